Background: an optimization exercise with open tools, aiming at small area. Do not read the settings as production practice.
Where RTL was checked, it was by simulation tests only, not by an equivalence proof against the original.
Order is by start time. A run may have started before the one above it ended, and the first run may already hold edits.
The series may have gaps, and a smaller design here may also do less where the tests do not look.
No functional check of the RTL was part of runs 2 and 3.
The clock cells of runs 6 to 15 come from the design's own scripts or RTL, not from TritonCTS.
The clock input has no modelled driver; a real chip could not lean on it and would need a root buffer or a full tree.
Power is estimated from default activity; no workload was simulated.

## design/flow/run.sh

```bash
#!/bin/bash
# synth_recipe.tcl (not shown) runs the flow's synth.tcl, then flattens the netlist and writes it again
# the make line also repeats each setting of config.mk as NAME=value (left out here)
make -C /OpenROAD-flow-scripts/flow DESIGN_CONFIG=/design/flow/config.mk WORK_HOME=/design/flow/orfs CLKGATE_MAP_FILE= SYNTH_SCRIPT=/design/flow/synth_recipe.tcl finish
```

## design/flow/config.mk

```make
export PLATFORM = sky130hd
export DESIGN_NAME = sync_fifo_sp
export DESIGN_NICKNAME = sync_fifo_sp
export VERILOG_FILES = /design/flow/design.v
export SDC_FILE = /design/flow/constraint.sdc
export NUM_CORES = 4
export LEC_CHECK = 0
export CAP_MARGIN = 20
export CORE_MARGIN = 2
export CORE_UTILIZATION = 40
export PLACE_DENSITY = 0.6
export SLEW_MARGIN = 20
```

## design/flow/constraint.sdc

```tcl
create_clock -name core_clock -period 5.0 [get_ports {clk}]
set_input_delay 1.0000 -clock core_clock [delete_from_list [all_inputs] [get_ports {clk}]]
set_output_delay 1.0000 -clock core_clock [all_outputs]
set_load 0.01 [all_outputs]
```

## design/flow/design.v

```verilog
module sync_fifo_sp#( 
	parameter W_WIDTH = 32,
	parameter R_WIDTH = 8 ,
	parameter DEPTH = 24
)(
	input						clk		,
	input						rst_n	,
	input						wr_en	,
	input		[W_WIDTH -1:0] 	din		,
	input						rd_en	,
	output  reg	[R_WIDTH -1:0]	dout	,
	output						wfull	,
	output						rempty	,
	output	reg [$clog2(DEPTH) :0]	fifo_cnt
);
localparam AW = $clog2(DEPTH);
reg [AW -1:0] w_ptr;
reg [AW -1:0] r_ptr;
generate 
if(W_WIDTH > R_WIDTH) begin  
	localparam SP_CNT = W_WIDTH/R_WIDTH ;
	reg [W_WIDTH -1:0] mem[0: DEPTH];
	reg  rd_flag;
	reg [$clog2(SP_CNT) -1:0] r_cnt;
	wire [W_WIDTH -1:0] mem_out;
	reg [W_WIDTH -1:0] shift_reg;
	reg [W_WIDTH -1:0] shift_q;
	always@(posedge clk or negedge rst_n) begin
		if(~rst_n)
			w_ptr <= 'd0;
		else if(wr_en && !wfull && w_ptr == DEPTH -1)
			w_ptr <= 'd0;
		else if(wr_en && !wfull)
			w_ptr <= w_ptr +1;
	end
	always@(posedge clk) begin
		if(wr_en && !wfull)
			mem[w_ptr] <= din;
	end
	always@(posedge clk or negedge rst_n) begin
		if(~rst_n)
			rd_flag <= 1'b0;
		else if(rd_en && !rempty && !(rd_flag && r_cnt == SP_CNT -1 && fifo_cnt == 1))
			rd_flag <= 1'b1;
		else if(rd_flag && r_cnt == SP_CNT -1)
			rd_flag <= 1'b0;	
	end
	always@(posedge clk or negedge rst_n) begin
		if(~rst_n)
			r_cnt <= 'd0;
		else if(rd_flag && r_cnt == SP_CNT -1)
			r_cnt <= 'd0;
		else if(rd_flag)
			r_cnt <= r_cnt +1;
	end
	always@(posedge clk or negedge rst_n) begin
		if(~rst_n)
			r_ptr <= 'd0;
		else if(rd_flag && r_cnt == SP_CNT -1 && r_ptr == DEPTH -1)
			r_ptr <= 'd0;
		else if(rd_flag && r_cnt == SP_CNT -1)
			r_ptr <= r_ptr +1;
	end
	assign mem_out = mem[r_ptr];
	always@(*) begin
		if(rd_flag && r_cnt==0) 
			shift_reg = mem_out;
		else
			shift_reg = shift_q;
	end
	always@(posedge clk or negedge rst_n) begin
		if(~rst_n)
			shift_q <= 'd0;
		else if(rd_flag)
			shift_q <= {{R_WIDTH{1'b0}}, shift_reg[W_WIDTH-1: R_WIDTH]};
	end
	always@(*) begin
		dout = shift_reg[R_WIDTH -1:0];
	end 
	always@(posedge clk or negedge rst_n) begin
		if(~rst_n)
			fifo_cnt <= 'd0;
		else if(wr_en && !wfull && rd_flag && r_cnt == SP_CNT -1 && !rempty)
			fifo_cnt <= fifo_cnt;
		else if(wr_en && !wfull)
			fifo_cnt <= fifo_cnt +1;
		else if(rd_flag && r_cnt == SP_CNT -1 && !rempty)
			fifo_cnt <= fifo_cnt -1;
	end
end
else if(W_WIDTH > R_WIDTH) begin  
	localparam SP_CNT = R_WIDTH/W_WIDTH ;
	reg [R_WIDTH -1:0] mem[0: DEPTH];
	reg wr_flag;
	reg [R_WIDTH -1:0] shift_reg;
	reg [$clog2(SP_CNT) -1:0] w_cnt;
	always@(posedge clk or negedge rst_n) begin
		if(~rst_n)
			w_cnt <= 'd0;
		else if(wr_en && w_cnt == SP_CNT -1 && !wfull)
			w_cnt <= 'd0;
		else if(wr_en && !wfull)
			w_cnt <= w_cnt +1;
	end
	always@(posedge clk or negedge rst_n) begin
		if(~rst_n)
			shift_reg <= 'd0;
		else if(wr_en && !wfull)
			shift_reg <= {shift_reg[R_WIDTH-W_WIDTH-1: 0] , din};
	end
	always@(posedge clk or negedge rst_n) begin
		if(~rst_n)
			wr_flag <= 1'b0;
		else if(wr_en && w_cnt == SP_CNT -1 && !wfull)
			wr_flag <= 1'b1;
		else
			wr_flag <= 1'b0;
	end
	always@(posedge clk or negedge rst_n) begin
		if(~rst_n)
			w_ptr <= 'd0;
		else if(wr_flag && !wfull && w_ptr == DEPTH -1)
			w_ptr <= 'd0;
		else if(wr_flag && !wfull)
			w_ptr <= w_ptr +1;
	end
	always@(posedge clk or negedge rst_n) begin
		if(~rst_n)
			r_ptr <= 'd0;
		else if(rd_en && !rempty && r_ptr == DEPTH -1)
			r_ptr <= 'd0;
		else if(rd_en && !rempty)
			r_ptr <= r_ptr +1;
	end
	always@(posedge clk) begin
		if(wr_flag && !wfull)
			mem[w_ptr] <= shift_reg;
	end
	always@(posedge clk) begin
		if(rd_en && !rempty)
			dout <= mem[r_ptr];
	end
	always@(posedge clk or negedge rst_n) begin
		if(~rst_n)
			fifo_cnt <= 'd0;
		else if(wr_flag && !wfull && rd_en && !rempty)
			fifo_cnt <= fifo_cnt;
		else if(wr_flag && !wfull)
			fifo_cnt <= fifo_cnt + 1;
		else if(rd_en && !rempty)
			fifo_cnt <= fifo_cnt -1;
	end
end
else begin
reg [W_WIDTH -1:0] mem[0: DEPTH];
always@(posedge clk or negedge rst_n) begin
	if(~rst_n) begin
		w_ptr <= 'd0;
		r_ptr <= 'd0;
	end
	else begin
		if(wr_en && !wfull && w_ptr == DEPTH -1)
			w_ptr <= 'd0;
		else if(wr_en && !wfull)
			w_ptr <= w_ptr + 1;
		if(rd_en && !rempty && r_ptr == DEPTH -1)	
			r_ptr <= 'd0;
		else if(rd_en && !rempty)
			r_ptr <= r_ptr + 1;
	end
end
always@(posedge clk or negedge rst_n) begin
	if(rst_n && wr_en && !wfull)
		mem[w_ptr] <= din;
end
always@(posedge clk or negedge rst_n) begin
	if(~rst_n)
		dout <= 'd0;
	if(rd_en && !rempty)
		dout <= mem[r_ptr];
end
always @(posedge clk or negedge rst_n) begin
	if(~rst_n)
		fifo_cnt <= 'd0;
	else if(wr_en && !wfull && rd_en && !rempty)
		fifo_cnt <= fifo_cnt;
	else if(wr_en && !wfull)
		fifo_cnt <= fifo_cnt+1;
	else if(rd_en && !rempty)
		fifo_cnt <= fifo_cnt -1;
end
end
endgenerate
assign wfull = fifo_cnt == DEPTH;
assign rempty = fifo_cnt == 0;
endmodule
```

==> results of run 1 <==
-- cells in the mapped netlist, types with 8 or more instances --
cell       number
and2_1          9
o21ai_0        18
mux4_2        103
a221oi_2       12
dfrtp_1        43
a211oi_1       18
o22ai_1        32
nand2_1       100
mux2i_1       157
o221ai_1       17
nor4_1         10
a22oi_1        17
o2bb2ai_1       8
buf_4          16
edfxtp_1      800
mux2_2         30
buf_2          27
a21o_1          9
clkbuf_1       36
a21oi_1        24
nor2_1         52
a22o_1         33
buf_6          15
ha_1           10
a31oi_1        15
-- power groups by stage --
stage	logic [mW]	registers [mW]	clock network, mW
after floorplan	4.31	8.58	0
after global placement	5.84	8.90	0
after detailed placement	5.89	8.93	0
after CTS	5.91	8.78	6.44
after global routing	6.27	8.83	6.73
final	5.86	8.78	6.33
-- area by class of cell --
type,instances,area (um^2)
Sequential cell,843,25100
Inverter,8,30.0
Clock inverter,47,469
Tap cell,1070,1340
Clock buffer,114,2350
Fill cell,6786,44000
Timing Repair Buffer,109,1110
Multi-Input combinational cell,748,7410
-- worst max-delay path by stage --
stage,from,end
final,r_ptr[1],dout[7]
after global routing,r_ptr[1],dout[7]
after CTS,r_ptr[1],dout[7]
after detailed placement,r_ptr[1],dout[7]
after global placement,r_ptr[1],dout[7]
after floorplan,fifo_cnt[0],genblk1.mem[16][0]
-- metrics by stage --
step | cells | util [%] | setup slack (ns)
final | 2939 | 46.2 | 0.371
after global routing | 2939 | 46.2 | 0.255
after CTS | 2938 | 46.2 | 0.307
after detailed placement | 2777 | 42.8 | 1.01
after global placement | 2777 | 42.8 | 0.989
after floorplan | 1704 | - | 0.626
-- metal layers --
layer	GRT usage, %	vias up	routed length [um]
met5	0	-	21
met4	6.00	4	2070
met2	30.0	530	37900
met3	2.70	112	4700
met1	26.0	8706	34000
li1	-	7134	-
-- flip-flops by register name (all words and copies together), names as in the netlist --
signal,count
genblk1.mem,800
genblk1.shift_q,24
fifo_cnt,6
r_ptr,5
w_ptr,5
genblk1.r_cnt,2
genblk1.rd_flag,1
-- worst register-to-register path, stage by stage, from the launching register on --
cell     delay (ns)
dfrtp_4        0.80
buf_4          0.42
buf_12         0.58
mux4_2         0.73
a22o_1         0.25
nor4b_1        0.62
o31ai_1        0.15
-- cells by family (layout without fill, tap and decap cells) --
logic type | Yosys count | in the layout | synth area share [%]
adders and majority gates | 10 | 10 | 0.379
muxes | 290 | 290 | 12.8
buffers and inverters | 113 | 278 | 2.18
and+or+nand+nor | 207 | 207 | 2.81
AOI/OAI and AO/OA | 232 | 232 | 5.51
DFF | 843 | 843 | 76.0
xor gates and xnor gates | 9 | 9 | 0.262
==> results.txt, run 1 <==
DRC Markers=0; fraction of layout cells with a size suffix above 1=20.3%; Post-synth EDFFs=800; Max-Cap Viols=0; Starting Density=40.3%; first-pass GRT wire length=115000 um; Synth Area per Inst=19.4 um^2; Die X-Extent=291 um; fin crit period=4.63 ns; Power, Total=21.0 mW; Comb power frac=28.0%; ANT cells=0; sequential area share after synthesis=76.0%; CP top delay family=simple AND/OR/NAND/NOR gates; Syn Nets=1750; IO Pins=52; Max Slew Vio Count=0; Critical Path RT=4.00 ns; Synth area leader=edfxtp_1; dominant synthesized flop cell=edfxtp_1; Switching Fraction=31.4%; Mapped Area=0.0330 mm^2; Internal=14.4 mW; worst slew pin tran=1.10 ns; cells along the critical path=nor2b_2 -> nand2b_1 -> o221ai_1 -> a211oi_1 -> a21oi_1 -> clkdlybuf4s50_1; switching pwr=6.58 mW; Leak=12.2 nW; post-DR wirelength/cell=26.8 um; TritonCTS clock tree=built; Layout Nets=1842; Netlist cell types=56; Warnings, synthesis=1; crit end category=output port; Final Hold Fails=0; clock group share of total power=30.2%; vias in the first global route=16998; most frequent cells in the layout=edfxtp_1 (800), mux2i_1 (157), mux4_2 (103); vias per std cell=5.61; Max IR drop VDD=0.418 mV; initial antenna violation count=2; CP Buf/Inv Count=1; critical path depth=6; CTS resizes=0; R2R Setup Slk=1.32 ns; Setup TNS=0 ns; H-tree depth=3; gpl congestion=0.802; async set or reset register ratio after synthesis=5.10%; Hold Worst Slack=0.237 ns; RSZ-0062 raised after global routing=false; commonest non-fill, non-tap cell in the layout=edfxtp_1; CTS Hold Buffers Added=0; flops & latches, synth=843; R2R depth=6; Setup Buffers After CTS=0; CTS root buf=clkbuf_16; Core Rows=105; drt pass-1 iters=5; clock-pin transition on the worst setup and hold timing paths=0.06 ns; reg2reg start=r_ptr[0]; Die Area=0.0848 mm^2; First DRT Iteration DRCs=1498; DR vias=16486; residual overflow from global routing=0; fin area=0.0378 mm^2; Hold/Removal Path Class=in -> async; Synth Instances=1704; largest net degree at the start of global routing=100; CTS sink count=843; startpoint types=flop; Crit Path Class=reg -> out; synth top area cells=edfxtp_1 (73%), mux4_2 (7.0%), mux2i_1 (4.8%); Num CTS Buffers=86; I/O Buffers=51; Core Box Area=0.0818 mm^2; worst clock skew=0.0390 ns; die height=291 um; Total GRT Usage=18.6%; Area Growth Syn to Fin=14.6%; sequential share of power=41.9%; top cell type's share of synthesized area=72.8%; post-DP HPWL=46100 um; Achievable Freq=0.216 GHz; CP Max Fanout=33; post-route ant nets=0; Worst Path Arrival=3.63 ns; final worst-path cycle share=92.6%; slowest stage delay, CP=0.70 ns; Routed WL=78700 um; max_slew headroom=26.6%; final setup violating endpoints=0; status=complete, no violations; Worst R2R End=genblk1.shift_q[2]; Power per Cell Area=555 mW/mm^2; Skew-Pair Late Insertion Delay=0.64 ns; slowest CP cell=dfrtp_4; clock buffer depth=3; placed inst area=0.0350 mm^2
==> run 2, diff against run 1 <==
==> design/flow/design.v (replaced) <==
module sync_fifo_sp #(
	parameter W_WIDTH = 32,
	parameter R_WIDTH = 8,
	parameter DEPTH   = 24
)(
	input                          clk,
	input                          rst_n,
	input                          wr_en,
	input      [W_WIDTH-1:0]       din,
	input                          rd_en,
	output     [R_WIDTH-1:0]       dout,
	output                         wfull,
	output                         rempty,
	output reg [$clog2(DEPTH):0]   fifo_cnt
);
localparam AW = $clog2(DEPTH);
localparam SP = W_WIDTH / R_WIDTH;
localparam KW = $clog2(SP);
localparam NB = DEPTH * SP;           
localparam NG = NB / 3;               
localparam N4 = NG / 4;               
reg [AW-1:0] w_ptr;
reg [AW-1:0] r_ptr;
reg          busy;
reg [KW-1:0] k;
assign wfull  = fifo_cnt == DEPTH;
assign rempty = fifo_cnt == 0;
wire wacc = wr_en & ~wfull;
wire fin  = busy & (k == SP - 1);
wire racc = rd_en & ~rempty & ~(fin & (fifo_cnt == 1));
always @(posedge clk or negedge rst_n) begin
	if (~rst_n) begin
		w_ptr    <= 0;
		r_ptr    <= 0;
		busy     <= 1'b0;
		k        <= 0;
		fifo_cnt <= 0;
	end else begin
		if (wacc)
			w_ptr <= (w_ptr == DEPTH - 1) ? 0 : w_ptr + 1'b1;
		if (fin)
			r_ptr <= (r_ptr == DEPTH - 1) ? 0 : r_ptr + 1'b1;
		busy <= (busy & ~fin) | racc;
		if (busy)
			k <= k + 1'b1;
		if (wacc & ~fin)
			fifo_cnt <= fifo_cnt + 1'b1;
		else if (~wacc & fin)
			fifo_cnt <= fifo_cnt - 1'b1;
	end
end
reg  [W_WIDTH-1:0] mem   [0:DEPTH-1];
wire [W_WIDTH-1:0] mem_d [0:DEPTH-1];
wire [DEPTH-1:0]   rsel_n;
wire [SP-1:0]      ksel_n;
wire [NB-1:0]      bsel;               
genvar i, b, g;
generate
for (b = 0; b < SP; b = b + 1) begin : g_k
	assign ksel_n[b] = k != b;
end
for (i = 0; i < DEPTH; i = i + 1) begin : g_word
	wire we = wacc & (w_ptr == i);
	for (b = 0; b < W_WIDTH; b = b + 1) begin : g_bit
		fifo_ao22 u_hold (.a1(we), .a2(din[b]), .b1(~we), .b2(mem[i][b]), .y(mem_d[i][b]));
	end
	always @(posedge clk)
		mem[i] <= mem_d[i];
	assign rsel_n[i] = r_ptr != i;
	for (b = 0; b < SP; b = b + 1) begin : g_byte
		fifo_nor2 u_sel (.a(rsel_n[i]), .b(ksel_n[b]), .y(bsel[i*SP + b]));
	end
end
for (b = 0; b < R_WIDTH; b = b + 1) begin : g_out
	wire [NG-1:0] t1;
	wire [N4-1:0] t2;
	wire [1:0]    t3;
	for (g = 0; g < NG; g = g + 1) begin : g_aoi
		fifo_aoi222 u_aoi (
			.a1(bsel[3*g]),     .a2(mem[(3*g)   / SP][((3*g)   % SP)*R_WIDTH + b]),
			.b1(bsel[3*g + 1]), .b2(mem[(3*g+1) / SP][((3*g+1) % SP)*R_WIDTH + b]),
			.c1(bsel[3*g + 2]), .c2(mem[(3*g+2) / SP][((3*g+2) % SP)*R_WIDTH + b]),
			.y(t1[g]));
	end
	for (g = 0; g < N4; g = g + 1) begin : g_nand
		fifo_nand4 u_nand (.a(t1[4*g]), .b(t1[4*g+1]), .c(t1[4*g+2]), .d(t1[4*g+3]), .y(t2[g]));
	end
	fifo_nor4 u_nor0 (.a(t2[0]), .b(t2[1]), .c(t2[2]), .d(t2[3]), .y(t3[0]));
	fifo_nor4 u_nor1 (.a(t2[4]), .b(t2[5]), .c(t2[6]), .d(t2[7]), .y(t3[1]));
	fifo_nand2 u_out (.a(t3[0]), .b(t3[1]), .y(dout[b]));
end
endgenerate
endmodule
module fifo_ao22 (input a1, input a2, input b1, input b2, output y);
assign y = (a1 & a2) | (b1 & b2);
endmodule
module fifo_aoi222 (input a1, input a2, input b1, input b2, input c1, input c2, output y);
assign y = ~((a1 & a2) | (b1 & b2) | (c1 & c2));
endmodule
module fifo_nand4 (input a, input b, input c, input d, output y);
assign y = ~(a & b & c & d);
endmodule
module fifo_nor4 (input a, input b, input c, input d, output y);
assign y = ~(a | b | c | d);
endmodule
module fifo_nand2 (input a, input b, output y);
assign y = ~(a & b);
endmodule
module fifo_nor2 (input a, input b, output y);
assign y = ~(a | b);
endmodule
--- a/design/flow/config.mk
+++ b/design/flow/config.mk
@@ -8,5 +8,9 @@
 export CAP_MARGIN = 20
 export CORE_MARGIN = 2
-export CORE_UTILIZATION = 40
-export PLACE_DENSITY = 0.6
+export CORE_UTILIZATION = 60
+export CTS_BUF_LIST = sky130_fd_sc_hd__clkbuf_2 sky130_fd_sc_hd__clkbuf_4
+export CTS_CLUSTER_SIZE = 20
+export PLACE_DENSITY = 0.7
 export SLEW_MARGIN = 20
+export SYNTH_HIERARCHICAL = 1
+export SYNTH_MINIMUM_KEEP_SIZE = 0
==> run 2 against run 1 <==
The layout now fails its checks (setup timing). Clock skew rose by 0.026 ns. Clock power fell by 13%. Critical path depth rose by 4. Non-clock buffer count rose by 65. Sequential share of layout area fell by 18 points. Worst setup slack got worse by 0.46 ns. Wire length rose by 30%. Cell count rose by 12%. Utilization rose by 26 points. Flip-flop and latch count fell by 56. Maximum frequency fell by 9.0%. Critical path type unchanged.
==> results.txt, run 2 <==
Power per Cell Area=706 mW/mm^2; Layout Nets=2597; Internal=15.4 mW; Starting Density=60.6%; Core Rows=78; I/O Buffers=51; Final Util=71.8%; R2R depth=6; Core Box Area=0.0453 mm^2; Crit. Startpoint=k[0]; Final Hold Fails=0; drt pass-1 iters=11; H-tree depth=4; initial antenna violation count=2; RSZ-0062 raised after global routing=true; crit end category=output port; SO Viols=setup timing; vias in the first global route=23564; Worst R2R End=mem[18][25]; Synth Instances=2192; Setup TNS=-0.121 ns; Achievable Freq=0.197 GHz; Leak=13.7 nW; Final Non-Filler Cells=3300; Max-Cap Viols=0; fin crit period=5.09 ns; CP top delay family=simple AND/OR/NAND/NOR gates; flops & latches, synth=787; commonest non-fill, non-tap cell in the layout=a22o_1; final setup violating endpoints=2; Warnings, synthesis=9; Total GRT Usage=42.0%; # placed instances=2909; gpl congestion=0.923; CTS root buf=clkbuf_4; fin worst setup slack=-0.0884 ns; First DRT Iteration DRCs=4938; slowest CP cell=a222oi_1; Mapped Area=0.0275 mm^2; filler cell count=3273; Critical Path RT=4.00 ns; CTS sink count=787; worst clock skew=0.0654 ns; Max Slew Vio Count=0; worst slew pin tran=1.29 ns; post-route ant nets=0; startpoint types=flop; Biggest register=mem; Synth area leader=dfxtp_1; synth top area cells=dfxtp_1 (56%), a22o_1 (25%), a222oi_1 (9.3%); Routed WL=102000 um; first-pass GRT wire length=150000 um; Switching Fraction=33.1%; status=finished with violations; Comb power frac=26.7%; residual overflow from global routing=0; Synth Area per Inst=12.5 um^2; max_slew headroom=14.0%; clock buffer depth=3; post-DP HPWL=57200 um; async set or reset register ratio after synthesis=2.41%; Syn Nets=2247; DR vias=25037; Area Growth Syn to Fin=18.4%; Regs by FF count=mem x768, fifo_cnt x6; Power, Total=23.0 mW; max FFs per register=768; Worst Path Arrival=4.09 ns; Die X-Extent=218 um; clock group share of total power=24.1%; Post-synth EDFFs=0; fraction of layout cells with a size suffix above 1=20.6%; DRC Markers=0; slowest stage delay, CP=0.61 ns; die height=218 um; Skew-Pair Late Insertion Delay=1.10 ns; Hold/Removal Path Class=in -> async; Max IR drop VDD=0.414 mV; most frequent cells in the layout=a22o_1 (769), dfxtp_1 (768), clkbuf_4 (277); sequential area share after synthesis=57.7%; CP Max Fanout=8; switching pwr=7.59 mW; top post-synthesis cells by count=a22o_1 (769), dfxtp_1 (768), a222oi_1 (256), nor2_1 (104), nand4_1 (79); post-DR wirelength/cell=31.0 um; CP Buf/Inv Count=4; fin area=0.0325 mm^2; final worst-path cycle share=102%; Hold Worst Slack=0.466 ns; cells along the critical path=buf_6 -> ha_2 -> clkinvlp_4 -> buf_4 -> nor2_4 -> a222oi_1 -> nand4_1 -> nor4_2 -> nand2_1 -> dlygate4sd2_1; dominant synthesized flop cell=dfxtp_1; top cell type's share of synthesized area=56.0%; reg2reg start=w_ptr[0]; Crit Path Class=reg -> out; TritonCTS clock tree=built; sequential share of power=49.2%; pre-CTS setup slack=0.375 ns; IO Pins=52; clock-pin transition on the worst setup and hold timing paths=0.07 ns; Num CTS Buffers=191; placed inst area=0.0292 mm^2; most frequent cell after synthesis=a22o_1; critical path depth=10; Netlist cell types=38; largest net degree at the start of global routing=33; vias per std cell=7.59; Die Area=0.0475 mm^2; R2R Setup Slk=2.10 ns; Worst Setup EP=dout[3]
[run 2: power groups by stage]
stage / Combinational [mW] / Sequential, mW / Clock, mW
2_1_floorplan: 3.74 / 10.6 / 0
3_3_place_gp: 5.21 / 11.2 / 0
3_5_place_dp: 5.43 / 11.2 / 0
4_1_cts: 5.72 / 11.2 / 5.57
5_1_grt: 6.48 / 11.5 / 5.90
6_report: 6.14 / 11.3 / 5.53
[run 2: kinds of logic after synthesis]
family | synth area share (%)
flip-flops | 57.7
adder cells (fa/ha/maj) | 0.866
AO/OA/AOI/OAI | 34.2
XOR/XNOR | 0.287
buffers and inverters | 0.488
AND/OR/NAND/NOR | 6.17
multiplexers | 0.242
[run 2: area by class of cell]
| type | count | area, um^2 | area share, % |
|---|---|---|---|
| inverters | 16 | 68.8 | 0.212 |
| flip-flops and latches | 787 | 15900 | 48.8 |
| repair buffers | 174 | 1440 | 4.43 |
| multi-input cells | 1372 | 11800 | 36.4 |
| diodes | 6 | 15.0 | 0.0462 |
| clock inverters | 68 | 468 | 1.44 |
| well taps | 600 | 751 | 2.31 |
| clock buffers | 277 | 2080 | 6.40 |
[run 2: per-layer routing]
layer / part of all wire (%) / vias up / track usage, %
met5: 0 / - / 0
met4: 5.0 / 0 / 22.3
met3: 14 / 346 / 11.6
met2: 41 / 2024 / 57.5
met1: 40 / 12273 / 60.0
li1: - / 10394 / -
[run 2: how the worst min path moves through the flow]
| stage | startpoint | end | slack (ns) | cells after the start |
|---|---|---|---|---|
| floorplan | mem[0][0] | mem[0][0] | 0.44 | 1 |
| global placement | mem[10][16] | mem[10][16] | 0.45 | 1 |
| detailed placement | mem[2][0] | mem[2][0] | 0.45 | 1 |
| CTS | rst_n | fifo_cnt[0] | 0.46 | 1 |
| global route | rst_n | fifo_cnt[0] | 0.47 | 2 |
| finish | rst_n | w_ptr[0] | 0.47 | 2 |
[run 2: modules after synthesis, one instance, submodules excluded]
| module | copies in the design | flip-flops and latches | area (um^2) |
|---|---|---|---|
| fifo_nand4 | 64 | 0 | 6.26 |
| fifo_nor2 | 96 | 0 | 3.75 |
| fifo_aoi222 | 256 | 0 | 10.0 |
| sync_fifo_sp | 1 | 787 | 17200 |
| fifo_nand2 | 8 | 0 | 3.75 |
| fifo_ao22 | 768 | 0 | 8.76 |
| fifo_nor4 | 16 | 0 | 12.5 |
[run 2: repair_timing]
action / CTS / global route
cloned: 0 / 1
endpoints found under the setup margin: 8 / 8
hold endpoints to repair: 0 / 19
setup buffers: 16 / 22
gates resized for setup: 126 / 30
pin swaps: 77 / 35
hold buffers: 0 / 1
[run 2: worst reg2reg max path: stages, from the launching register on]
cell     delay (ns)
dfrtp_1        0.44
inv_1          0.10
ha_1           0.30
nor2b_1        1.04
and4b_1        0.37
buf_4          0.35
a22o_1         0.21
==> run 3, diff against run 2 <==
--- a/design/flow/config.mk
+++ b/design/flow/config.mk
@@ -8,8 +8,7 @@
 export CAP_MARGIN = 20
 export CORE_MARGIN = 2
-export CORE_UTILIZATION = 60
-export CTS_BUF_LIST = sky130_fd_sc_hd__clkbuf_2 sky130_fd_sc_hd__clkbuf_4
-export CTS_CLUSTER_SIZE = 20
-export PLACE_DENSITY = 0.7
+export CORE_UTILIZATION = 50
+export CTS_BUF_LIST = sky130_fd_sc_hd__clkbuf_4 sky130_fd_sc_hd__clkbuf_8
+export PLACE_DENSITY = 0.6
 export SLEW_MARGIN = 20
 export SYNTH_HIERARCHICAL = 1
==> run 3 against run 2 <==
The layout still fails its checks (setup timing). Final area rose by 0.15%. Sequential share of layout area fell by 0.079 points. Critical path depth fell by 1. Largest power group unchanged. Highest routed layer unchanged.
==> results.txt, run 3 <==
I/O Buffers=51; Layout Nets=2514; Synth area leader=dfxtp_1; Worst R2R End=mem[8][23]; Achievable Freq=0.199 GHz; largest net degree at the start of global routing=33; initial antenna violation count=0; sequential area share after synthesis=57.7%; post-DP HPWL=60000 um; Hold/Removal Path Class=in -> async; Syn Nets=2247; R2R depth=7; Power per Cell Area=716 mW/mm^2; worst slew pin tran=1.26 ns; fin area=0.0326 mm^2; Core Box Area=0.0540 mm^2; async set or reset register ratio after synthesis=2.41%; DRC Markers=0; gpl congestion=0.942; dominant synthesized flop cell=dfxtp_1; clock-pin transition on the worst setup and hold timing paths=0.07 ns; Total GRT Usage=37.5%; First DRT Iteration DRCs=4091; fin crit period=5.03 ns; SO Viols=setup timing; top cell type's share of synthesized area=56.0%; placed inst area=0.0293 mm^2; startpoint types=flop; most frequent cells in the layout=a22o_1 (769), dfxtp_1 (768), a222oi_1 (256); Final Hold Fails=0; worst clock skew=0.0373 ns; Leak=13.7 nW; Worst Path Arrival=4.03 ns; reg2reg start=fifo_cnt[0]; Power, Total=23.3 mW; flops & latches, synth=787; max_slew headroom=16.3%; most frequent cell after synthesis=a22o_1; status=finished with violations; Num CTS Buffers=131; Core Rows=85; Routed WL=109000 um; synth top area cells=dfxtp_1 (56%), a22o_1 (25%), a222oi_1 (9.3%); CTS sink count=787; Warnings, synthesis=9; Synth Instances=2192; Regs by FF count=mem x768, fifo_cnt x6; CTS root buf=clkbuf_8; CTS Hold Buffers Added=0; Post-synth EDFFs=0; R2R Setup Slk=2.00 ns; die height=238 um; crit end category=output port; TritonCTS clock tree=built; Skew-Pair Late Insertion Delay=0.82 ns; first-pass GRT wire length=156000 um; DR vias=24154; post-DR wirelength/cell=33.6 um; Critical Path RT=4.00 ns; Die Area=0.0568 mm^2; H-tree depth=4; Starting Density=50.8%; Max-Cap Viols=0; fraction of layout cells with a size suffix above 1=17.2%; IO Pins=52; top post-synthesis cells by count=a22o_1 (769), dfxtp_1 (768), a222oi_1 (256), nor2_1 (104), nand4_1 (79); Synth Area per Inst=12.5 um^2; drt pass-1 iters=8; commonest non-fill, non-tap cell in the layout=a22o_1; CP Max Fanout=8; vias per std cell=7.42; max FFs per register=768; Die X-Extent=238 um; Biggest register=mem; Mapped Area=0.0275 mm^2; Max IR drop VDD=0.348 mV; final setup violating endpoints=1; final worst-path cycle share=101%; Area Growth Syn to Fin=18.6%; clock buffer depth=3; residual overflow from global routing=0; Crit. Startpoint=r_ptr[1]; fin worst setup slack=-0.0252 ns; post-route ant nets=0; Max Slew Vio Count=0; Setup TNS=-0.0252 ns; Crit Path Class=reg -> out; Netlist cell types=38; vias in the first global route=22776
run 3: changes by cell type in the layout (fill, tap and decap cells not counted), moves of 16 or more:
| cell | previous run | this run |
|---|---|---|
| nor2_2 | 47 | 27 |
| nor2_1 | 50 | 76 |
| buf_4 | 110 | 89 |
| clkbuf_4 | 277 | 33 |
| clkdlybuf4s50_1 | 27 | 11 |
| clkinv_1 | 51 | 0 |
| clkbuf_8 | 0 | 174 |
run 3: per-layer routing:
layer  track usage [%]  part of all wire [%]  up-vias
met2              52.9                    42     1629
met3              11.0                    12      283
met4              18.1                   4.5        0
met5                 0                     0        -
li1                  -                     -    10120
met1              52.5                    41    12122
run 3: logic make-up after synthesis:
family | after synthesis | share of synthesized area, %
adders and majority gates | 19 | 0.866
AOI/OAI and AO/OA | 1038 | 34.2
muxes | 6 | 0.242
xor gates and xnor gates | 9 | 0.287
buffers and inverters | 33 | 0.488
DFF | 787 | 57.7
and+or+nand+nor | 300 | 6.17
run 3: timing repair:
item | CTS | global route
setup endpoints to repair | 8 | 8
cloned | 1 | 2
pin swaps | 66 | 39
gates resized for setup | 52 | 29
setup buffers | 3 | 6
run 3: report_power, final:
| group | internal, mW | switching, mW |
|---|---|---|
| logic | 3.01 | 3.03 |
| registers | 9.34 | 1.87 |
| clock network | 3.41 | 2.67 |
| total | 15.8 | 7.57 |
run 3: cell type report:
type / count / area [um^2]
fillers: 4480 / 21500
repair buffers: 151 / 1240
well taps: 696 / 871
inverters: 16 / 68.8
clock inverters: 25 / 183
flip-flops and latches: 787 / 15900
clock buffers: 207 / 2640
diodes: 1 / 2.50
multi-input cells: 1372 / 11700
run 3: per-stage QoR:
stage	hold slack [ns]	util, %	setup WS (ns)	cells
after floorplan	0.438	-	1.89	2192
after global placement	0.450	54.3	0.418	3010
after detailed placement	0.451	54.3	0.394	3010
after CTS	0.154	59.9	-0.0959	3246
after global routing	0.198	60.3	-0.00570	3254
final	0.195	60.3	-0.0252	3255
run 3: worst max-delay path, cell delays in order, from the launching register on:
cell and delay, ns:
dfrtp_2 0.45, ha_4 0.19, and4b_2 0.27, inv_4 0.13
nor2_2 0.10, a222oi_1 0.66, nand4_1 0.51, nor4_2 0.40
nand2_1 0.17, dlygate4sd2_1 0.32
run 3: worst max-delay path by stage:
stage	endpoint	slack [ns]	cells past startpoint
finish	dout[2]	-0.03	9
global route	dout[6]	-0.006	9
CTS	dout[0]	-0.1	11
detailed placement	dout[3]	0.39	9
global placement	dout[3]	0.42	9
floorplan	dout[0]	1.89	7
run 3: per-module statistics from Yosys, one instance, submodules excluded, a selection:
module / flip-flops and latches / copies in the design / cells / cell area (um^2)
fifo_nor2: 0 / 96 / 1 / 3.75
fifo_aoi222: 0 / 256 / 1 / 10.0
fifo_nor4: 0 / 16 / 1 / 12.5
fifo_ao22: 0 / 768 / 1 / 8.76
sync_fifo_sp: 787 / 1 / 984 / 17200
fifo_nand2: 0 / 8 / 1 / 3.75
==> run 4, diff against run 3 <==
--- a/design/flow/design.v
+++ b/design/flow/design.v
@@ -21,12 +21,15 @@
 localparam N4 = NG / 4;               
 reg [AW-1:0] w_ptr;
-reg [AW-1:0] r_ptr;
+reg [AW-1:0] r_ptr;       
+reg [KW-1:0] k;           
 reg          busy;
-reg [KW-1:0] k;
+reg [R_WIDTH-1:0] dout_q;
 assign wfull  = fifo_cnt == DEPTH;
 assign rempty = fifo_cnt == 0;
+assign dout   = dout_q;
 wire wacc = wr_en & ~wfull;
-wire fin  = busy & (k == SP - 1);
+wire fin  = busy & (k == 0);
 wire racc = rd_en & ~rempty & ~(fin & (fifo_cnt == 1));
+wire busy_d = (busy & ~fin) | racc;
 always @(posedge clk or negedge rst_n) begin
 	if (~rst_n) begin
@@ -39,9 +42,10 @@
 		if (wacc)
 			w_ptr <= (w_ptr == DEPTH - 1) ? 0 : w_ptr + 1'b1;
-		if (fin)
-			r_ptr <= (r_ptr == DEPTH - 1) ? 0 : r_ptr + 1'b1;
-		busy <= (busy & ~fin) | racc;
-		if (busy)
+		busy <= busy_d;
+		if (busy_d) begin
 			k <= k + 1'b1;
+			if (k == SP - 1)
+				r_ptr <= (r_ptr == DEPTH - 1) ? 0 : r_ptr + 1'b1;
+		end
 		if (wacc & ~fin)
 			fifo_cnt <= fifo_cnt + 1'b1;
@@ -55,4 +59,5 @@
 wire [SP-1:0]      ksel_n;
 wire [NB-1:0]      bsel;               
+wire [R_WIDTH-1:0] rd_byte;
 genvar i, b, g;
 generate
@@ -88,7 +93,9 @@
 	fifo_nor4 u_nor0 (.a(t2[0]), .b(t2[1]), .c(t2[2]), .d(t2[3]), .y(t3[0]));
 	fifo_nor4 u_nor1 (.a(t2[4]), .b(t2[5]), .c(t2[6]), .d(t2[7]), .y(t3[1]));
-	fifo_nand2 u_out (.a(t3[0]), .b(t3[1]), .y(dout[b]));
+	fifo_nand2 u_out (.a(t3[0]), .b(t3[1]), .y(rd_byte[b]));
 end
 endgenerate
+always @(posedge clk)
+	dout_q <= rd_byte;
 endmodule
 module fifo_ao22 (input a1, input a2, input b1, input b2, output y);
--- a/design/flow/config.mk
+++ b/design/flow/config.mk
@@ -8,7 +8,9 @@
 export CAP_MARGIN = 20
 export CORE_MARGIN = 2
-export CORE_UTILIZATION = 50
-export CTS_BUF_LIST = sky130_fd_sc_hd__clkbuf_4 sky130_fd_sc_hd__clkbuf_8
-export PLACE_DENSITY = 0.6
+export CORE_UTILIZATION = 55
+export CTS_BUF_LIST = sky130_fd_sc_hd__clkbuf_8
+export CTS_CLUSTER_DIAMETER = 50
+export CTS_CLUSTER_SIZE = 16
+export PLACE_DENSITY = 0.65
 export SLEW_MARGIN = 20
 export SYNTH_HIERARCHICAL = 1
==> run 4 against run 3 <==
The run now finishes clean. Global-route usage fell by 2.5 points. Clock skew fell by 0.0084 ns. Critical path depth fell by 1. Sequential power barely moved. Clock power fell by 37%. Worst setup slack improved by 1.4 ns. Die area fell by 8.7%. Total power fell by 15%. Largest cell class unchanged. Largest power group unchanged.
==> results.txt, run 4 <==
status=complete, no violations; worst clock skew=0.0289 ns; Hold/Removal Path Class=reg -> reg; Warnings, synthesis=9; DRC Markers=0; top post-synthesis cells by count=dfxtp_1 (776), a22o_1 (768), a222oi_1 (256), nor2_1 (114), nand4_1 (65); Die Area=0.0519 mm^2; drt pass-1 iters=8; CP Max Fanout=14; post-route ant nets=0; startpoint types=flop; vias per std cell=7.46; CTS resizes=0; CTS root buf=clkbuf_8; CTS Hold Buffers Added=0; Hold Path Sink=mem[12][10]; met2 global-route usage=51.0%; Setup Buffers After CTS=0; Max Slew Vio Count=0; Core Box Area=0.0498 mm^2; Skew-Pair Late Insertion Delay=0.68 ns; Netlist cell types=43; max_slew headroom=26.0%; Synth area leader=dfxtp_1; vias in the first global route=21305; crit end category=flop; H-tree depth=3; Max-Cap Viols=0; clock-pin transition on the worst setup and hold timing paths=0.10 ns; top cell type's share of synthesized area=56.4%; Num CTS Buffers=68; flops & latches, synth=795; Area Growth Syn to Fin=10.1%; Synth Instances=2208; fraction of layout cells with a size suffix above 1=8.86%; worst slew pin tran=1.11 ns; Starting Density=55.4%; Total GRT Usage=35.0%; final worst-path cycle share=71.5%; final setup violating endpoints=0; reg2reg start=k[0]; max FFs per register=768; slowest CP cell=nor4_2; First DRT Iteration DRCs=4127; Achievable Freq=0.280 GHz; Biggest register=mem; Power per Cell Area=657 mW/mm^2; synth top area cells=dfxtp_1 (56%), a22o_1 (24%), a222oi_1 (9.3%); Die X-Extent=228 um; Syn Nets=2263; Most common cell on crit path=inv_1; R2R depth=8; commonest non-fill, non-tap cell in the layout=dfxtp_1; slowest stage delay, CP=0.74 ns; R2R Setup Slk=1.42 ns; largest net degree at the start of global routing=34; CTS sink count=795; Crit Path Class=reg -> reg; initial antenna violation count=0; Worst R2R End=dout_q[6]; fin crit period=3.58 ns; Post-synth EDFFs=0; DR vias=22858; dominant synthesized flop cell=dfxtp_1; most frequent cell after synthesis=dfxtp_1; Final Non-Filler Cells=3066; Max IR drop VDD=0.405 mV; IO Pins=52; TritonCTS clock tree=built; Routed WL=94700 um; Worst Path Arrival=4.09 ns; Final Hold Fails=0; Synth Area per Inst=12.5 um^2; first-pass GRT wire length=139000 um; Setup TNS=0 ns; met1 usage=51.6%; I/O Buffers=51; Layout Nets=2407; RSZ-0062 raised after global routing=false; sequential area share after synthesis=58.1%; post-DP HPWL=54200 um; clock buffer depth=3; Regs by FF count=mem x768, dout_q x8, fifo_cnt x6; Most Crowded Layer GR=met1; Leak=12.6 nW; hold depth=1; GRT met3 Usage=6.30%; Critical Path RT=5.51 ns; post-DR wirelength/cell=30.9 um; residual overflow from global routing=0; die height=228 um; hold_sp=mem[12][10]; gpl congestion=0.831; Core Rows=82; cells along the critical path=inv_1 -> ha_1 -> inv_1 -> nor2_1 -> a222oi_1 -> nand4_1 -> nor4_2 -> nand2_1; Mapped Area=0.0275 mm^2; # placed instances=2954; most frequent cells in the layout=dfxtp_1 (776), a22o_1 (768), a222oi_1 (256); async set or reset register ratio after synthesis=2.39%
[run 4: where the power goes]
group	switching (mW)	internal [mW]
clock	2.22	1.63
sequential	1.74	9.37
combinational	2.40	2.57
total	6.35	13.6
[run 4: logic make-up (layout without fill, tap and decap cells)]
family | count (synthesis) | after routing | share of synthesized area [%]
muxes | 5 | 5 | 0.241
AOI/OAI and AO/OA | 1035 | 1035 | 34.0
adders and majority gates | 19 | 19 | 0.863
and+or+nand+nor | 307 | 307 | 5.89
xor gates and xnor gates | 9 | 9 | 0.286
DFF | 795 | 795 | 58.1
other | 0 | 1 | 0
buffers and inverters | 38 | 223 | 0.613
[run 4: stage by stage]
| stage | power (mW) | instance area, um^2 | setup slack [ns] | utilization, % | hold slack [ns] |
|---|---|---|---|---|---|
| 3_3_place_gp | 15.7 | 29000 | 1.22 | 58.2 | 0.451 |
| 5_1_grt | 20.9 | 30300 | 1.27 | 61.0 | 0.485 |
| 6_report | 19.9 | 30300 | 1.42 | 61.0 | 0.478 |
| 4_1_cts | 19.8 | 30300 | 1.08 | 60.9 | 0.478 |
| 3_5_place_dp | 16.0 | 29000 | 1.08 | 58.2 | 0.451 |
| 2_1_floorplan | 14.2 | 27500 | 1.90 | - | 0.438 |
[run 4: worst max-delay path: cells and delay by family, from the launching register on]
kind            cells  cell delay [ns]
buf+inv             2             0.64
flops               1             0.38
fa+ha+maj           1             0.22
compound gates      1             0.48
simple gates        4             1.68
[run 4: worst max-delay path by stage]
stage / slack, ns / end / start / cells after the start
after detailed placement: 1.08 / mem[14][20] / wr_en / 5
final: 1.42 / dout_q[6] / k[0] / 8
after floorplan: 1.90 / mem[12][0] / fifo_cnt[0] / 8
after global routing: 1.27 / mem[23][1] / fifo_cnt[0] / 9
after CTS: 1.08 / mem[14][20] / fifo_cnt[0] / 7
after global placement: 1.22 / mem[14][7] / wr_en / 5
[run 4: layout make-up]
cell class	count	area [um^2]
antenna	1	2.50
clock buffer	78	1070
clock inverter	33	287
fill	4033	19400
inverter	26	97.6
multi-input combinational	1375	11400
sequential	795	16000
tap	672	841
timing repair buffer	86	618
[run 4: per-module statistics from Yosys, one instance, submodules excluded]
module        cell area (um^2)  cells inside  copies in the design  flip-flops and latches
fifo_ao22                 8.76             1                   768                       0
fifo_nand2                3.75             1                     8                       0
fifo_nor4                 12.5             1                    16                       0
fifo_nand4                6.26             1                    64                       0
fifo_nor2                 3.75             1                    96                       0
sync_fifo_sp             17300          1000                     1                     795
fifo_aoi222               10.0             1                   256                       0
[run 4: layer usage]
layer | part of all wire (%) | vias to the layer above
met1 | 43 | 11417
met4 | 3.7 | 0
li1 | - | 9775
met2 | 43 | 1451
met5 | 0 | -
met3 | 11 | 215
==> run 5, diff against run 4 <==
==> design/flow/flow/run.sh (new file) <==
#!/bin/bash
# The standard layout (bash standard.sh), with two changes:
#  - clock tree synthesis without dummy loads on the clock tree;
#  - port buffers of the smallest buffer cell (repair may still resize them).
set -euo pipefail
cd "$(dirname "$0")/.."
export CTS_ARGS="-sink_clustering_enable -repair_clock_nets -buf_list sky130_fd_sc_hd__clkbuf_8 -sink_clustering_size 16 -sink_clustering_max_diameter 50 -dont_use_dummy_load"
export BUFFER_PORTS_ARGS="-buffer_cell sky130_fd_sc_hd__buf_1"
bash standard.sh > standard.log 2>&1
==> design/flow/standard.sh (new file) <==
#!/bin/bash
# synth_recipe.tcl (not shown) runs the flow's synth.tcl, then flattens the netlist and writes it again
# the make line also repeats each setting of config.mk as NAME=value (left out here)
make -C /OpenROAD-flow-scripts/flow DESIGN_CONFIG=/design/flow/config.mk WORK_HOME=/design/flow/orfs CLKGATE_MAP_FILE= SYNTH_SCRIPT=/design/flow/synth_recipe.tcl "${@:-finish}"
removed: design/flow/run.sh
==> run 5 against run 4 <==
Clock skew grew 0.049 ns. Largest cell class unchanged. Still clean. Register-to-register slack worse by 0.20 ns. Worst setup slack worse by 0.20 ns. Critical path type unchanged.
==> results.txt, run 5 <==
Max Slew Vio Count=0; Netlist cell types=43; Setup TNS=0 ns; DR vias=22788; CTS sink count=795; CP top delay family=simple AND/OR/NAND/NOR gates; Die Area=0.0519 mm^2; clock group share of total power=16.8%; Max-Cap Viols=0; residual overflow from global routing=0; Die X-Extent=228 um; Crit. Startpoint=k[0]; critical path depth=8; R2R depth=8; top post-synthesis cells by count=dfxtp_1 (776), a22o_1 (768), a222oi_1 (256), nor2_1 (114), nand4_1 (65); Leak=12.3 nW; Internal=13.1 mW; Final Hold Fails=0; Core Rows=82; worst slew pin tran=1.23 ns; RSZ-0062 raised after global routing=false; clock buffer depth=3; flops & latches, synth=795; max FFs per register=768; final setup violating endpoints=0; Skew-Pair Late Insertion Delay=0.69 ns; vias per std cell=7.56; Worst Path Arrival=4.31 ns; Critical Path RT=5.53 ns; Synth Instances=2208; sequential area share after synthesis=58.1%; reg2reg start=k[0]; area of the multi-input gates=0.0114 mm^2; Worst R2R End=dout_q[0]; Achievable Freq=0.265 GHz; Core Box Area=0.0498 mm^2; die height=228 um; Max IR drop VDD=0.348 mV; Num CTS Buffers=68; Worst Setup EP=dout_q[0]; Starting Density=55.4%; Regs by FF count=mem x768, dout_q x8, fifo_cnt x6; most frequent cell after synthesis=dfxtp_1; First DRT Iteration DRCs=4208; Power, Total=19.3 mW; vias in the first global route=21269; clock-pin transition on the worst setup and hold timing paths=0.09 ns; worst clock skew=0.0774 ns; Biggest register=mem; Layout Nets=2400; Total GRT Usage=35.8%; Mapped Area=0.0275 mm^2; top cell type's share of synthesized area=56.4%; slowest CP cell=a222oi_1; Synth Area per Inst=12.5 um^2; first-pass GRT wire length=141000 um; drt pass-1 iters=9; Comb power frac=25.6%; I/O Buffers=51; TritonCTS clock tree=built; async set or reset register ratio after synthesis=2.39%; fraction of layout cells with a size suffix above 1=7.51%; Syn Nets=2263; R2R Setup Slk=1.22 ns; initial antenna violation count=1; final worst-path cycle share=75.6%; Area Growth Syn to Fin=8.03%; filler cell count=4053; Crit Path Class=reg -> reg; startpoint types=flop; dominant synthesized flop cell=dfxtp_1; fin crit period=3.78 ns; cells along the critical path=ha_1 -> inv_1 -> buf_4 -> nor2_1 -> a222oi_1 -> nand4_1 -> nor4_2 -> nand2_1; DRC Markers=0; CTS Hold Buffers Added=0; H-tree depth=3; sequential share of power=57.6%; CP Max Fanout=13; post-DR wirelength/cell=31.8 um; CP Buf/Inv Count=2; Warnings, synthesis=9; Post-synth EDFFs=0; Hold/Removal Path Class=in -> async; largest net degree at the start of global routing=34; IO Pins=52; CTS root buf=clkbuf_8; post-route ant nets=0; crit end category=flop; post-DP HPWL=54800 um; Switching Fraction=32.1%; most frequent cells in the layout=dfxtp_1 (776), a22o_1 (768), a222oi_1 (256); Routed WL=95900 um; Setup Buffers After CTS=0; CTS resizes=0; synth top area cells=dfxtp_1 (56%), a22o_1 (24%), a222oi_1 (9.3%); Power per Cell Area=648 mW/mm^2; Synth area leader=dfxtp_1; max_slew headroom=18.0%; slowest stage delay, CP=0.65 ns; switching pwr=6.19 mW; status=complete, no violations; gpl congestion=0.886; commonest non-fill, non-tap cell in the layout=dfxtp_1; register cell area after layout=0.0160 mm^2; Hold Worst Slack=0.284 ns
## run 5: cell counts after synthesis
No cell type changed its count.
## run 5: how the worst min path moves through the flow
stage,start,endpoint,slack (ns),depth (start not counted)
6_report,rst_n,fifo_cnt[3],0.28,2
5_1_grt,rst_n,fifo_cnt[3],0.27,2
4_1_cts,rst_n,fifo_cnt[3],0.25,2
3_5_place_dp,mem[13][16],mem[13][16],0.45,1
3_3_place_gp,mem[9][0],mem[9][0],0.45,1
2_1_floorplan,mem[0][0],mem[0][0],0.44,1
## run 5: worst reg2reg max path: cells and delay by family (launching register included)
family | cells | cell delay, ns
DFF | 1 | 0.41
buffers and inverters | 2 | 1.01
adders and majority gates | 1 | 0.28
and+or+nand+nor | 4 | 1.32
AOI/OAI and AO/OA | 1 | 0.66
## run 5: layer usage
layer,wire length [um],track usage [%],vias to the layer above
li1,-,-,9727
met4,3190,12.2,0
met5,0,0,-
met2,41000,52.3,1434
met1,40800,52.9,11432
met3,10900,6.91,195
## run 5: per-module statistics from Yosys, one instance, submodules excluded
module / cells inside / cell area, um^2
sync_fifo_sp: 1000 / 17300
fifo_nor4: 1 / 12.5
fifo_aoi222: 1 / 10.0
fifo_ao22: 1 / 8.76
fifo_nand4: 1 / 6.26
fifo_nand2: 1 / 3.75
fifo_nor2: 1 / 3.75
## run 5: through the flow
step / utilization, % / cell area, um^2 / std cells / worst slack (ns)
detailed placement: 57.8 / 28800 / 2946 / 1.41
global placement: 57.8 / 28800 / 2946 / 1.45
floorplan: - / 27500 / 2208 / 1.90
CTS: 59.7 / 29700 / 3014 / 1.42
global route: 59.8 / 29800 / 3016 / 1.15
finish: 59.8 / 29800 / 3016 / 1.22
## run 5: power groups by stage
stage                     logic [mW]  clock network, mW  registers, mW
final                           4.94               3.24           11.1
after global routing            5.29               3.50           11.4
after CTS                       4.83               3.27           11.0
after detailed placement        4.81                  0           11.1
after global placement          4.63                  0           11.0
after floorplan                 3.55                  0           10.6
## run 5: layout make-up
cell class                 instances  share of cell area [%]
antenna                            1                 0.00841
clock buffer                      68                    3.15
inverter                          26                   0.328
multi-input combinational       1375                    38.4
sequential                       795                    53.8
tap                              672                    2.83
timing repair buffer              79                    1.51
## run 5: cell families (layout without fill, tap and decap cells)
kind of cell / after synthesis / count (layout) / synth area share (%)
AO/OA/AOI/OAI: 1035 / 1035 / 34.0
flip-flops: 795 / 795 / 58.1
AND/OR/NAND/NOR: 307 / 307 / 5.89
buffers and inverters: 38 / 173 / 0.613
adder cells (fa/ha/maj): 19 / 19 / 0.863
XOR/XNOR: 9 / 9 / 0.286
multiplexers: 5 / 5 / 0.241
other: 0 / 1 / 0
==> run 6, diff against run 5 <==
==> design/flow/flow/run.sh (replaced) <==
#!/bin/bash
# The standard layout (bash standard.sh), with two changes:
#  - the clock tree is built by cts_tree.tcl (sourced as the PRE_CTS hook, it
#    replaces clock_tree_synthesis): flip-flops split by recursive bisection
#    into groups of CTREE_LEAF_SIZE, each driven by one inverter, the leaf
#    inverters grouped under mid-level inverters, all under one root buffer;
#  - port buffers of the smallest buffer cell (repair may still resize them).
set -euo pipefail
cd "$(dirname "$0")/.."
export PRE_CTS_TCL="$PWD/flow/cts_tree.tcl"
export CTREE_LEAF_CELL=sky130_fd_sc_hd__inv_8
export CTREE_LEAF_SIZE=20
export CTREE_MID_CELL=sky130_fd_sc_hd__inv_12
export CTREE_MID_SIZE=5
export CTREE_ROOT_CELL=sky130_fd_sc_hd__clkbuf_16
export BUFFER_PORTS_ARGS="-buffer_cell sky130_fd_sc_hd__buf_1"
bash standard.sh > standard.log 2>&1
==> design/flow/flow/cts_tree.tcl (new file) <==
# Clock tree built in place of clock_tree_synthesis (sourced as the PRE_CTS hook).
# The flip-flops are split by recursive bisection of their placement into compact
# groups of at most CTS_LEAF_SIZE; each group gets one leaf buffer at its centre.
# The leaf buffers are grouped the same way under mid-level buffers, which a
# single root buffer next to the clock port's load centre drives. Every register
# sees the same number of buffer levels.

proc ctree_env {name default} {
  if {[info exists ::env($name)] && $::env($name) ne ""} { return $::env($name) }
  return $default
}

proc ctree_bisect {items maxn} {
  set n [llength $items]
  if {$n <= $maxn} { return [list $items] }
  set g [expr {($n + $maxn - 1) / $maxn}]
  set g1 [expr {$g / 2}]
  set k [expr {int(round(double($n) * $g1 / $g))}]
  set xs [lmap it $items {lindex $it 0}]
  set ys [lmap it $items {lindex $it 1}]
  set dx [expr {[tcl::mathfunc::max {*}$xs] - [tcl::mathfunc::min {*}$xs]}]
  set dy [expr {[tcl::mathfunc::max {*}$ys] - [tcl::mathfunc::min {*}$ys]}]
  set axis [expr {$dx >= $dy ? 0 : 1}]
  set sorted [lsort -integer -index $axis $items]
  return [concat [ctree_bisect [lrange $sorted 0 [expr {$k - 1}]] $maxn] \
                 [ctree_bisect [lrange $sorted $k end] $maxn]]
}

proc ctree_centre {items} {
  set sx 0; set sy 0
  foreach it $items { set sx [expr {$sx + [lindex $it 0]}]; set sy [expr {$sy + [lindex $it 1]}] }
  set n [llength $items]
  return [list [expr {$sx / $n}] [expr {$sy / $n}]]
}

proc ctree_buffer {block master name x y innet outnet} {
  set inst [odb::dbInst_create $block $master $name]
  set w [$master getWidth]; set h [$master getHeight]
  $inst setLocation [expr {int($x - $w / 2)}] [expr {int($y - $h / 2)}]
  $inst setPlacementStatus PLACED
  [$inst findITerm A] connect $innet
  set out [$inst findITerm X]
  if {$out eq "NULL" || $out eq ""} { set out [$inst findITerm Y] }
  $out connect $outnet
  return $inst
}

proc clock_tree_synthesis {args} {
  set db [ord::get_db]
  set block [ord::get_db_block]
  set leaf_master [$db findMaster [ctree_env CTREE_LEAF_CELL sky130_fd_sc_hd__clkbuf_4]]
  set mid_master  [$db findMaster [ctree_env CTREE_MID_CELL sky130_fd_sc_hd__clkbuf_8]]
  set root_master [$db findMaster [ctree_env CTREE_ROOT_CELL sky130_fd_sc_hd__clkbuf_16]]
  set leaf_size [ctree_env CTREE_LEAF_SIZE 16]
  set mid_size  [ctree_env CTREE_MID_SIZE 8]

  set clknet [$block findNet clk]
  set sinks {}
  foreach it [$clknet getITerms] {
    set inst [$it getInst]
    set box [$inst getBBox]
    lappend sinks [list [expr {([$box xMin] + [$box xMax]) / 2}] \
                        [expr {([$box yMin] + [$box yMax]) / 2}] $it]
  }
  puts "ctree: [llength $sinks] clock sinks"

  # leaves
  set leaves {}
  set i 0
  foreach grp [ctree_bisect $sinks $leaf_size] {
    lassign [ctree_centre $grp] cx cy
    set net [odb::dbNet_create $block "clknet_leaf_$i"]
    $net setSigType CLOCK
    foreach s $grp { set it [lindex $s 2]; $it disconnect; $it connect $net }
    lappend leaves [list $cx $cy $i]
    incr i
  }
  # mid level (none when CTREE_MID_SIZE is 0: the root drives the leaves)
  set rootnet [odb::dbNet_create $block "clknet_root"]
  $rootnet setSigType CLOCK
  if {$mid_size == 0} {
    foreach l $leaves {
      lassign $l lx ly li
      ctree_buffer $block $leaf_master "clkbuf_leaf_$li" $lx $ly $rootnet [$block findNet "clknet_leaf_$li"]
    }
    lassign [ctree_centre $leaves] cx cy
    ctree_buffer $block $root_master "clkbuf_root" $cx $cy $clknet $rootnet
    puts "ctree: [llength $leaves] leaf buffers, 1 root buffer"
    global_connect
    set_propagated_clock [all_clocks]
    return
  }
  set mids {}
  set j 0
  foreach grp [ctree_bisect $leaves $mid_size] {
    lassign [ctree_centre $grp] cx cy
    set net [odb::dbNet_create $block "clknet_mid_$j"]
    $net setSigType CLOCK
    foreach l $grp {
      lassign $l lx ly li
      ctree_buffer $block $leaf_master "clkbuf_leaf_$li" $lx $ly $net [$block findNet "clknet_leaf_$li"]
    }
    ctree_buffer $block $mid_master "clkbuf_mid_$j" $cx $cy $rootnet $net
    lappend mids [list $cx $cy $j]
    incr j
  }
  lassign [ctree_centre $mids] cx cy
  ctree_buffer $block $root_master "clkbuf_root" $cx $cy $clknet $rootnet
  puts "ctree: [llength $leaves] leaf buffers, [llength $mids] mid buffers, 1 root buffer"
  global_connect
  set_propagated_clock [all_clocks]
}
==> run 6 against run 5 <==
Still clean on timing, DRC and antenna. Global-route usage fell by 0.71 points. Via count fell by 0.15%. First-iteration DRC count up 7.1%. Worst setup slack got worse by 0.0013 ns. Wire length is 0.59% lower. Flip-flop and latch count unchanged. Combinational power is essentially flat. Utilization fell by 0.67 points. Register-to-register slack is essentially flat. Clock skew is 0.062 ns lower. Critical path type unchanged. Largest cell class unchanged.
==> results.txt, run 6 <==
fraction of layout cells with a size suffix above 1=6.76%; switching pwr=6.56 mW; Layout Nets=2381; final worst-path cycle share=75.6%; post-DR wirelength/cell=31.8 um; post-DP HPWL=54800 um; Power, Total=18.8 mW; async set or reset register ratio after synthesis=2.39%; Crit Path Class=reg -> reg; Internal=12.3 mW; vias per std cell=7.59; Max-Cap Viols=0; final setup violating endpoints=0; top cell type's share of synthesized area=56.4%; Warnings, synthesis=9; Synth area leader=dfxtp_1; main combinational cell family by area after synthesis=compound AO/OA/AOI/OAI gates; flops & latches, synth=795; area share of and/or/nand/nor cells after synthesis=5.89%; Final Hold Fails=0; Switching Fraction=34.8%; Core Box Area=0.0498 mm^2; Critical Path RT=5.44 ns; dominant synthesized flop cell=dfxtp_1; synth top area cells=dfxtp_1 (56%), a22o_1 (24%), a222oi_1 (9.3%); Core Rows=82; DRC Markers=0; crit end category=flop; pre-CTS setup slack=1.41 ns; CP Max Fanout=14; Netlist cell types=43; share of synthesized area spent on multiplexers=0.241%; Comb power frac=26.2%; status=complete, no violations; max FFs per register=768; cells along the critical path=inv_1 -> ha_1 -> inv_1 -> buf_4 -> nor2_1 -> a222oi_1 -> nand4_1 -> nor4_2 -> nand2_1; startpoint types=flop; most frequent cells in the layout=dfxtp_1 (776), a22o_1 (768), a222oi_1 (256); initial antenna violation count=0; largest net degree at the start of global routing=34; slowest stage delay, CP=0.69 ns; IO Pins=52; commonest non-fill, non-tap cell in the layout=dfxtp_1; Die X-Extent=228 um; Mapped Area=0.0275 mm^2; fin worst setup slack=1.22 ns; filler cell count=4085; first-pass GRT wire length=140000 um; Die Area=0.0519 mm^2; Adder-Cell Fraction of Synth Area=0.863%; Routed WL=95300 um; Syn Nets=2263; drt pass-1 iters=8; CTS resizes=0; Power per Cell Area=640 mW/mm^2; Final Util=59.1%; Skew-Pair Late Insertion Delay=0.58 ns; die height=228 um; sequential area share after synthesis=58.1%; sequential share of power=59.0%; ANT cells=0; worst clock skew=0.0156 ns; Post-synth EDFFs=0; DR vias=22754; post-synthesis compound-gate area fraction=34.0%; post-route ant nets=0; gpl congestion=0.886; clock-pin transition on the worst setup and hold timing paths=0.10 ns; residual overflow from global routing=0; max_slew headroom=17.0%; Total GRT Usage=35.1%; Synth Instances=2208; CTS Hold Buffers Added=0; clock group share of total power=14.8%; Synth Area per Inst=12.5 um^2; Area Growth Syn to Fin=6.82%; Achievable Freq=0.265 GHz; Most common cell on crit path=inv_1; slowest CP cell=nor4_2; Setup Buffers After CTS=0; Hold/Removal Path Class=in -> async; Biggest register=mem; Regs by FF count=mem x768, dout_q x8, fifo_cnt x6; Max IR drop VDD=0.394 mV; First DRT Iteration DRCs=4505; top post-synthesis cells by count=dfxtp_1 (776), a22o_1 (768), a222oi_1 (256), nor2_1 (114), nand4_1 (65); R2R Setup Slk=1.22 ns; Setup TNS=0 ns; vias in the first global route=21096; I/O Buffers=51; XOR/XNOR share of the synthesized area=0.286%; Leak=12.1 nW; RSZ-0062 raised after global routing=false; most frequent cell after synthesis=dfxtp_1; Starting Density=55.4%; worst slew pin tran=1.25 ns; Max Slew Vio Count=0; fin crit period=3.78 ns; Worst Path Arrival=4.22 ns
==> run 6: modules after synthesis, one instance, submodules excluded <==
| module | flip-flops and latches | cells inside | area [um^2] | copies in the design |
|---|---|---|---|---|
| fifo_ao22 | 0 | 1 | 8.76 | 768 |
| fifo_aoi222 | 0 | 1 | 10.0 | 256 |
| fifo_nand2 | 0 | 1 | 3.75 | 8 |
| fifo_nand4 | 0 | 1 | 6.26 | 64 |
| fifo_nor2 | 0 | 1 | 3.75 | 96 |
| fifo_nor4 | 0 | 1 | 12.5 | 16 |
| sync_fifo_sp | 795 | 1000 | 17300 | 1 |
==> run 6: power groups by stage <==
stage / clock network, mW / logic, mW / registers (mW)
detailed placement: 0 / 4.81 / 11.1
CTS: 2.83 / 4.83 / 11.0
finish: 2.79 / 4.93 / 11.1
floorplan: 0 / 3.55 / 10.6
global placement: 0 / 4.63 / 11.0
global route: 3.06 / 5.29 / 11.4
==> run 6: per-stage QoR <==
stage	hold slack [ns]	cell area, um^2	std cells
floorplan	0.438	27500	2208
global placement	0.450	28800	2946
detailed placement	0.451	28800	2946
global route	0.387	29400	2996
finish	0.367	29400	2996
CTS	0.353	29400	2995
==> run 6: worst paths after layout <==
kind,from,to,cells after the start
worst max-delay path,k[0],dout_q[3],9
max in group asynchronous,rst_n,w_ptr[4],2
worst min-delay path,rst_n,fifo_cnt[4],2
worst max register to register,k[0],dout_q[3],9
worst min register to register,mem[1][19],mem[1][19],1
min in group core_clock,mem[1][19],mem[1][19],1
==> run 6: cell type report <==
cell class | instances | area, um^2 | area share, %
tap | 672 | 841 | 2.86
sequential | 795 | 16000 | 54.4
multi-input combinational | 1375 | 11400 | 38.8
timing repair buffer | 79 | 449 | 1.53
buffer | 1 | 25.0 | 0.0850
inverter | 74 | 678 | 2.30
==> run 6: logic make-up (layout without fill, tap and decap cells) <==
kind of cell	count (synthesis)	in the layout
compound gates	1035	1035
flops	795	795
simple gates	307	307
xor+xnor	9	9
mux	5	5
buf+inv	38	154
fa+ha+maj	19	19
==> run 6: worst max-delay path: cells and delay by family, from the launching register on <==
kind	cells	cell delay, ns
flip-flops	1	0.39
adder cells (fa/ha/maj)	1	0.22
AO/OA/AOI/OAI	1	0.55
buffers and inverters	3	1.14
AND/OR/NAND/NOR	4	1.34
==> run 6: routing by layer <==
| metal | global-route usage [%] | vias to the layer above | routed length, um |
|---|---|---|---|
| li1 | - | 9721 | - |
| met1 | 51.6 | 11352 | 40000 |
| met2 | 51.1 | 1473 | 40300 |
| met3 | 7.46 | 208 | 11400 |
| met4 | 11.8 | 0 | 3650 |
| met5 | 0 | - | 0 |
==> run 7, diff against run 6 <==
--- a/design/flow/design.v
+++ b/design/flow/design.v
@@ -12,5 +12,5 @@
 	output                         wfull,
 	output                         rempty,
-	output reg [$clog2(DEPTH):0]   fifo_cnt
+	output     [$clog2(DEPTH):0]   fifo_cnt
 );
 localparam AW = $clog2(DEPTH);
@@ -25,10 +25,12 @@
 reg          busy;
 reg [R_WIDTH-1:0] dout_q;
-assign wfull  = fifo_cnt == DEPTH;
-assign rempty = fifo_cnt == 0;
+reg [AW-1:0] cnt;         
+assign fifo_cnt = {1'b0, cnt};
+assign wfull  = cnt[AW-1] & cnt[AW-2];
+assign rempty = cnt == 0;
 assign dout   = dout_q;
 wire wacc = wr_en & ~wfull;
 wire fin  = busy & (k == 0);
-wire racc = rd_en & ~rempty & ~(fin & (fifo_cnt == 1));
+wire racc = rd_en & ~rempty & ~(fin & (cnt == 1));
 wire busy_d = (busy & ~fin) | racc;
 always @(posedge clk or negedge rst_n) begin
@@ -38,5 +40,5 @@
 		busy     <= 1'b0;
 		k        <= 0;
-		fifo_cnt <= 0;
+		cnt      <= 0;
 	end else begin
 		if (wacc)
@@ -49,7 +51,7 @@
 		end
 		if (wacc & ~fin)
-			fifo_cnt <= fifo_cnt + 1'b1;
+			cnt <= cnt + 1'b1;
 		else if (~wacc & fin)
-			fifo_cnt <= fifo_cnt - 1'b1;
+			cnt <= cnt - 1'b1;
 	end
 end
@@ -61,16 +63,28 @@
 wire [R_WIDTH-1:0] rd_byte;
 genvar i, b, g;
+wire [7:0] wlo, rlo;
+wire [2:0] whi, rhi;
 generate
+for (i = 0; i < 8; i = i + 1) begin : g_lo
+	assign wlo[i] = w_ptr[2:0] == i;
+	assign rlo[i] = r_ptr[2:0] == i;
+end
+for (i = 0; i < 3; i = i + 1) begin : g_hi
+	assign whi[i] = wacc & (w_ptr[AW-1:3] == i);
+	assign rhi[i] = r_ptr[AW-1:3] == i;
+end
 for (b = 0; b < SP; b = b + 1) begin : g_k
 	assign ksel_n[b] = k != b;
 end
 for (i = 0; i < DEPTH; i = i + 1) begin : g_word
-	wire we = wacc & (w_ptr == i);
+	wire we, wen;
+	fifo_nand2 u_wdec (.a(whi[i / 8]), .b(wlo[i % 8]), .y(wen));
+	fifo_inv   u_winv (.a(wen), .y(we));
 	for (b = 0; b < W_WIDTH; b = b + 1) begin : g_bit
-		fifo_ao22 u_hold (.a1(we), .a2(din[b]), .b1(~we), .b2(mem[i][b]), .y(mem_d[i][b]));
+		fifo_ao22 u_hold (.a1(we), .a2(din[b]), .b1(wen), .b2(mem[i][b]), .y(mem_d[i][b]));
 	end
 	always @(posedge clk)
 		mem[i] <= mem_d[i];
-	assign rsel_n[i] = r_ptr != i;
+	fifo_nand2 u_rdec (.a(rhi[i / 8]), .b(rlo[i % 8]), .y(rsel_n[i]));
 	for (b = 0; b < SP; b = b + 1) begin : g_byte
 		fifo_nor2 u_sel (.a(rsel_n[i]), .b(ksel_n[b]), .y(bsel[i*SP + b]));
@@ -80,5 +94,5 @@
 	wire [NG-1:0] t1;
 	wire [N4-1:0] t2;
-	wire [1:0]    t3;
+	wire [3:0]    t3;
 	for (g = 0; g < NG; g = g + 1) begin : g_aoi
 		fifo_aoi222 u_aoi (
@@ -91,7 +105,8 @@
 		fifo_nand4 u_nand (.a(t1[4*g]), .b(t1[4*g+1]), .c(t1[4*g+2]), .d(t1[4*g+3]), .y(t2[g]));
 	end
-	fifo_nor4 u_nor0 (.a(t2[0]), .b(t2[1]), .c(t2[2]), .d(t2[3]), .y(t3[0]));
-	fifo_nor4 u_nor1 (.a(t2[4]), .b(t2[5]), .c(t2[6]), .d(t2[7]), .y(t3[1]));
-	fifo_nand2 u_out (.a(t3[0]), .b(t3[1]), .y(rd_byte[b]));
+	for (g = 0; g < 4; g = g + 1) begin : g_nor
+		fifo_nor2 u_nor (.a(t2[2*g]), .b(t2[2*g+1]), .y(t3[g]));
+	end
+	fifo_nand4 u_out (.a(t3[0]), .b(t3[1]), .c(t3[2]), .d(t3[3]), .y(rd_byte[b]));
 end
 endgenerate
@@ -108,6 +123,6 @@
 assign y = ~(a & b & c & d);
 endmodule
-module fifo_nor4 (input a, input b, input c, input d, output y);
-assign y = ~(a | b | c | d);
+module fifo_inv (input a, output y);
+assign y = ~a;
 endmodule
 module fifo_nand2 (input a, input b, output y);
==> run 7 against run 6 <==
Worst setup slack gained 0.45 ns. Global-route usage decreased by 0.27 points. Cell count barely moved. Synthesized cell count down 0.27%. Combinational power is 11% lower. Critical endpoint is now dout_q[1]. Largest cell class unchanged.
==> results.txt, run 7 <==
Core Rows=81; Worst Path Arrival=3.70 ns; CTS resizes=0; Hold/Removal Path Class=in -> async; most frequent cells in the layout=dfxtp_1 (776), a22o_1 (768), a222oi_1 (256); Critical Path RT=5.37 ns; largest net degree at the start of global routing=34; RSZ-0062 raised after global routing=false; Max-Cap Viols=0; max_slew headroom=17.9%; dominant synthesized flop cell=dfxtp_1; Regs by FF count=mem x768, dout_q x8; DRC Markers=0; Hold Worst Slack=0.390 ns; max FFs per register=768; Setup Buffers After CTS=0; sequential area share after synthesis=58.5%; post-DR wirelength/cell=30.9 um; Layout Nets=2389; fin crit period=3.33 ns; vias in the first global route=20831; die height=227 um; Max Slew Vio Count=0; filler cell count=4021; Leak=12.0 nW; Achievable Freq=0.301 GHz; Power per Cell Area=608 mW/mm^2; R2R Setup Slk=1.67 ns; gpl congestion=0.897; Synth Area per Inst=12.4 um^2; Synth Instances=2202; Final Util=59.7%; Skew-Pair Late Insertion Delay=0.57 ns; Mapped Area=0.0273 mm^2; crit end category=flop; ANT cells=0; async set or reset register ratio after synthesis=2.27%; Starting Density=55.8%; Total GRT Usage=34.8%; Die X-Extent=227 um; fraction of layout cells with a size suffix above 1=5.23%; Synth area leader=dfxtp_1; synth top area cells=dfxtp_1 (57%), a22o_1 (25%), a222oi_1 (9.4%); clock-pin transition on the worst setup and hold timing paths=0.11 ns; top post-synthesis cells by count=dfxtp_1 (776), a22o_1 (768), a222oi_1 (256), nor2_1 (130), nand4_1 (76); flops & latches, synth=794; Warnings, synthesis=9; Area Growth Syn to Fin=7.01%; Syn Nets=2258; Biggest register=mem; CTS Hold Buffers Added=0; IO Pins=52; Routed WL=92700 um; Setup TNS=0 ns; Final Hold Fails=0; final setup violating endpoints=0; DR vias=22620; residual overflow from global routing=0; status=complete, no violations; commonest non-fill, non-tap cell in the layout=dfxtp_1; First DRT Iteration DRCs=3675; I/O Buffers=50; CP Max Fanout=10; Crit Path Class=reg -> reg; final worst-path cycle share=66.5%; worst clock skew=0.0174 ns; first-pass GRT wire length=136000 um; Core Box Area=0.0490 mm^2; vias per std cell=7.55; initial antenna violation count=2; Die Area=0.0514 mm^2; Netlist cell types=41; Post-synth EDFFs=0; Max IR drop VDD=0.314 mV; startpoint types=flop; drt pass-1 iters=9; post-DP HPWL=53500 um; worst slew pin tran=1.23 ns; most frequent cell after synthesis=dfxtp_1; top cell type's share of synthesized area=56.9%; post-route ant nets=0
## run 7: final cells by class
class | count | area, um^2 | area share [%]
plain buffers | 1 | 25.0 | 0.0856
multi-input cells | 1364 | 11200 | 38.2
inverters | 89 | 739 | 2.53
flip-flops and latches | 794 | 16000 | 54.7
repair buffers | 83 | 488 | 1.67
well taps | 664 | 831 | 2.84
## run 7: modules after synthesis (local to each module, per instance)
module	cells inside	times used
sync_fifo_sp	906	1
fifo_aoi222	1	256
fifo_ao22	1	768
fifo_nand4	1	72
fifo_inv	1	24
fifo_nand2	1	48
fifo_nor2	1	128
## run 7: where the power goes
group | switching, mW | internal, mW
logic | 2.19 | 2.23
clock network | 2.37 | 0.401
registers | 1.54 | 9.05
## run 7: worst max-delay path, cell delays in order (launching register included)
cell	delay (ns)
dfrtp_1	0.44
inv_1	0.08
ha_1	0.26
inv_1	0.38
buf_4	0.31
nor2_1	0.20
a222oi_1	0.50
nand4_1	0.37
nor2_1	0.31
nand4_1	0.26
## run 7: stage by stage
stage          area, um^2  std cells  setup WS [ns]  power, mW
2_1_floorplan       27300       2202           1.78       13.3
3_3_place_gp        28600       2946           1.48       14.7
3_5_place_dp        28600       2946           1.45       14.9
4_1_cts             29200       2995           1.76       17.7
5_1_grt             29200       2995           1.63       18.6
6_report            29200       2995           1.67       17.8
## run 7: path summary, 6_finish.rpt
check	from	to	cells after the start
min	rst_n	r_ptr[2]	2
min in group core_clock	mem[4][15]	mem[4][15]	1
max	k[0]	dout_q[1]	9
min reg2reg	mem[4][15]	mem[4][15]	1
max in group asynchronous	rst_n	cnt[1]	2
max reg2reg	k[0]	dout_q[1]	9
## run 7: logic make-up after synthesis
logic type	Yosys count	synth area share [%]
fa+ha+maj	20	0.916
flops	794	58.5
other cells	1	0.0137
simple gates	291	5.06
compound gates	1041	34.4
buf+inv	44	0.637
xor+xnor	6	0.192
mux	5	0.215
## run 7: routing by layer
| layer | wire, um | GRT usage (%) | up-vias |
|---|---|---|---|
| met5 | 26 | 0 | - |
| met3 | 10500 | 5.09 | 192 |
| met1 | 39000 | 52.1 | 11332 |
| li1 | - | - | 9673 |
| met2 | 40100 | 52.0 | 1419 |
| met4 | 3070 | 9.89 | 4 |
==> run 8, diff against run 7 <==
--- a/design/flow/design.v
+++ b/design/flow/design.v
@@ -24,30 +24,26 @@
 reg [KW-1:0] k;           
 reg          busy;
-reg [R_WIDTH-1:0] dout_q;
 reg [AW-1:0] cnt;         
 assign fifo_cnt = {1'b0, cnt};
 assign wfull  = cnt[AW-1] & cnt[AW-2];
 assign rempty = cnt == 0;
-assign dout   = dout_q;
 wire wacc = wr_en & ~wfull;
-wire fin  = busy & (k == 0);
+wire fin  = busy & (k == SP - 1);
 wire racc = rd_en & ~rempty & ~(fin & (cnt == 1));
-wire busy_d = (busy & ~fin) | racc;
 always @(posedge clk or negedge rst_n) begin
 	if (~rst_n) begin
-		w_ptr    <= 0;
-		r_ptr    <= 0;
-		busy     <= 1'b0;
-		k        <= 0;
-		cnt      <= 0;
+		w_ptr <= 0;
+		r_ptr <= 0;
+		busy  <= 1'b0;
+		k     <= 0;
+		cnt   <= 0;
 	end else begin
 		if (wacc)
 			w_ptr <= (w_ptr == DEPTH - 1) ? 0 : w_ptr + 1'b1;
-		busy <= busy_d;
-		if (busy_d) begin
+		if (fin)
+			r_ptr <= (r_ptr == DEPTH - 1) ? 0 : r_ptr + 1'b1;
+		busy <= (busy & ~fin) | racc;
+		if (busy)
 			k <= k + 1'b1;
-			if (k == SP - 1)
-				r_ptr <= (r_ptr == DEPTH - 1) ? 0 : r_ptr + 1'b1;
-		end
 		if (wacc & ~fin)
 			cnt <= cnt + 1'b1;
@@ -111,6 +107,5 @@
 end
 endgenerate
-always @(posedge clk)
-	dout_q <= rd_byte;
+assign dout = rd_byte;
 endmodule
 module fifo_ao22 (input a1, input a2, input b1, input b2, output y);
--- a/design/flow/config.mk
+++ b/design/flow/config.mk
@@ -8,9 +8,6 @@
 export CAP_MARGIN = 20
 export CORE_MARGIN = 2
-export CORE_UTILIZATION = 55
-export CTS_BUF_LIST = sky130_fd_sc_hd__clkbuf_8
-export CTS_CLUSTER_DIAMETER = 50
-export CTS_CLUSTER_SIZE = 16
-export PLACE_DENSITY = 0.65
+export CORE_UTILIZATION = 75
+export PLACE_DENSITY = 0.85
 export SLEW_MARGIN = 20
 export SYNTH_HIERARCHICAL = 1
==> run 8 against run 7 <==
Clock power is 3% lower. Sequential share of layout area grew 0.25 points. Maximum frequency down 32%. First-iteration DRC count up 19%. Largest cell class unchanged. Utilization is 21 points higher. Area after synthesis fell by 0.74%.
==> results.txt, run 8 <==
Post-synth EDFFs=0; Hold/Removal Path Class=in -> async; First DRT Iteration DRCs=4374; most frequent cell after synthesis=a22o_1; Final Hold Fails=0; top post-synthesis cells by count=a22o_1 (770), dfxtp_1 (768), a222oi_1 (256), nor2_1 (131), nand4_1 (76); largest net degree at the start of global routing=34; switching pwr=6.29 mW; fin area=0.0288 mm^2; Crit Path Class=reg -> out; Max Slew Vio Count=0; Die X-Extent=194 um; Starting Density=76.2%; Leak=11.9 nW; first-pass GRT wire length=132000 um; final worst-path cycle share=97.9%; drt pass-1 iters=9; Biggest register=mem; most frequent cells in the layout=a22o_1 (770), dfxtp_1 (768), a222oi_1 (256); Final Util=81.0%; post-DR wirelength/cell=31.5 um; Core Rows=69; async set or reset register ratio after synthesis=2.29%; ANT cells=0; fin crit period=4.90 ns; Switching Fraction=34.8%; Final Non-Filler Cells=2786; commonest non-fill, non-tap cell in the layout=a22o_1; placed inst area=0.0282 mm^2; clock-pin transition on the worst setup and hold timing paths=0.10 ns; Total GRT Usage=44.4%; Warnings, synthesis=9; WL met2=37200 um; worst clock skew=0.0109 ns; Routed WL=87900 um; max FFs per register=768; Synth area leader=dfxtp_1; gpl congestion=0.951; post-DP HPWL=52600 um; I/O Buffers=50; Worst Path Arrival=3.90 ns; Skew-Pair Late Insertion Delay=0.56 ns; crit end category=output port; Comb power frac=25.3%; Internal=11.8 mW; pre-CTS setup slack=0.942 ns; Power, Total=18.0 mW; fin worst setup slack=0.103 ns; Setup Buffers After CTS=0; sequential share of power=59.7%; IO Pins=52; CTS resizes=0; initial antenna violation count=0; die height=194 um; met3 routed WL=12700 um; Netlist cell types=33; flops & latches, synth=786; CTS Hold Buffers Added=0; Core Box Area=0.0356 mm^2; max_slew headroom=24.1%; Synth Instances=2192; DRC Markers=0; synth top area cells=dfxtp_1 (57%), a22o_1 (25%), a222oi_1 (9.5%); startpoint types=flop; Achievable Freq=0.204 GHz; DR vias=22986; Area Growth Syn to Fin=6.23%; Power per Cell Area=627 mW/mm^2; top cell type's share of synthesized area=56.7%; Mapped Area=0.0271 mm^2; Layout Nets=2383; sequential area share after synthesis=58.4%; worst slew pin tran=1.14 ns; post-route ant nets=0; fraction of layout cells with a size suffix above 1=5.42%; wl on met1=32700 um; Max IR drop VDD=0.505 mV; clock group share of total power=15.0%; Die Area=0.0377 mm^2; Hold Worst Slack=0.400 ns; vias per std cell=8.25; Setup TNS=0 ns; Syn Nets=2248; Max-Cap Viols=0; CP Max Fanout=11; R2R depth=6; vias in the first global route=21816; Max Used Layer=met4; residual overflow from global routing=0; RSZ-0062 raised after global routing=false; Synth Area per Inst=12.4 um^2; final setup violating endpoints=0; Critical Path RT=4.00 ns; dominant synthesized flop cell=dfxtp_1; # placed instances=2737; status=complete, no violations
==> run 8: changes by cell type after synthesis, sizes merged, moves of 2 or more <==
cell	delta
inv	-2
a31oi	+2
o21ai	-2
o31ai	-2
dfxtp	-8
nand2b	-2
a22o	+2
==> run 8: power groups by stage <==
| stage | logic [mW] | registers [mW] | clock network [mW] |
|---|---|---|---|
| after CTS | 4.43 | 10.7 | 2.69 |
| after floorplan | 3.19 | 10.2 | 0 |
| after global routing | 4.84 | 11.0 | 2.90 |
| after detailed placement | 4.41 | 10.7 | 0 |
| after global placement | 4.16 | 10.6 | 0 |
| final | 4.56 | 10.8 | 2.70 |
==> run 8: cells by family after synthesis <==
logic type	after synthesis	share of synthesized area, %
AOI/OAI and AO/OA	1039	34.6
xor gates and xnor gates	6	0.194
adders and majority gates	20	0.923
buffers and inverters	43	0.614
DFF	786	58.4
muxes	5	0.203
other	1	0.0138
and+or+nand+nor	292	5.05
==> run 8: final timing paths <==
path	start	end	slack (ns)
worst max-delay path	k[0]	dout[6]	0.10
worst min register to register	mem[12][13]	mem[12][13]	0.48
worst max register to register	cnt[3]	mem[12][17]	1.70
min in group core_clock	mem[12][13]	mem[12][13]	0.48
max in group asynchronous	rst_n	busy	4.26
worst min-delay path	rst_n	cnt[3]	0.40
==> run 8: final cells by class <==
cell class	instances	area, um^2
inverters	87	727
flip-flops and latches	786	15800
fillers	2223	6770
multi-input cells	1363	11100
plain buffers	1	25.0
repair buffers	88	527
well taps	461	577
==> run 8: worst max-delay path, stage by stage (launching register included) <==
cell and delay, ns:
dfrtp_1 0.44, ha_1 0.26, inv_1 0.42, buf_4 0.31
nor2_1 0.22, a222oi_1 0.47, nand4_1 0.26, nor2_1 0.52
nand4_1 0.24, buf_1 0.18
==> run 8: modules after synthesis, one instance, submodules excluded <==
module,flip-flops and latches,times used,cell area (um^2),cells inside
fifo_nor2,0,128,3.75,1
sync_fifo_sp,786,1,16600,896
fifo_nand4,0,72,6.26,1
fifo_inv,0,24,3.75,1
fifo_aoi222,0,256,10.0,1
fifo_nand2,0,48,3.75,1
fifo_ao22,0,768,8.76,1
==> run 8: routing by layer <==
layer	vias up	global-route usage (%)
met3	348	9.05
met4	0	20.6
li1	9666	-
met5	-	0
met1	11158	62.5
met2	1814	66.1
==> run 9, diff against run 8 <==
--- a/design/flow/design.v
+++ b/design/flow/design.v
@@ -31,4 +31,8 @@
 wire fin  = busy & (k == SP - 1);
 wire racc = rd_en & ~rempty & ~(fin & (cnt == 1));
+wire w_lo7 = &w_ptr[2:0];
+wire r_lo7 = &r_ptr[2:0];
+wire [1:0] w_hi_n = (w_ptr[4:3] == 2'd2) ? 2'd0 : w_ptr[4:3] + 1'b1;
+wire [1:0] r_hi_n = (r_ptr[4:3] == 2'd2) ? 2'd0 : r_ptr[4:3] + 1'b1;
 always @(posedge clk or negedge rst_n) begin
 	if (~rst_n) begin
@@ -39,8 +43,14 @@
 		cnt   <= 0;
 	end else begin
-		if (wacc)
-			w_ptr <= (w_ptr == DEPTH - 1) ? 0 : w_ptr + 1'b1;
-		if (fin)
-			r_ptr <= (r_ptr == DEPTH - 1) ? 0 : r_ptr + 1'b1;
+		if (wacc) begin
+			w_ptr[2:0] <= w_ptr[2:0] + 1'b1;
+			if (w_lo7)
+				w_ptr[4:3] <= w_hi_n;
+		end
+		if (fin) begin
+			r_ptr[2:0] <= r_ptr[2:0] + 1'b1;
+			if (r_lo7)
+				r_ptr[4:3] <= r_hi_n;
+		end
 		busy <= (busy & ~fin) | racc;
 		if (busy)
==> run 9 against run 8 <==
Sequential share of layout area is 0.10 points higher. Die area is 0.19% lower. Synthesized cell count is 0.55% lower. Maximum frequency is 0.79% higher. Largest cell class unchanged. Critical path type unchanged. Register-to-register slack better by 0.09 ns. Worst hold slack hardly changed. Clock skew is 0.0062 ns higher. Final area is 0.19% lower. Via count is 0.48% higher. Clock power hardly changed.
==> results.txt, run 9 <==
Syn Nets=2236; Power, Total=17.4 mW; startpoint types=flop; fraction of layout cells with a size suffix above 1=5.62%; Starting Density=76.1%; pre-CTS setup slack=1.04 ns; Mapped Area=0.0271 mm^2; fin crit period=4.86 ns; CP top delay family=simple AND/OR/NAND/NOR gates; CP Max Fanout=12; Final Hold Fails=0; top cell type's share of synthesized area=56.8%; commonest non-fill, non-tap cell in the layout=a22o_1; Synth Area per Inst=12.4 um^2; Layout Nets=2373; post-DP HPWL=52200 um; slowest CP cell=a222oi_1; CTS resizes=0; Synth area leader=dfxtp_1; die height=194 um; filler cell count=2266; gpl congestion=0.933; RSZ-0062 raised after global routing=false; vias in the first global route=21455; fin area=0.0287 mm^2; largest net degree at the start of global routing=34; top post-synthesis cells by count=a22o_1 (769), dfxtp_1 (768), a222oi_1 (256), nor2_1 (131), nand4_1 (75); Skew-Pair Late Insertion Delay=0.57 ns; Crit. Startpoint=k[0]; Max IR drop VDD=0.474 mV; max FFs per register=768; Max-Cap Viols=0; placed inst area=0.0281 mm^2; CTS Hold Buffers Added=0; most frequent cell after synthesis=a22o_1; crit end category=output port; status=complete, no violations; Biggest register=mem; drt pass-1 iters=9; worst clock skew=0.0171 ns; final setup violating endpoints=0; Leak=11.9 nW; First DRT Iteration DRCs=4783; DRC Markers=0; Power per Cell Area=607 mW/mm^2; Die Area=0.0376 mm^2; DR vias=23096; Synth Instances=2180; async set or reset register ratio after synthesis=2.29%; Warnings, synthesis=9; initial antenna violation count=2; Max Slew Vio Count=0; clock-pin transition on the worst setup and hold timing paths=0.10 ns; Crit Path Class=reg -> out; flops & latches, synth=786; Total GRT Usage=44.8%; R2R Setup Slk=1.79 ns; Final Util=80.8%; max_slew headroom=13.9%; Setup TNS=0 ns; Post-synth EDFFs=0; worst slew pin tran=1.29 ns; cells along the critical path=ha_1 -> inv_1 -> buf_4 -> nor2_1 -> a222oi_1 -> nand4_1 -> nor2_1 -> nand4_1 -> buf_1; Core Rows=69; sequential area share after synthesis=58.5%; Critical Path RT=4.00 ns; residual overflow from global routing=0; Routed WL=89000 um; final worst-path cycle share=97.2%; IO Pins=52; Core Box Area=0.0356 mm^2; Die X-Extent=194 um; register cell area after layout=0.0158 mm^2; Netlist cell types=30; reg2reg start=cnt[3]; Achievable Freq=0.206 GHz; Worst Path Arrival=3.86 ns; vias per std cell=8.32; dominant synthesized flop cell=dfxtp_1; post-route ant nets=0; Setup Buffers After CTS=0; fin worst setup slack=0.142 ns; area of the multi-input gates=0.0111 mm^2; slowest stage delay, CP=0.53 ns; I/O Buffers=50; Hold/Removal Path Class=in -> async; synth top area cells=dfxtp_1 (57%), a22o_1 (25%), a222oi_1 (9.5%); CP Buf/Inv Count=3; Area Growth Syn to Fin=6.23%; post-DR wirelength/cell=32.0 um; most frequent cells in the layout=a22o_1 (769), dfxtp_1 (768), a222oi_1 (256); first-pass GRT wire length=132000 um
[run 9: through the flow]
| stage | hold slack [ns] | instances |
|---|---|---|
| floorplan | 0.438 | 2180 |
| global placement | 0.451 | 2727 |
| detailed placement | 0.451 | 2727 |
| CTS | 0.480 | 2776 |
| global route | 0.430 | 2777 |
| finish | 0.399 | 2777 |
[run 9: worst paths after layout]
kind	endpoint	depth (start not counted)
worst max-delay path	dout[5]	9
worst min-delay path	w_ptr[0]	1
worst max register to register	mem[7][17]	6
worst min register to register	mem[16][25]	1
max in group asynchronous	cnt[0]	1
min in group core_clock	mem[16][25]	1
[run 9: kinds of logic after synthesis]
family / after synthesis / synth area share [%]
mux: 6 / 0.245
flops: 786 / 58.5
simple gates: 284 / 4.91
other cells: 1 / 0.0139
xor+xnor: 8 / 0.259
fa+ha+maj: 20 / 0.925
buf+inv: 41 / 0.587
compound gates: 1034 / 34.6
[run 9: Yosys stat by module (local to each module, per instance)]
module | area (um^2) | flip-flops and latches | cells | times used
fifo_nor2 | 3.75 | 0 | 1 | 128
fifo_nand2 | 3.75 | 0 | 1 | 48
fifo_nand4 | 6.26 | 0 | 1 | 72
fifo_inv | 3.75 | 0 | 1 | 24
sync_fifo_sp | 16600 | 786 | 884 | 1
fifo_ao22 | 8.76 | 0 | 1 | 768
fifo_aoi222 | 10.0 | 0 | 1 | 256
[run 9: where the power goes]
group	switching [mW]	internal (mW)	leakage, nW	total [mW]
registers	1.52	8.74	6.57	10.3
logic	2.33	2.15	5.02	4.49
clock network	2.31	0.400	0.313	2.71
[run 9: layout make-up]
class                      instances  area share [%]
inverter                          87            2.53
tap                              461            2.01
antenna                            1         0.00871
timing repair buffer              88            1.79
multi-input combinational       1353            38.5
buffer                             1          0.0871
sequential                       786            55.1
[run 9: layer usage]
layer | track usage [%] | part of all wire, %
met1 | 63.4 | 36
met2 | 63.8 | 41
met3 | 11.6 | 16
met4 | 23.0 | 6.4
met5 | 0 | 0.015
==> run 10, diff against run 9 <==
--- a/design/flow/design.v
+++ b/design/flow/design.v
@@ -64,22 +64,20 @@
 reg  [W_WIDTH-1:0] mem   [0:DEPTH-1];
 wire [W_WIDTH-1:0] mem_d [0:DEPTH-1];
-wire [DEPTH-1:0]   rsel_n;
-wire [SP-1:0]      ksel_n;
 wire [NB-1:0]      bsel;               
 wire [R_WIDTH-1:0] rd_byte;
 genvar i, b, g;
-wire [7:0] wlo, rlo;
-wire [2:0] whi, rhi;
+wire [7:0]    wlo, rlo_n;
+wire [2:0]    whi;
+wire [3*SP-1:0] rhk_n;
 generate
 for (i = 0; i < 8; i = i + 1) begin : g_lo
 	assign wlo[i] = w_ptr[2:0] == i;
-	assign rlo[i] = r_ptr[2:0] == i;
+	assign rlo_n[i] = r_ptr[2:0] != i;
 end
 for (i = 0; i < 3; i = i + 1) begin : g_hi
 	assign whi[i] = wacc & (w_ptr[AW-1:3] == i);
-	assign rhi[i] = r_ptr[AW-1:3] == i;
-end
-for (b = 0; b < SP; b = b + 1) begin : g_k
-	assign ksel_n[b] = k != b;
+	for (b = 0; b < SP; b = b + 1) begin : g_k
+		assign rhk_n[i*SP + b] = ~((r_ptr[AW-1:3] == i) & (k == b));
+	end
 end
 for (i = 0; i < DEPTH; i = i + 1) begin : g_word
@@ -92,7 +90,6 @@
 	always @(posedge clk)
 		mem[i] <= mem_d[i];
-	fifo_nand2 u_rdec (.a(rhi[i / 8]), .b(rlo[i % 8]), .y(rsel_n[i]));
 	for (b = 0; b < SP; b = b + 1) begin : g_byte
-		fifo_nor2 u_sel (.a(rsel_n[i]), .b(ksel_n[b]), .y(bsel[i*SP + b]));
+		fifo_nor2 u_sel (.a(rlo_n[i % 8]), .b(rhk_n[(i / 8)*SP + b]), .y(bsel[i*SP + b]));
 	end
 end
==> run 10 against run 9 <==
Utilization shrank 0.25 points. Final area shrank 0.56%. Worst hold slack gained 0.017 ns. Critical path type unchanged. Critical endpoint is now dout[3]. Sequential power is essentially flat. Synthesized cell count shrank 0.60%. Cell count shrank 0.94%.
==> results.txt, run 10 <==
status=complete, no violations; Max Slew Vio Count=0; final setup violating endpoints=0; fin worst setup slack=0.0303 ns; Biggest register=mem; Internal=11.2 mW; Area Growth Syn to Fin=5.91%; switching pwr=6.00 mW; max_slew headroom=24.1%; DRC Markers=0; initial antenna violation count=1; Max IR drop VDD=0.490 mV; Netlist cell types=30; die height=194 um; Setup Buffers After CTS=0; CP Max Fanout=12; largest net degree at the start of global routing=34; Die X-Extent=194 um; first-pass GRT wire length=130000 um; Final Util=80.5%; Warnings, synthesis=9; Leak=11.8 nW; Mapped Area=0.0270 mm^2; post-DP HPWL=51800 um; top cell type's share of synthesized area=57.0%; area of the multi-input gates=0.0110 mm^2; fraction of layout cells with a size suffix above 1=5.11%; Synth Instances=2167; GRT met3 Usage=8.87%; filler cell count=2169; drt pass-1 iters=11; Synth area leader=dfxtp_1; Setup TNS=0 ns; Die Area=0.0375 mm^2; Power, Total=17.2 mW; Starting Density=76.1%; max FFs per register=768; IO Pins=52; residual overflow from global routing=0; met1 usage=64.9%; Core Rows=69; startpoint types=flop; I/O Buffers=50; pre-CTS setup slack=0.826 ns; sequential area share after synthesis=58.6%; RSZ-0062 raised after global routing=false; First DRT Iteration DRCs=5233; R2R depth=6; Worst R2R End=mem[3][8]; Final Hold Fails=0; crit end category=output port; gpl congestion=0.942; Synth Area per Inst=12.5 um^2; vias per std cell=8.25; ANT cells=0; dominant synthesized flop cell=dfxtp_1; clock group share of total power=15.7%; Crit Path Class=reg -> out; Comb power frac=24.8%; Worst Path Arrival=3.97 ns; reg2reg start=cnt[3]; Core Box Area=0.0355 mm^2; top post-synthesis cells by count=a22o_1 (768), dfxtp_1 (768), a222oi_1 (256), nor2_1 (131), nand4_1 (75); Most Crowded Layer GR=met1; synth top area cells=dfxtp_1 (57%), a22o_1 (25%), a222oi_1 (9.5%); post-DR wirelength/cell=31.7 um; Routed WL=87100 um; most frequent cells in the layout=a22o_1 (768), dfxtp_1 (768), a222oi_1 (256); Post-synth EDFFs=0; worst clock skew=0.0146 ns; Critical Path RT=4.00 ns; Max-Cap Viols=0; worst slew pin tran=1.14 ns; register cell area after layout=0.0158 mm^2; flops & latches, synth=786; Power per Cell Area=601 mW/mm^2; CTS Hold Buffers Added=0; Switching Fraction=34.9%; Total GRT Usage=44.1%; Achievable Freq=0.201 GHz; Hold/Removal Path Class=in -> async; async set or reset register ratio after synthesis=2.29%; met2 global-route usage=62.3%; clock-pin transition on the worst setup and hold timing paths=0.09 ns; CTS resizes=0; Syn Nets=2223; Layout Nets=2348; DR vias=22688; vias in the first global route=20905; sequential share of power=59.6%; post-route ant nets=0; fin crit period=4.97 ns; final worst-path cycle share=99.4%; Skew-Pair Late Insertion Delay=0.56 ns; R2R Setup Slk=1.90 ns
## run 10: critical path, cell delays in order, from the launching register on
cell and delay (ns):
dfrtp_1 0.43, ha_1 0.26, ha_1 0.19, inv_1 0.44
nor2_1 0.30, a222oi_1 0.62, nand4_1 0.29, nor2_1 0.44
nand4_1 0.25, buf_1 0.19
## run 10: final cells by class
cell class / instances / share of cell area (%)
inverter: 86 / 2.53
buffer: 1 / 0.0876
timing repair buffer: 76 / 1.48
tap: 461 / 2.02
multi-input combinational: 1341 / 38.5
sequential: 786 / 55.4
## run 10: logic make-up after synthesis
family / after synthesis / synth area share [%]
xor+xnor: 8 / 0.260
fa+ha+maj: 20 / 0.927
other cells: 1 / 0.0139
flops: 786 / 58.6
mux: 6 / 0.246
compound gates: 1035 / 34.7
buf+inv: 40 / 0.570
simple gates: 271 / 4.67
## run 10: per-layer routing
layer	wire length, um	vias up
met5	8	-
met4	5370	2
met3	13900	382
met2	35500	1954
met1	32400	10801
li1	-	9549
## run 10: how the worst max path moves through the flow
stage          cells after the start  slack [ns]          to     start
2_1_floorplan                      5        1.67  mem[16][0]     wr_en
3_3_place_gp                       9        0.90     dout[3]  r_ptr[0]
3_5_place_dp                       9        0.83     dout[3]  r_ptr[0]
4_1_cts                            9        0.21     dout[3]  r_ptr[0]
5_1_grt                            9        0.09     dout[3]  r_ptr[0]
6_report                           9        0.03     dout[3]  r_ptr[0]
## run 10: through the flow
step / cells / hold slack [ns] / instance area (um^2)
2_1_floorplan: 2167 / 0.438 / 27000
3_3_place_gp: 2702 / 0.451 / 28000
3_5_place_dp: 2702 / 0.452 / 28000
4_1_cts: 2751 / 0.480 / 28600
5_1_grt: 2751 / 0.440 / 28600
6_report: 2751 / 0.416 / 28600
## run 10: per-module statistics from Yosys, one instance, submodules excluded
module,area (um^2),copies in the design,cells
fifo_nand4,6.26,72,1
fifo_aoi222,10.0,256,1
sync_fifo_sp,16600,1,895
fifo_ao22,8.76,768,1
fifo_inv,3.75,24,1
fifo_nand2,3.75,24,1
fifo_nor2,3.75,128,1
## run 10: power by group through the flow
stage / registers [mW] / logic, mW / clock network (mW)
after global placement: 10.2 / 3.89 / 0
after detailed placement: 10.2 / 4.11 / 0
after CTS: 10.1 / 4.13 / 2.69
after floorplan: 9.76 / 2.94 / 0
final: 10.2 / 4.25 / 2.69
after global routing: 10.4 / 4.52 / 2.90
==> run 11, diff against run 10 <==
--- a/design/flow/design.v
+++ b/design/flow/design.v
@@ -73,12 +73,10 @@
 for (i = 0; i < 8; i = i + 1) begin : g_lo
 	assign wlo[i] = w_ptr[2:0] == i;
-	assign rlo_n[i] = r_ptr[2:0] != i;
 end
 for (i = 0; i < 3; i = i + 1) begin : g_hi
 	assign whi[i] = wacc & (w_ptr[AW-1:3] == i);
-	for (b = 0; b < SP; b = b + 1) begin : g_k
-		assign rhk_n[i*SP + b] = ~((r_ptr[AW-1:3] == i) & (k == b));
-	end
 end
+fifo_dec_lo u_rlo (.a(r_ptr[2:0]), .yn(rlo_n));
+fifo_dec_hk u_rhk (.h(r_ptr[AW-1:3]), .k(k), .yn(rhk_n));
 for (i = 0; i < DEPTH; i = i + 1) begin : g_word
 	wire we, wen;
@@ -116,4 +114,22 @@
 assign dout = rd_byte;
 endmodule
+module fifo_dec_lo (input [2:0] a, output [7:0] yn);
+genvar i;
+generate
+for (i = 0; i < 8; i = i + 1) begin : g
+	assign yn[i] = a != i;
+end
+endgenerate
+endmodule
+module fifo_dec_hk (input [1:0] h, input [1:0] k, output [11:0] yn);
+genvar i, j;
+generate
+for (i = 0; i < 3; i = i + 1) begin : g_h
+	for (j = 0; j < 4; j = j + 1) begin : g_k
+		assign yn[4*i + j] = ~((h == i) & (k == j));
+	end
+end
+endgenerate
+endmodule
 module fifo_ao22 (input a1, input a2, input b1, input b2, output y);
 assign y = (a1 & a2) | (b1 & b2);
--- a/design/flow/config.mk
+++ b/design/flow/config.mk
@@ -10,4 +10,5 @@
 export CORE_UTILIZATION = 75
 export PLACE_DENSITY = 0.85
+export SETUP_SLACK_MARGIN = 0.2
 export SLEW_MARGIN = 20
 export SYNTH_HIERARCHICAL = 1
==> run 11 against run 10 <==
Worst hold slack lost 0.019 ns. Die area is essentially flat. Clock skew grew 0.0028 ns. Critical path depth shrank 2. Flip-flop and latch count is the same. Maximum frequency grew 3.9%. Critical endpoint is now dout[6]. Largest power group unchanged.
==> results.txt, run 11 <==
Leak=11.8 nW; DR vias=23439; Synth Area per Inst=12.5 um^2; fin crit period=4.78 ns; Crit Path Class=reg -> out; largest net degree at the start of global routing=34; flops & latches, synth=786; async set or reset register ratio after synthesis=2.29%; post-DP HPWL=53300 um; Synth area leader=dfxtp_1; Die X-Extent=194 um; Comb power frac=25.7%; worst clock skew=0.0174 ns; Power per Cell Area=613 mW/mm^2; Worst Path Arrival=3.78 ns; Internal=11.3 mW; post-route ant nets=0; first-pass GRT wire length=136000 um; I/O Buffers=50; max_slew headroom=15.9%; Routed WL=92200 um; Max Slew Vio Count=0; Switching Fraction=35.7%; synth top area cells=dfxtp_1 (57%), a22o_1 (25%), a222oi_1 (9.5%); initial antenna violation count=0; Total GRT Usage=46.7%; Mapped Area=0.0270 mm^2; residual overflow from global routing=0; CTS Hold Buffers Added=0; drt pass-1 iters=14; switching pwr=6.28 mW; Hold Worst Slack=0.397 ns; Layout Nets=2336; Biggest register=mem; Max IR drop VDD=0.423 mV; CP Max Fanout=15; dominant synthesized flop cell=dfxtp_1; clock group share of total power=15.5%; vias per std cell=8.53; die height=194 um; Final Hold Fails=0; startpoint types=flop; First DRT Iteration DRCs=5088; final worst-path cycle share=95.7%; vias in the first global route=21727; Skew-Pair Late Insertion Delay=0.57 ns; Warnings, synthesis=9; most frequent cells in the layout=a22o_1 (768), dfxtp_1 (768), a222oi_1 (256); gpl congestion=0.982; Post-synth EDFFs=0; post-DR wirelength/cell=33.6 um; Max-Cap Viols=0; IO Pins=52; RSZ-0062 raised after global routing=true; Hold/Removal Path Class=in -> async; status=complete, no violations; sequential area share after synthesis=58.6%; Syn Nets=2205; Starting Density=76.1%; Core Rows=69; fraction of layout cells with a size suffix above 1=6.12%; Core Box Area=0.0355 mm^2; clock-pin transition on the worst setup and hold timing paths=0.10 ns; ANT cells=0; top post-synthesis cells by count=a22o_1 (768), dfxtp_1 (768), a222oi_1 (256), nor2_1 (130), nand4_1 (75); Die Area=0.0375 mm^2; Setup TNS=0 ns; top cell type's share of synthesized area=57.0%; Critical Path RT=4.00 ns; max FFs per register=768; sequential share of power=58.7%; DRC Markers=0; Netlist cell types=39; Synth Instances=2157; worst slew pin tran=1.26 ns; Achievable Freq=0.209 GHz; crit end category=output port; final setup violating endpoints=0; Area Growth Syn to Fin=6.43%
==> run 11: changes by cell type in the layout (fill, tap and decap cells not counted), moves of 3 or more <==
cell / previous run / this run
ha_1: 20 / 12
nand2_1: 48 / 29
inv_1: 37 / 30
buf_4: 26 / 34
or4b_4: 0 / 3
or3b_4: 0 / 3
nand4bb_2: 0 / 3
nand3b_1: 0 / 3
==> run 11: layout make-up <==
type / instances / area, um^2
multi-input combinational: 1334 / 11100
fill: 2213 / 6760
inverter: 79 / 697
tap: 461 / 577
sequential: 786 / 15800
buffer: 1 / 25.0
timing repair buffer: 86 / 532
==> run 11: final timing paths <==
| kind | from | to | slack, ns | depth (start not counted) |
|---|---|---|---|---|
| worst max-delay path | r_ptr[4] | dout[6] | 0.22 | 7 |
| worst min-delay path | rst_n | k[1] | 0.40 | 1 |
| worst max register to register | cnt[3] | mem[16][21] | 1.76 | 6 |
| worst min register to register | mem[4][3] | mem[4][3] | 0.48 | 1 |
| max in group asynchronous | rst_n | k[0] | 4.21 | 1 |
| min in group core_clock | mem[4][3] | mem[4][3] | 0.48 | 1 |
==> run 11: cell families after synthesis <==
family                     count (synthesis)  synth area share (%)
DFF                                      786                  58.6
and+or+nand+nor                          272                  5.08
xor gates and xnor gates                   9                 0.292
AOI/OAI and AO/OA                       1035                  34.7
adders and majority gates                 12                 0.556
buffers and inverters                     37                 0.547
muxes                                      5                 0.204
other                                      1                0.0139
==> run 11: repair_timing <==
action / in CTS / in global routing
setup buffers: 0 / 8
endpoints found under the setup margin: 0 / 4
gates resized for setup: 0 / 14
==> run 11: critical path, cell delays in order, from the launching register on <==
cell       delay [ns]
dfrtp_1          0.62
nand4bb_2        0.39
nor2_1           0.24
a222oi_1         0.87
nand4_1          0.17
nor2_1           0.31
nand4_1          0.37
buf_1            0.23
==> run 11: power by group through the flow <==
stage	clock network, mW	logic [mW]	registers [mW]
3_5_place_dp	0	4.25	10.3
5_1_grt	2.91	4.76	10.5
3_3_place_gp	0	4.05	10.2
2_1_floorplan	0	2.99	9.81
6_report	2.73	4.53	10.3
4_1_cts	2.70	4.26	10.2
==> run 11: modules after synthesis (local to each module, per instance) <==
| module | times used | cells inside | area, um^2 |
|---|---|---|---|
| fifo_ao22 | 768 | 1 | 8.76 |
| fifo_aoi222 | 256 | 1 | 10.0 |
| fifo_nand4 | 72 | 1 | 6.26 |
| fifo_nor2 | 128 | 1 | 3.75 |
| fifo_inv | 24 | 1 | 3.75 |
| fifo_dec_lo | 1 | 8 | 60.1 |
| fifo_nand2 | 24 | 1 | 3.75 |
| sync_fifo_sp | 1 | 861 | 16400 |
| fifo_dec_hk | 1 | 16 | 141 |
==> run 11: metal layers <==
| layer | vias to the layer above | share of wire, % | global-route usage [%] |
|---|---|---|---|
| met3 | 448 | 17 | 15.3 |
| met4 | 0 | 6.7 | 24.5 |
| li1 | 9560 | - | - |
| met1 | 11156 | 36 | 64.9 |
| met5 | - | 0 | 0 |
| met2 | 2275 | 40 | 64.9 |
==> run 11: per-stage QoR <==
step           setup slack [ns]  instance area [um^2]  utilization (%)  std cells  total power [mW]
2_1_floorplan              1.67                 27000                -       2157              12.8
3_3_place_gp              0.904                 28000             78.8       2689              14.3
3_5_place_dp              0.837                 28000             78.8       2689              14.5
4_1_cts                   0.237                 28600             80.5       2738              17.2
5_1_grt                   0.155                 28700             81.0       2747              18.2
6_report                  0.217                 28700             81.0       2747              17.6
==> run 12, diff against run 11 <==
--- a/design/flow/design.v
+++ b/design/flow/design.v
@@ -123,12 +123,22 @@
 endmodule
 module fifo_dec_hk (input [1:0] h, input [1:0] k, output [11:0] yn);
+wire [2:0] hs;
+wire [3:0] ks;
+fifo_dec_h u_h (.a(h), .y(hs));
+fifo_dec_k u_k (.a(k), .y(ks));
 genvar i, j;
 generate
 for (i = 0; i < 3; i = i + 1) begin : g_h
 	for (j = 0; j < 4; j = j + 1) begin : g_k
-		assign yn[4*i + j] = ~((h == i) & (k == j));
+		fifo_nand2 u_n (.a(hs[i]), .b(ks[j]), .y(yn[4*i + j]));
 	end
 end
 endgenerate
+endmodule
+module fifo_dec_h (input [1:0] a, output [2:0] y);
+assign y = {a == 2'd2, a == 2'd1, a == 2'd0};
+endmodule
+module fifo_dec_k (input [1:0] a, output [3:0] y);
+assign y = {a == 2'd3, a == 2'd2, a == 2'd1, a == 2'd0};
 endmodule
 module fifo_ao22 (input a1, input a2, input b1, input b2, output y);
--- a/design/flow/config.mk
+++ b/design/flow/config.mk
@@ -10,5 +10,4 @@
 export CORE_UTILIZATION = 75
 export PLACE_DENSITY = 0.85
-export SETUP_SLACK_MARGIN = 0.2
 export SLEW_MARGIN = 20
 export SYNTH_HIERARCHICAL = 1
==> run 12 against run 11 <==
Still clean on timing, DRC and antenna. First-iteration DRC count shrank 15%. Utilization shrank 0.57 points. Clock skew decreased by 0.0045 ns. Synthesized cell count up 0.14%. Worst setup slack improved by 0.062 ns.
==> results.txt, run 12 <==
status=complete, no violations; First DRT Iteration DRCs=4318; drt pass-1 iters=11; worst slew pin tran=1.14 ns; Core Box Area=0.0355 mm^2; gpl congestion=0.966; Area Growth Syn to Fin=5.88%; Final Hold Fails=0; filler cell count=2254; sequential area share after synthesis=58.7%; Setup TNS=0 ns; post-route ant nets=0; initial antenna violation count=1; Total GRT Usage=44.4%; Crit Path Class=reg -> out; async set or reset register ratio after synthesis=2.29%; Die X-Extent=194 um; Netlist cell types=38; pre-CTS setup slack=1.05 ns; Syn Nets=2208; synth top area cells=dfxtp_1 (57%), a22o_1 (25%), a222oi_1 (9.5%); I/O Buffers=50; most frequent cells in the layout=a22o_1 (768), dfxtp_1 (768), a222oi_1 (256); dominant synthesized flop cell=dfxtp_1; top cell type's share of synthesized area=57.1%; Synth Area per Inst=12.5 um^2; Core Rows=69; largest net degree at the start of global routing=34; Max-Cap Viols=0; Synth area leader=dfxtp_1; fraction of layout cells with a size suffix above 1=5.13%; Layout Nets=2331; Worst Path Arrival=3.72 ns; post-DR wirelength/cell=31.9 um; worst clock skew=0.0129 ns; fin worst setup slack=0.279 ns; Hold/Removal Path Class=in -> async; cells along the critical path=or3b_1 -> nor2_1 -> a222oi_1 -> nand4_1 -> nor2_1 -> nand4_1 -> buf_1; startpoint types=flop; residual overflow from global routing=0; post-DP HPWL=52200 um; crit end category=output port; fin crit period=4.72 ns; final worst-path cycle share=94.4%; vias in the first global route=21670; Mapped Area=0.0269 mm^2; Starting Density=75.9%; final setup violating endpoints=0; DR vias=23107; die height=194 um; CP top delay family=simple AND/OR/NAND/NOR gates; max_slew headroom=24.2%; IO Pins=52; max FFs per register=768; slowest stage delay, CP=0.64 ns; Warnings, synthesis=9; Post-synth EDFFs=0; Power per Cell Area=606 mW/mm^2; RSZ-0062 raised after global routing=false; first-pass GRT wire length=131000 um; CTS Hold Buffers Added=0; CP Max Fanout=12; Die Area=0.0375 mm^2; Achievable Freq=0.212 GHz; vias per std cell=8.42; Setup Buffers After CTS=0; slowest CP cell=or3b_1; CTS resizes=0; Synth Instances=2160; Critical Path RT=4.00 ns; Routed WL=87600 um; CP Buf/Inv Count=1; clock-pin transition on the worst setup and hold timing paths=0.10 ns; Leak=11.7 nW; top post-synthesis cells by count=a22o_1 (768), dfxtp_1 (768), a222oi_1 (256), nor2_1 (132), nand4_1 (75); Max IR drop VDD=0.480 mV; Power, Total=17.3 mW; DRC Markers=0; Biggest register=mem; flops & latches, synth=786; Max Slew Vio Count=0; Skew-Pair Late Insertion Delay=0.56 ns
run 12: cell count changes after synthesis, sizes merged:
| cell | change |
|---|---|
| nand4b | -2 |
| and2 | +1 |
| nand4bb | -5 |
| or4b | -4 |
| buf | -4 |
| or4 | -1 |
| and2b | +2 |
| nand2 | +12 |
| nor2b | +2 |
| nor2 | +2 |
run 12: layout make-up:
type / instances / area [um^2] / area share [%]
Antenna cell: 1 / 2.50 / 0.00877
Inverter: 79 / 697 / 2.44
Multi-Input combinational cell: 1341 / 11000 / 38.5
Buffer: 1 / 25.0 / 0.0877
Tap cell: 461 / 577 / 2.02
Timing Repair Buffer: 74 / 409 / 1.43
Sequential cell: 786 / 15800 / 55.5
run 12: worst register-to-register path, cell delays in order, from the launching register on:
cell and delay [ns]:
dfrtp_1 0.52, a21bo_2 0.31, nor3b_1 0.81, nand2_1 0.15, buf_4 0.29, inv_1 0.87, a22o_1 0.30
run 12: where the power goes:
part	switching, mW	internal (mW)
logic	2.16	2.10
clock network	2.32	0.400
registers	1.57	8.73
total	6.05	11.2
run 12: final timing paths:
| check | from | to | slack [ns] | depth (start not counted) |
|---|---|---|---|---|
| max | r_ptr[2] | dout[0] | 0.28 | 7 |
| min | rst_n | r_ptr[2] | 0.42 | 1 |
| max reg2reg | cnt[3] | mem[16][19] | 1.71 | 6 |
| min reg2reg | mem[8][22] | mem[8][22] | 0.48 | 1 |
| max in group asynchronous | rst_n | cnt[2] | 4.19 | 1 |
| min in group core_clock | mem[8][22] | mem[8][22] | 0.48 | 1 |
run 12: layer usage:
metal	up-vias	share of wire, %	GRT usage (%)	routed length [um]
met4	0	6.3	22.7	5520
met5	-	0	0	0
met1	11231	36	61.4	31500
met2	1947	43	66.8	37800
li1	9545	-	-	-
met3	384	15	9.08	12700
run 12: cell families after synthesis:
family,synth area share [%]
adder cells (fa/ha/maj),0.557
multiplexers,0.204
other,0.0139
XOR/XNOR,0.293
AO/OA/AOI/OAI,34.7
AND/OR/NAND/NOR,4.97
flip-flops,58.7
buffers and inverters,0.474
run 12: Yosys stat by module, one instance, submodules excluded, excerpt:
module        times used  flip-flops and latches  cells inside
fifo_ao22            768                       0             1
fifo_aoi222          256                       0             1
fifo_dec_h             1                       0             3
fifo_dec_k             1                       0             4
fifo_dec_lo            1                       0             8
fifo_inv              24                       0             1
fifo_nand2            36                       0             1
fifo_nand4            72                       0             1
fifo_nor2            128                       0             1
sync_fifo_sp           1                     786           861
run 12: stage by stage:
step | utilization, % | hold slack, ns | instance area, um^2 | cells
2_1_floorplan | - | 0.438 | 26900 | 2160
3_3_place_gp | 78.7 | 0.451 | 27900 | 2693
3_5_place_dp | 78.7 | 0.452 | 27900 | 2693
4_1_cts | 80.4 | 0.480 | 28500 | 2742
5_1_grt | 80.4 | 0.442 | 28500 | 2743
6_report | 80.4 | 0.416 | 28500 | 2743
==> run 13, diff against run 12 <==
--- a/design/flow/design.v
+++ b/design/flow/design.v
@@ -71,10 +71,6 @@
 wire [3*SP-1:0] rhk_n;
 generate
-for (i = 0; i < 8; i = i + 1) begin : g_lo
-	assign wlo[i] = w_ptr[2:0] == i;
-end
-for (i = 0; i < 3; i = i + 1) begin : g_hi
-	assign whi[i] = wacc & (w_ptr[AW-1:3] == i);
-end
+fifo_dec_wlo u_wlo (.a(w_ptr[2:0]), .y(wlo));
+fifo_dec_whi u_whi (.a(w_ptr[AW-1:3]), .en(wacc), .y(whi));
 fifo_dec_lo u_rlo (.a(r_ptr[2:0]), .yn(rlo_n));
 fifo_dec_hk u_rhk (.h(r_ptr[AW-1:3]), .k(k), .yn(rhk_n));
@@ -136,4 +132,15 @@
 endgenerate
 endmodule
+module fifo_dec_wlo (input [2:0] a, output [7:0] y);
+genvar i;
+generate
+for (i = 0; i < 8; i = i + 1) begin : g
+	assign y[i] = a == i;
+end
+endgenerate
+endmodule
+module fifo_dec_whi (input [1:0] a, input en, output [2:0] y);
+assign y = {en & (a == 2'd2), en & (a == 2'd1), en & (a == 2'd0)};
+endmodule
 module fifo_dec_h (input [1:0] a, output [2:0] y);
 assign y = {a == 2'd2, a == 2'd1, a == 2'd0};
==> run 13 against run 12 <==
Still clean. Flip-flop and latch count stayed put. Sequential power is 5% higher. Worst hold slack worse by 0.032 ns. Combinational power is 9.6% higher. Cell count is 0.11% lower. Worst setup slack worse by 0.21 ns. Area after synthesis is 0.15% lower. Register-to-register slack better by 0.30 ns. Die area is 0.14% lower. Wire length is 3.4% higher. Via count is 0.29% higher. Largest power group unchanged. Highest routed layer unchanged.
==> results.txt, run 13 <==
XOR/XNOR share of the synthesized area=0.326%; largest net degree at the start of global routing=34; Routed WL=90600 um; fin worst setup slack=0.0734 ns; Layout Nets=2324; Biggest register=mem; fin crit period=4.93 ns; First DRT Iteration DRCs=5208; dominant synthesized flop cell=dfxtp_1; IO Pins=52; max FFs per register=768; top post-synthesis cells by count=a22o_1 (768), dfxtp_1 (768), a222oi_1 (256), nor2_1 (132), nand4_1 (75); Hold/Removal Path Class=in -> async; Warnings, synthesis=9; vias in the first global route=21725; Hold Worst Slack=0.383 ns; post-DP HPWL=53100 um; Synth Area per Inst=12.5 um^2; critical path depth=8; fraction of layout cells with a size suffix above 1=5.53%; Skew-Pair Late Insertion Delay=0.57 ns; Switching Fraction=35.7%; post-DR wirelength/cell=33.0 um; CTS Hold Buffers Added=0; Worst Path Arrival=3.93 ns; RSZ-0062 raised after global routing=false; area share of and/or/nand/nor cells after synthesis=5.09%; synth top area cells=dfxtp_1 (57%), a22o_1 (25%), a222oi_1 (9.5%); switching pwr=6.49 mW; async set or reset register ratio after synthesis=2.29%; Synth area leader=dfxtp_1; CP top delay family=simple AND/OR/NAND/NOR gates; final setup violating endpoints=0; Adder-Cell Fraction of Synth Area=0.326%; gpl congestion=1.06; pre-CTS setup slack=1.04 ns; ANT cells=0; CP Max Fanout=8; DRC Markers=0; DR vias=23175; startpoint types=flop; Post-synth EDFFs=0; Final Hold Fails=0; Internal=11.7 mW; worst clock skew=0.0132 ns; flops & latches, synth=786; main combinational cell family by area after synthesis=compound AO/OA/AOI/OAI gates; Mapped Area=0.0269 mm^2; I/O Buffers=50; slowest stage delay, CP=0.86 ns; first-pass GRT wire length=134000 um; Power per Cell Area=636 mW/mm^2; worst slew pin tran=1.17 ns; die height=193 um; share of synthesized area spent on multiplexers=0.247%; CTS resizes=0; Achievable Freq=0.203 GHz; Crit Path Class=reg -> out; Synth Instances=2152; Area Growth Syn to Fin=6.12%; Syn Nets=2195; Critical Path RT=4.00 ns; Total GRT Usage=45.9%; crit end category=output port; CP Buf/Inv Count=1; Leak=11.8 nW; sequential area share after synthesis=58.8%; post-synthesis compound-gate area fraction=34.7%; Core Rows=69; Comb power frac=25.7%; Starting Density=75.8%; residual overflow from global routing=0; initial antenna violation count=0; Max-Cap Viols=0; Max IR drop VDD=0.461 mV; top cell type's share of synthesized area=57.2%; post-route ant nets=0; final worst-path cycle share=98.5%; Max Slew Vio Count=0; most frequent cells in the layout=a22o_1 (768), dfxtp_1 (768), a222oi_1 (256); R2R depth=7; vias per std cell=8.46; Core Box Area=0.0355 mm^2; drt pass-1 iters=12; Die Area=0.0374 mm^2; cells along the critical path=and2_2 -> nand2_1 -> nor2_1 -> a222oi_1 -> nand4_1 -> nor2_1 -> nand4_1 -> buf_1; sequential share of power=59.3%; Die X-Extent=193 um; Setup Buffers After CTS=0; slowest CP cell=a222oi_1; Setup TNS=0 ns; clock group share of total power=14.9%; clock-pin transition on the worst setup and hold timing paths=0.10 ns; status=complete, no violations; Netlist cell types=41; max_slew headroom=21.8%
run 13: cell count changes after synthesis, moves of 2 or more:
cell and delta:
inv_1 -3, and2_1 -4, o21ai_0 -2, nor3b_1 +2
and3b_2 +3, nor2b_1 -3, and3b_1 +2, ha_1 -5
run 13: kinds of logic after synthesis:
family                     after synthesis
adders and majority gates                7
and+or+nand+nor                        280
xor gates and xnor gates                10
buffers and inverters                   29
DFF                                    786
muxes                                    6
other                                    1
AOI/OAI and AO/OA                     1033
run 13: power by group through the flow:
| stage | clock network [mW] | logic [mW] | registers, mW |
|---|---|---|---|
| after floorplan | 0 | 3.17 | 10.2 |
| after global placement | 0 | 4.22 | 10.6 |
| after detailed placement | 0 | 4.47 | 10.7 |
| after CTS | 2.70 | 4.48 | 10.7 |
| after global routing | 2.95 | 4.91 | 11.0 |
| final | 2.71 | 4.67 | 10.8 |
run 13: cell type report:
type	instances	area, um^2
inverters	75	682
repair buffers	80	474
flip-flops and latches	786	15800
well taps	461	577
plain buffers	1	25.0
fillers	2221	6940
multi-input cells	1337	11000
run 13: worst register-to-register path, stage by stage (launching register included):
cell	delay, ns
dfrtp_1	0.49
a21boi_1	0.17
buf_4	0.21
nor3b_2	0.51
nand2_1	0.10
buf_4	0.27
inv_1	0.87
a22o_1	0.31
run 13: worst paths after layout:
| path | startpoint | end | slack (ns) |
|---|---|---|---|
| setup reg to reg | cnt[3] | mem[1][28] | 2.01 |
| hold reg to reg | mem[19][11] | mem[19][11] | 0.48 |
| setup / recovery | k[1] | dout[0] | 0.07 |
| hold / removal | rst_n | cnt[1] | 0.38 |
| max in group asynchronous | rst_n | k[0] | 4.27 |
| min in group core_clock | mem[19][11] | mem[19][11] | 0.48 |
run 13: stage by stage:
step / power (mW) / instances / cell area [um^2] / util (%)
3_3_place_gp: 14.9 / 2690 / 27900 / 78.7
6_report: 18.2 / 2740 / 28500 / 80.4
2_1_floorplan: 13.3 / 2152 / 26900 / -
3_5_place_dp: 15.2 / 2690 / 27900 / 78.7
4_1_cts: 17.8 / 2739 / 28500 / 80.4
5_1_grt: 18.8 / 2740 / 28500 / 80.4
run 13: modules after synthesis (local to each module, per instance), excerpt:
| module | area (um^2) | flops+latches | times used |
|---|---|---|---|
| fifo_nand2 | 3.75 | 0 | 36 |
| fifo_dec_h | 18.8 | 0 | 1 |
| fifo_nand4 | 6.26 | 0 | 72 |
| fifo_aoi222 | 10.0 | 0 | 256 |
| fifo_dec_lo | 60.1 | 0 | 1 |
| fifo_dec_whi | 30.0 | 0 | 1 |
| fifo_ao22 | 8.76 | 0 | 768 |
| sync_fifo_sp | 16300 | 786 | 1 |
| fifo_nor2 | 3.75 | 0 | 128 |
| fifo_inv | 3.75 | 0 | 24 |
| fifo_dec_k | 26.3 | 0 | 1 |
| fifo_dec_wlo | 65.1 | 0 | 1 |
run 13: metal layers:
metal	up-vias	routed length, um	share of wire, %	global-route usage, %
li1	9535	-	-	-
met1	11085	32500	36	63.5
met2	2119	36600	40	64.5
met3	436	15400	17	15.0
met4	0	6120	6.8	23.3
met5	-	0	0	0
==> run 14, diff against run 13 <==
--- a/design/flow/design.v
+++ b/design/flow/design.v
@@ -71,6 +71,10 @@
 wire [3*SP-1:0] rhk_n;
 generate
-fifo_dec_wlo u_wlo (.a(w_ptr[2:0]), .y(wlo));
-fifo_dec_whi u_whi (.a(w_ptr[AW-1:3]), .en(wacc), .y(whi));
+for (i = 0; i < 8; i = i + 1) begin : g_lo
+	assign wlo[i] = w_ptr[2:0] == i;
+end
+for (i = 0; i < 3; i = i + 1) begin : g_hi
+	assign whi[i] = wacc & (w_ptr[AW-1:3] == i);
+end
 fifo_dec_lo u_rlo (.a(r_ptr[2:0]), .yn(rlo_n));
 fifo_dec_hk u_rhk (.h(r_ptr[AW-1:3]), .k(k), .yn(rhk_n));
@@ -132,15 +136,4 @@
 endgenerate
 endmodule
-module fifo_dec_wlo (input [2:0] a, output [7:0] y);
-genvar i;
-generate
-for (i = 0; i < 8; i = i + 1) begin : g
-	assign y[i] = a == i;
-end
-endgenerate
-endmodule
-module fifo_dec_whi (input [1:0] a, input en, output [2:0] y);
-assign y = {en & (a == 2'd2), en & (a == 2'd1), en & (a == 2'd0)};
-endmodule
 module fifo_dec_h (input [1:0] a, output [2:0] y);
 assign y = {a == 2'd2, a == 2'd1, a == 2'd0};
--- a/design/flow/flow/run.sh
+++ b/design/flow/flow/run.sh
@@ -10,5 +10,5 @@
 export PRE_CTS_TCL="$PWD/flow/cts_tree.tcl"
 export CTREE_LEAF_CELL=sky130_fd_sc_hd__inv_8
-export CTREE_LEAF_SIZE=20
+export CTREE_LEAF_SIZE=22
 export CTREE_MID_CELL=sky130_fd_sc_hd__inv_12
 export CTREE_MID_SIZE=5
==> run 14 against run 13 <==
Still clean on timing, DRC and antenna. Cell count is essentially flat. Critical endpoint unchanged. Critical path depth shrank 1. First-iteration DRC count shrank 11%. Global-route usage shrank 1.4 points. Wire length shrank 3.2%. Synthesized cell count grew 0.37%. Area after synthesis grew 0.15%. Largest power group unchanged. Final area shrank 0.19%. Clock skew grew 0.019 ns.
==> results.txt, run 14 <==
Routed WL=87600 um; slowest CP cell=or3b_1; Final Util=80.3%; CTS Hold Buffers Added=0; Total GRT Usage=44.5%; post-DR wirelength/cell=32.0 um; first-pass GRT wire length=131000 um; Leak=11.7 nW; IO Pins=52; most frequent cells in the layout=a22o_1 (768), dfxtp_1 (768), a222oi_1 (256); crit end category=output port; Crit Path Class=reg -> out; vias in the first global route=21593; Area Growth Syn to Fin=5.75%; flops & latches, synth=786; synth top area cells=dfxtp_1 (57%), a22o_1 (25%), a222oi_1 (9.5%); RSZ-0062 raised after global routing=false; fraction of layout cells with a size suffix above 1=5.00%; sequential area share after synthesis=58.7%; startpoint types=flop; DRC Markers=0; clock-pin transition on the worst setup and hold timing paths=0.11 ns; top post-synthesis cells by count=a22o_1 (768), dfxtp_1 (768), a222oi_1 (256), nor2_1 (132), nand4_1 (75); top cell type's share of synthesized area=57.1%; Max-Cap Viols=0; ANT cells=0; First DRT Iteration DRCs=4631; Synth Area per Inst=12.5 um^2; Core Rows=69; CP Max Fanout=12; Worst Path Arrival=3.75 ns; Syn Nets=2208; max FFs per register=768; Mapped Area=0.0269 mm^2; Synth area leader=dfxtp_1; max_slew headroom=24.5%; Skew-Pair Late Insertion Delay=0.57 ns; I/O Buffers=50; gpl congestion=0.966; drt pass-1 iters=13; initial antenna violation count=1; Starting Density=75.9%; slowest stage delay, CP=0.66 ns; Max IR drop VDD=0.480 mV; dominant synthesized flop cell=dfxtp_1; final setup violating endpoints=0; Die Area=0.0375 mm^2; Biggest register=mem; largest net degree at the start of global routing=34; post-DP HPWL=52200 um; worst clock skew=0.0320 ns; Max Slew Vio Count=0; die height=194 um; Die X-Extent=194 um; Core Box Area=0.0355 mm^2; worst slew pin tran=1.13 ns; Power per Cell Area=604 mW/mm^2; vias per std cell=8.35; filler cell count=2245; Netlist cell types=38; Warnings, synthesis=9; Setup TNS=0 ns; Layout Nets=2328; final worst-path cycle share=95.0%; fin crit period=4.75 ns; Post-synth EDFFs=0; async set or reset register ratio after synthesis=2.29%; CTS resizes=0; Achievable Freq=0.211 GHz; Synth Instances=2160; Final Hold Fails=0; residual overflow from global routing=0; status=complete, no violations; Setup Buffers After CTS=0; Hold/Removal Path Class=in -> async; post-route ant nets=0; cells along the critical path=or3b_1 -> nor2_1 -> a222oi_1 -> nand4_1 -> nor2_1 -> nand4_1 -> buf_1; Critical Path RT=4.00 ns; DR vias=22879
run 14: changes by cell type after synthesis, sizes merged:
cell / change
xor2: -1
nor3b: -3
o21ai: +2
a21boi: -1
nand2: +1
mux2: -1
inv: +4
and2: +4
nor2b: +3
ha: +5
a21bo: +1
and3: -1
and3b: -5
run 14: logic make-up (layout without fill, tap and decap cells):
logic type | Yosys count | in the layout | share of synthesized area, %
muxes | 5 | 5 | 0.204
AOI/OAI and AO/OA | 1035 | 1035 | 34.7
adders and majority gates | 12 | 12 | 0.557
and+or+nand+nor | 279 | 279 | 4.97
xor gates and xnor gates | 9 | 9 | 0.293
DFF | 786 | 786 | 58.7
buffers and inverters | 33 | 151 | 0.474
other | 1 | 1 | 0.0139
run 14: final cells by class:
cell class	instances	area, um^2	share of cell area (%)
Timing Repair Buffer	75	424	1.49
Inverter	75	652	2.29
Sequential cell	786	15800	55.5
Buffer	1	25.0	0.0878
Tap cell	461	577	2.02
Multi-Input combinational cell	1341	11000	38.6
run 14: worst max-delay path: cells and delay by family (launching register included):
family	cells	cell delay (ns)
DFF	1	0.49
AOI/OAI and AO/OA	1	0.63
and+or+nand+nor	5	1.88
buffers and inverters	1	0.17
run 14: routing by layer:
metal  part of all wire, %  wire, um  track usage (%)  vias to the layer above
met2                    43     37800             67.1                     1944
met5                 0.052        46                0                        -
met1                    36     31500             61.0                    11050
met4                   5.8      5120             21.0                        4
li1                      -         -                -                     9519
met3                    15     13200             10.4                      362
run 14: worst paths after layout:
kind                            start         end  slack (ns)  cells past startpoint
max                          r_ptr[2]     dout[0]        0.25                      7
min                             rst_n        k[1]        0.41                      1
max reg2reg                    cnt[4]  mem[16][6]        1.72                      6
min reg2reg                mem[8][22]  mem[8][22]        0.48                      1
max in group asynchronous       rst_n      cnt[3]        4.17                      1
min in group core_clock    mem[8][22]  mem[8][22]        0.48                      1
run 14: report_power, final:
part | internal, mW | switching, mW | leakage, nW | total (mW)
combinational | 2.10 | 2.17 | 4.84 | 4.27
sequential | 8.73 | 1.58 | 6.57 | 10.3
clock | 0.376 | 2.24 | 0.288 | 2.62
run 14: modules after synthesis (local to each module, per instance), a selection:
module | copies in the design | cells | cell area (um^2)
fifo_dec_h | 1 | 3 | 18.8
fifo_ao22 | 768 | 1 | 8.76
fifo_nor2 | 128 | 1 | 3.75
fifo_nand4 | 72 | 1 | 6.26
fifo_aoi222 | 256 | 1 | 10.0
fifo_nand2 | 36 | 1 | 3.75
run 14: per-stage QoR:
stage	instance area, um^2	setup WS (ns)	power, mW	hold WS [ns]	instances
3_3_place_gp	27900	1.10	14.1	0.451	2693
6_report	28500	0.252	17.2	0.413	2739
2_1_floorplan	26900	1.67	12.8	0.438	2160
5_1_grt	28500	0.246	17.8	0.434	2739
4_1_cts	28500	0.432	17.0	0.482	2738
3_5_place_dp	27900	1.05	14.4	0.452	2693
==> run 15, diff against run 14 <==
--- a/design/flow/flow/run.sh
+++ b/design/flow/flow/run.sh
@@ -12,5 +12,5 @@
 export CTREE_LEAF_SIZE=22
 export CTREE_MID_CELL=sky130_fd_sc_hd__inv_12
-export CTREE_MID_SIZE=5
+export CTREE_MID_SIZE=12
 export CTREE_ROOT_CELL=sky130_fd_sc_hd__clkbuf_16
 export BUFFER_PORTS_ARGS="-buffer_cell sky130_fd_sc_hd__buf_1"
==> run 15 against run 14 <==
Area after synthesis unchanged. Clock power down 6%. Synthesized cell count unchanged. Final area down 0.34%. Critical endpoint unchanged.
==> results.txt, run 15 <==
Worst R2R End=mem[19][3]; Synth Area per Inst=12.5 um^2; post-DR wirelength/cell=31.9 um; CP Max Fanout=12; Synth Instances=2160; max FFs per register=768; final worst-path cycle share=93.6%; Final Non-Filler Cells=2733; Post-synth EDFFs=0; Area Growth Syn to Fin=5.40%; Synth area leader=dfxtp_1; sequential area share after synthesis=58.7%; drt pass-1 iters=10; fin crit period=4.68 ns; residual overflow from global routing=0; Max-Cap Viols=0; flops & latches, synth=786; ANT cells=0; Power per Cell Area=599 mW/mm^2; Starting Density=75.9%; Total GRT Usage=44.3%; I/O Buffers=50; Hold/Removal Path Class=reg -> reg; final setup violating endpoints=0; post-DP HPWL=52200 um; clock-pin transition on the worst setup and hold timing paths=0.11 ns; Setup Buffers After CTS=0; vias per std cell=8.37; Achievable Freq=0.214 GHz; initial antenna violation count=0; hold_sp=mem[21][29]; Die Area=0.0375 mm^2; vias in the first global route=21544; Max Slew Vio Count=0; synth top area cells=dfxtp_1 (57%), a22o_1 (25%), a222oi_1 (9.5%); status=complete, no violations; RSZ-0062 raised after global routing=false; max_slew headroom=25.1%; Syn Nets=2208; CTS resizes=0; die height=194 um; Worst Path Arrival=3.68 ns; cells along the critical path=or3b_1 -> nor2_1 -> a222oi_1 -> nand4_1 -> nor2_1 -> nand4_1 -> buf_1; Critical Path RT=4.00 ns; gpl congestion=0.966; DRC Markers=0; largest net degree at the start of global routing=34; Routed WL=87300 um; Core Box Area=0.0355 mm^2; Leak=11.7 nW; R2R depth=6; post-route ant nets=0; top cell type's share of synthesized area=57.1%; Final Util=80.0%; DR vias=22872; worst slew pin tran=1.12 ns; most frequent cells in the layout=a22o_1 (768), dfxtp_1 (768), a222oi_1 (256); async set or reset register ratio after synthesis=2.29%; # placed instances=2693; top post-synthesis cells by count=a22o_1 (768), dfxtp_1 (768), a222oi_1 (256), nor2_1 (132), nand4_1 (75); CP Buf/Inv Count=1; Setup TNS=0 ns; Core Rows=69; Layout Nets=2322; Warnings, synthesis=9; slowest CP cell=or3b_1; reg2reg start=cnt[3]; worst clock skew=0.0120 ns; dominant synthesized flop cell=dfxtp_1; crit end category=output port; critical path depth=7; Die X-Extent=194 um; Final Hold Fails=0; slowest stage delay, CP=0.67 ns; First DRT Iteration DRCs=4414; Max IR drop VDD=0.518 mV; Crit Path Class=reg -> out; Mapped Area=0.0269 mm^2; CP top delay family=simple AND/OR/NAND/NOR gates; hold depth=1; Netlist cell types=38; Biggest register=mem; CTS Hold Buffers Added=0; Skew-Pair Late Insertion Delay=0.48 ns; fraction of layout cells with a size suffix above 1=4.75%; Hold Path Sink=mem[21][29]; startpoint types=flop; R2R Setup Slk=1.73 ns; first-pass GRT wire length=131000 um; IO Pins=52
==> run 15: cell types whose count changed in the layout (fill, tap and decap cells not counted) <==
cell / change
inv_12: -5
buf_8: -1
==> run 15: cells by family after synthesis <==
| logic type | synth area share, % |
|---|---|
| DFF | 58.7 |
| muxes | 0.204 |
| and+or+nand+nor | 4.97 |
| buffers and inverters | 0.474 |
| AOI/OAI and AO/OA | 34.7 |
| other | 0.0139 |
| adders and majority gates | 0.557 |
| xor gates and xnor gates | 0.293 |
==> run 15: how the worst max path moves through the flow <==
stage | startpoint | to | slack [ns]
after detailed placement | r_ptr[2] | dout[0] | 1.05
after floorplan | wr_en | mem[16][0] | 1.67
after global routing | r_ptr[0] | dout[0] | 0.35
after global placement | r_ptr[2] | dout[0] | 1.10
after CTS | r_ptr[2] | dout[0] | 0.52
final | r_ptr[2] | dout[0] | 0.32
==> run 15: per-module statistics from Yosys, one instance, submodules excluded, a selection <==
module,cell area [um^2],copies in the design
sync_fifo_sp,16400,1
fifo_dec_k,26.3,1
fifo_dec_h,18.8,1
fifo_nand2,3.75,36
fifo_ao22,8.76,768
fifo_aoi222,10.0,256
fifo_inv,3.75,24
fifo_dec_lo,60.1,1
fifo_nor2,3.75,128
fifo_nand4,6.26,72
==> run 15: power by group <==
group | switching [mW] | total (mW) | internal (mW)
clock | 2.14 | 2.46 | 0.318
combinational | 2.16 | 4.26 | 2.10
sequential | 1.57 | 10.3 | 8.72
==> run 15: per-layer routing <==
layer | wire, um | vias up | GRT usage (%) | part of all wire [%]
li1 | - | 9508 | - | -
met1 | 31600 | 11132 | 61.1 | 36
met2 | 37800 | 1856 | 66.8 | 43
met3 | 12700 | 376 | 9.88 | 15
met4 | 5230 | 0 | 20.8 | 6.0
met5 | 0 | - | 0 | 0
==> run 15: per-stage QoR <==
step | hold slack (ns) | area, um^2 | setup WS, ns | power [mW]
final | 0.481 | 28400 | 0.319 | 17.0
after global routing | 0.492 | 28400 | 0.347 | 17.7
after CTS | 0.482 | 28400 | 0.525 | 16.8
after detailed placement | 0.452 | 27900 | 1.05 | 14.4
after global placement | 0.451 | 27900 | 1.10 | 14.1
after floorplan | 0.438 | 26900 | 1.67 | 12.8
==> run 15: layout make-up <==
type / count / area (um^2)
well taps: 461 / 577
inverters: 70 / 571
flip-flops and latches: 786 / 15800
plain buffers: 1 / 25.0
repair buffers: 74 / 409
fillers: 2275 / 7090
multi-input cells: 1341 / 11000
==> run 15: worst reg2reg max path, stage by stage (launching register included) <==
cell and delay (ns):
dfrtp_1 0.52, a21bo_2 0.30, nor3b_1 0.81, nand2_1 0.15, buf_4 0.29, inv_1 0.85, a22o_1 0.30

-- afterwards: timing with drivers on the ports --
Ports are ideal in the flow. The routed layouts listed here were re-timed in OpenROAD.
Step 1 (the two cells are an assumption about what drives the block):
set clk [get_ports {clk}]
set_driving_cell -lib_cell sky130_fd_sc_hd__clkbuf_16 $clk
set_driving_cell -lib_cell sky130_fd_sc_hd__buf_2 [delete_from_list [all_inputs] $clk]
Step 2 moves the port delays by t, midway between the first and last clock arrival at a register: inputs arrive t later, outputs are due t later. That takes back most of the time a late clock gives input paths.
Slacks: ideal ports / drivers / drivers and shift; pairs: ideal ports / drivers.
| run | t, ns | setup slack, ns | worst register clock-pin slew, ns | worst slew at a driven data input, ns | pins driven straight from the clock port |
|---|---|---|---|---|---|
| run 1 | 0.684 | 0.371 / 0.303 / 0.987 | 0.06 / 0.06 | 0.06 | 1 |
| run 2 | 1.123 | -0.088 / -0.145 / 0.978 | 0.08 / 0.08 | 0.04 | 1 |
| run 3 | 0.865 | -0.025 / -0.084 / 0.780 | 0.07 / 0.07 | 0.03 | 1 |
| run 4 | 0.720 | 1.425 / 1.411 / 1.278 | 0.10 / 0.10 | 0.04 | 1 |
| run 5 | 0.704 | 1.222 / 1.222 / 1.222 | 0.11 / 0.11 | 0.03 | 1 |
| run 6 | 0.632 | 1.221 / 1.221 / 1.221 | 0.11 / 0.11 | 0.03 | 1 |
| run 7 | 0.623 | 1.673 / 1.673 / 1.377 | 0.11 / 0.11 | 0.08 | 1 |
| run 8 | 0.613 | 0.103 / 0.044 / 0.656 | 0.10 / 0.10 | 0.04 | 1 |
| run 9 | 0.619 | 0.142 / 0.081 / 0.699 | 0.11 / 0.11 | 0.09 | 1 |
| run 10 | 0.611 | 0.030 / -0.026 / 0.585 | 0.10 / 0.10 | 0.08 | 1 |
| run 11 | 0.629 | 0.217 / 0.153 / 0.782 | 0.11 / 0.11 | 0.03 | 1 |
| run 12 | 0.613 | 0.279 / 0.221 / 0.833 | 0.10 / 0.10 | 0.09 | 1 |
| run 13 | 0.628 | 0.073 / 0.008 / 0.636 | 0.10 / 0.10 | 0.03 | 1 |
| run 14 | 0.611 | 0.252 / 0.196 / 0.806 | 0.11 / 0.11 | 0.08 | 1 |
| run 15 | 0.533 | 0.319 / 0.260 / 0.793 | 0.11 / 0.11 | 0.08 | 1 |
For run 7, which loses most, drivers alone change the setup slack by 0.000 ns; drivers and shift together by -0.296 ns.
